From an optimization exercise on the open Yosys and OpenROAD flow, aimed at small area; shortcuts taken in it are not production practice. The RTL was checked by simulation tests, not by an equivalence proof against the original design. Runs are listed by start time; runs that overlapped did not see each other's results, and the first one shown may already differ from the original design. The series may have gaps, and a smaller design here may also do less where the tests do not look. The clock port is modelled as an ideal driver; clocking choices that lean on that would not hold on a real chip. No activity file was given, so power comes from the tool's default toggle rates.

==> design.v <==
module fifo
  #(
       parameter DEPTH = 32,
       parameter WIDTH = 32
  )
  (
    input clk,
    input rst,
    input push,
    input [WIDTH-1:0] data_in,
    input pop,
    output logic [$clog2(DEPTH)-1:0] pop_pointer,
    output logic mem_full,
    output logic mem_empty,
    output logic [WIDTH-1:0] data_out
  );
  logic [WIDTH-1:0] mem [DEPTH-1:0];
  logic [$clog2(DEPTH)-1:0] push_pointer;
  logic roll_pointer;
  always @ (posedge clk) begin
    if (rst) begin
      for (int i=0; i <= DEPTH-1; i++) begin
        mem[i] <= {WIDTH{1'b0}};
      end
    end
    else if (push & !mem_full) begin
      mem[push_pointer] <= data_in;
    end
  end
  always @ (posedge clk) begin
    if (rst) begin
      push_pointer <= 'b0;
    end
    else if (push) begin
      push_pointer <= (push_pointer + 'b1) % DEPTH;
    end
  end
  always @ (*) begin
    data_out = 'b0;
    if (pop & !mem_empty) begin
      data_out = mem[pop_pointer];
    end
  end
  always @ (posedge clk) begin
    if (rst) begin
      pop_pointer <= 'b0;
    end
    else if (pop) begin
      pop_pointer <= (pop_pointer + 'b1) % DEPTH;
    end
  end
  always @ (posedge clk) begin
    if (rst) begin
      roll_pointer <= 'b0;
    end
    else if ((push & pop) & (push_pointer == (DEPTH-1) & pop_pointer == (DEPTH-1))) begin
      roll_pointer <= roll_pointer;
    end
    else if (push & (push_pointer == (DEPTH-1))) begin
      roll_pointer <= !roll_pointer;
    end
    else if (pop & (pop_pointer == (DEPTH-1))) begin
      roll_pointer <= !roll_pointer;
    end
  end
  assign mem_empty = !roll_pointer & (pop_pointer == push_pointer);
  assign mem_full = roll_pointer & (pop_pointer == push_pointer);
endmodule
==> run.sh <==
#!/bin/bash
# synth_recipe.tcl (not shown) runs the flow's synth.tcl, then flattens the netlist and writes it again
# the make line also repeats each setting of config.mk as NAME=value (left out here)
make -C /OpenROAD-flow-scripts/flow DESIGN_CONFIG=/design/flow/config.mk WORK_HOME=/design/flow/orfs CLKGATE_MAP_FILE= SYNTH_SCRIPT=/design/flow/synth_recipe.tcl finish
==> config.mk <==
export PLATFORM = sky130hd
export DESIGN_NAME = fifo
export DESIGN_NICKNAME = fifo
export VERILOG_FILES = /design/flow/design.v
export SDC_FILE = /design/flow/constraint.sdc
export NUM_CORES = 4
export LEC_CHECK = 0
export CAP_MARGIN = 20
export CORE_MARGIN = 2
export CORE_UTILIZATION = 40
export SLEW_MARGIN = 20
==> constraint.sdc <==
create_clock -name core_clock -period 10.0 [get_ports {clk}]
set_input_delay 2.0000 -clock core_clock [delete_from_list [all_inputs] [get_ports {clk}]]
set_output_delay 2.0000 -clock core_clock [all_outputs]
set_load 0.01 [all_outputs]
==> run_results.csv, run 1 <==
group,metric,value,unit
sta,post-route-period-util,64.8,%
yosys,synth-seq-area-share,66.0,%
grt,grt_pass1_wl,196,mm
power_and_ir_drop,power.static_leakage,18.7,nW
sta,timing.clock.skew,0.0329,ns
critical_path,worstPathRequired,8.00,ns
cells_and_area,finalCoreUtilization,45.7,%
yosys,netlist_instances,2984,
clocking,post_cts_setup_buffer_count,0,
die,die_w,347,um
drt,remaining_drc_errors,0,
die,die_y,347,um
place,io_buffers,74,
drt,drt_wl_total,136,mm
clocking,clock_tree.htree_level_count,3,
grt,grt_start_max_net_pins,132,
grt,grt.overflow.total,0,
clocking,clock-root-buffer,"sky130_fd_sc_hd__clkbuf_16",
grt,initial_antenna_violation_count,7,
die,placement_rows,125,
cells_and_area,final_design_area_no_fill,53200,sq um
clocking,cts_num_sinks,1040,
yosys,syn-mean-instance-area,15.8,sq um
clocking,ctsLongestPathBuffers,3,
critical_path,worst-endpoint-arrival,4.48,ns
die,die_area,120000,sq um
place,detailed_place.area,49600,sq um
sta,setup_total_negative_slack,0,ns
cells_and_area,synthToLayoutAreaGrowth,13.0,%
clocking,post_cts_hold_buffer_count,0,
yosys,synthTopCellsByArea,"sky130_fd_sc_hd__edfxtp_1 65%, sky130_fd_sc_hd__and2_1 14%, sky130_fd_sc_hd__mux4_2 12%",
place,finalWeightedCongestion,0.770,
power_and_ir_drop,power-per-cell-area,186,nW/um^2
critical_path,worst_path_largest_cell_delay,0.70,ns
critical_path,crit_path_frequent_cell,"sky130_fd_sc_hd__clkdlybuf4s50_1",
run_status,status,"no timing/DRC/antenna violations",
yosys,post_synth_instance_area,47100,sq um
critical_path,cpMaxStageDelayCell,"sky130_fd_sc_hd__clkdlybuf4s50_1",
die,top_level_ports,75,
clocking,cts_resized,0,
drt,avgRoutedWirePerCell,29.8,um
yosys,library_cells_used_by_synthesis,34,
place,place.detailed.hpwl,73.4,mm
critical_path,ordered_cell_list_for_the_critical_path,"clkdlybuf4s50_1 > inv_1 > a311oi_4 > buf_4 > a22o_1 > clkdlybuf4s50_1",
critical_path,cp_endpoint_kind,"output pin",
sta,setup_violations,0,
critical_path,worst_setup_path_start_kind,"input port",
die,initial_core_utilization,40.4,%
clocking,clkLatencyLatePin,0.70,ns
critical_path,buffers_plus_inverters_on_the_worst_setup_path,4,
critical_path,crit_path_max_fanout,32,
critical_path,cpLargestDelayFamily,"buffers and inverters",
sta,worst-slew-pin-transition,1.14,ns
clocking,tritoncts,"built",
drt,viasPerCell,5.77,
sta,maximum_clock_rate,154,MHz
hold_path,hold_depth,2,
grt,vias_in_the_first_global_route,27837,
hold_path,hold_path_startpoint,"push_pointer[1]$_SDFFE_PP0P_",
yosys,postSynthRegisterBits,1040,
yosys,netlist.area_leader.share,65.3,%
cells_and_area,layout-drive-gt1-share,19.0,%
clocking,cts.reportedPaths.clkPinSlew,0.06,ns
cells_and_area,nFillCells,9928,
drt,drtPass1Iterations,5,
yosys,netlist.top_cell.by_area,"sky130_fd_sc_hd__edfxtp_1",
critical_path,r2r_start,"push_pointer[3]$_SDFFE_PP0P_",
power_and_ir_drop,fin_total_pwr,9.92,mW
critical_path,crit_cells,6,
job,maxCapViolCount,0,
sta,rsz0062_at_grt,"no",
grt,global_route.usage.total,22.6,%
drt,antenna_violating_nets_post_route,0,
hold_path,worst_hold_path_type,"reg -> reg",
critical_path,setup.worst_path.start,"pop",
yosys,yosysWarnings,1,
cells_and_area,nNetsFinal,2988,
cells_and_area,antennaDiodeCount,0,
die,fp.coreArea,117000,sq um
sta,timing.slew.headroom,24.0,%
sta,period_needed,6.48,ns
clocking,numCtsBuffers,108,
critical_path,crit_type,"in -> out",
critical_path,r2r_cells,7,
drt,detailroute.via_count,26343,
sta,finalHoldViolations,0,
drt,drt_iter0_markers,3098,
yosys,number_of_nets_produced_by_synthesis,3027,
power_and_ir_drop,vdd_ir_drop_max,134,uV
sta,timing.final.max_slew_violations,0,
-- cell type report --
| type | count | area (sq um) | area share (%) |
|---|---|---|---|
| Clock buffer | 132 | 2840 | 5.33 |
| Clock inverter | 71 | 744 | 1.40 |
| Inverter | 4 | 15.0 | 0.0282 |
| Multi-Input combinational cell | 1638 | 15300 | 28.7 |
| Sequential cell | 1040 | 31100 | 58.4 |
| Tap cell | 1524 | 1910 | 3.58 |
| Timing Repair Buffer | 153 | 1360 | 2.55 |
-- cells in the mapped netlist --
| master | instances |
|---|---|
| sky130_fd_sc_hd__buf_1 | 10 |
| sky130_fd_sc_hd__xnor2_1 | 4 |
| sky130_fd_sc_hd__ha_1 | 7 |
| sky130_fd_sc_hd__nor3_2 | 1 |
| sky130_fd_sc_hd__nand4_1 | 2 |
| sky130_fd_sc_hd__buf_2 | 37 |
| sky130_fd_sc_hd__xor2_1 | 9 |
| sky130_fd_sc_hd__or3b_2 | 1 |
| sky130_fd_sc_hd__and2b_2 | 1 |
| sky130_fd_sc_hd__dfxtp_1 | 16 |
| sky130_fd_sc_hd__nor2_1 | 16 |
| sky130_fd_sc_hd__or3_1 | 1 |
| sky130_fd_sc_hd__nand2_1 | 71 |
| sky130_fd_sc_hd__a311oi_1 | 4 |
| sky130_fd_sc_hd__edfxtp_1 | 1024 |
| sky130_fd_sc_hd__nand2_4 | 3 |
| sky130_fd_sc_hd__a311oi_2 | 29 |
| sky130_fd_sc_hd__or2_2 | 32 |
| sky130_fd_sc_hd__a22o_1 | 32 |
| sky130_fd_sc_hd__and3_1 | 2 |
| sky130_fd_sc_hd__clkbuf_1 | 252 |
| sky130_fd_sc_hd__nor2_2 | 1 |
| sky130_fd_sc_hd__and2_1 | 1025 |
| sky130_fd_sc_hd__or3b_1 | 1 |
| sky130_fd_sc_hd__nor2b_1 | 2 |
| sky130_fd_sc_hd__a31oi_1 | 1 |
| sky130_fd_sc_hd__nand2_2 | 1 |
| sky130_fd_sc_hd__a22oi_1 | 128 |
| sky130_fd_sc_hd__mux4_2 | 256 |
| sky130_fd_sc_hd__inv_1 | 4 |
| sky130_fd_sc_hd__nand3_1 | 1 |
| sky130_fd_sc_hd__buf_4 | 3 |
| sky130_fd_sc_hd__nand3b_1 | 3 |
| sky130_fd_sc_hd__mux2i_1 | 4 |
-- report_power, final --
group	internal [mW]	total [mW]	switching, mW
logic	0.319	0.830	0.511
registers	4.93	4.99	0.0579
clock network	2.40	4.10	1.70
-- routing by layer --
layer,vias to the layer above,wire (um),track usage (%)
li1,10985,-,-
met1,13990,52500,29.0
met2,1156,68500,39.0
met3,210,10800,4.12
met4,2,4250,7.20
met5,-,13,0
-- tightest hold or removal path: stages, from the launching register on --
cell	delay [ns]
sky130_fd_sc_hd__dfxtp_1	0.37
sky130_fd_sc_hd__mux2i_1	0.14
sky130_fd_sc_hd__nor2_1	0.05
-- through the flow --
step,instances,hold slack (ns),setup WS (ns)
final,4562,0.600,3.52
after global routing,4562,0.649,3.41
after CTS,4562,0.609,3.47
after detailed placement,4359,0.599,3.48
after global placement,4359,0.588,3.55
after floorplan,2984,0.555,4.76
-- cell usage in the layout (no fill, tap or decap), types with 4 or more instances in the layout --
cell,count
sky130_fd_sc_hd__or2_2,32
sky130_fd_sc_hd__clkdlybuf4s50_1,71
sky130_fd_sc_hd__clkbuf_1,22
sky130_fd_sc_hd__clkbuf_16,110
sky130_fd_sc_hd__edfxtp_1,1024
sky130_fd_sc_hd__mux4_2,256
sky130_fd_sc_hd__a22oi_1,128
sky130_fd_sc_hd__clkinv_1,23
sky130_fd_sc_hd__inv_1,4
sky130_fd_sc_hd__nor2_1,15
sky130_fd_sc_hd__and2_1,1024
sky130_fd_sc_hd__a311oi_4,33
sky130_fd_sc_hd__clkinv_2,23
sky130_fd_sc_hd__mux2i_1,4
sky130_fd_sc_hd__bufinv_16,15
sky130_fd_sc_hd__a22o_1,32
sky130_fd_sc_hd__inv_6,4
sky130_fd_sc_hd__dfxtp_1,13
sky130_fd_sc_hd__ha_1,7
sky130_fd_sc_hd__buf_4,76
sky130_fd_sc_hd__xor2_1,9
sky130_fd_sc_hd__xnor2_1,4
sky130_fd_sc_hd__nand2_1,71
-- worst paths after layout --
check / endpoint / slack [ns]
setup / recovery: data_out[30] / 3.52
hold / removal: push_pointer[1]$_SDFFE_PP0P_ / 0.60
setup reg to reg: mem[29][15]$_SDFFCE_PN0P_ / 6.11
hold reg to reg: push_pointer[1]$_SDFFE_PP0P_ / 0.60
-- cells by family after synthesis --
| group | count (synthesis) | synth area share [%] |
|---|---|---|
| DFF | 1040 | 66.0 |
| muxes | 260 | 12.3 |
| AOI/OAI and AO/OA | 194 | 3.65 |
| buffers and inverters | 306 | 2.56 |
| and+or+nand+nor | 1164 | 15.1 |
| adders and majority gates | 7 | 0.186 |
| xor gates and xnor gates | 13 | 0.242 |
-- flip-flops by register name, summed over array words and instances (netlist names), named ones only --
name	count
mem	1024
push_pointer	5
pop_pointer	5
roll_pointer	1
==> inputs of run 2 (changes only) <==
==> design.v (replaced) <==
module fifo
  #(
       parameter DEPTH = 32,
       parameter WIDTH = 32
  )
  (
    input clk,
    input rst,
    input push,
    input [WIDTH-1:0] data_in,
    input pop,
    output logic [$clog2(DEPTH)-1:0] pop_pointer,
    output logic mem_full,
    output logic mem_empty,
    output logic [WIDTH-1:0] data_out
  );
  localparam AW = $clog2(DEPTH);
  logic [WIDTH-1:0] mem [DEPTH-1:0];
  logic [AW-1:0] push_pointer;
  logic roll_pointer;
  always_ff @(posedge clk) begin
    if (push) mem[push_pointer] <= data_in;
  end
  always_ff @(posedge clk) begin
    if (rst) begin
      push_pointer <= '0;
      pop_pointer  <= '0;
      roll_pointer <= 1'b0;
    end else begin
      if (push) push_pointer <= push_pointer + 1'b1;
      if (pop)  pop_pointer  <= pop_pointer + 1'b1;
      if ((push && push_pointer == AW'(DEPTH-1)) != (pop && pop_pointer == AW'(DEPTH-1)))
        roll_pointer <= ~roll_pointer;
    end
  end
  assign mem_empty = !roll_pointer & (pop_pointer == push_pointer);
  assign mem_full  =  roll_pointer & (pop_pointer == push_pointer);
  always_comb begin
    data_out = '0;
    for (int i = 0; i < DEPTH; i++)
      data_out = data_out | (mem[i] & {WIDTH{pop_pointer == AW'(i)}});
  end
endmodule
==> run_results.csv, run 2 <==
group,metric,value,unit
die,fp.coreArea,96400,sq um
cells_and_area,layout-drive-gt1-share,12.3,%
die,initial_core_utilization,40.2,%
cells_and_area,seqCellArea,31000,sq um
die,top_level_ports,75,
grt,vias_in_the_first_global_route,21507,
sta,post-route-period-util,71.2,%
drt,avgRoutedWirePerCell,29.3,um
grt,initial_antenna_violation_count,5,
place,detailed_place.area,41400,sq um
die,die_area,99500,sq um
sta,finalHoldWorstSlack,0.573,ns
clocking,ctsLongestPathBuffers,3,
sta,finalHoldViolations,0,
drt,drt_wl_total,106,mm
cells_and_area,antennaDiodeCount,0,
power_and_ir_drop,power-per-cell-area,200,nW/um^2
clocking,cts.reportedPaths.clkPinSlew,0.06,ns
clocking,numCtsBuffers,100,
job,maxCapViolCount,0,
place,placed_instances,3445,
grt,global_route.usage.total,21.2,%
critical_path,worst-endpoint-arrival,5.12,ns
drt,drt_iter0_markers,2369,
yosys,synth.top_cells.by_count,"1024 x sky130_fd_sc_hd__edfxtp_1, 157 x sky130_fd_sc_hd__a22oi_1, 156 x sky130_fd_sc_hd__mux2i_1",
critical_path,cp_endpoint_kind,"output pin",
cells_and_area,reg.largest.list,"mem x1024, pop_pointer x5, push_pointer x5",
cells_and_area,nFillCells,8152,
critical_path,crit_type,"reg -> out",
cells_and_area,multi_input_comb_area,7380,sq um
drt,antenna_violating_nets_post_route,0,
drt,viasPerCell,5.97,
place,finalWeightedCongestion,0.797,
sta,maximum_clock_rate,141,MHz
yosys,post_synth_instance_area,38800,sq um
run_status,status,"no timing/DRC/antenna violations",
drt,remaining_drc_errors,0,
critical_path,crit_path_max_fanout,83,
cells_and_area,final_design_area_no_fill,44400,sq um
sta,setup_total_negative_slack,0,ns
yosys,synth-seq-area-share,79.8,%
yosys,library_cells_used_by_synthesis,52,
clocking,post_cts_setup_buffer_count,0,
sta,worst-slew-pin-transition,1.12,ns
yosys,synth_edf_count,1024,
grt,grt_start_max_net_pins,84,
sta,setup_violations,0,
clocking,clock_tree.htree_level_count,3,
critical_path,worstPathRequired,8.00,ns
place,place.detailed.hpwl,58.1,mm
yosys,leading_register_cell_type_out_of_synthesis,"sky130_fd_sc_hd__edfxtp_1",
cells_and_area,finalCoreUtilization,46.1,%
sta,setup_ws,2.88,ns
cells_and_area,post_layout_nonfiller_instances,3627,
clocking,clkLatencyLatePin,0.68,ns
yosys,async_flop_share,0,%
yosys,synthTopCellsByArea,"sky130_fd_sc_hd__edfxtp_1 79%, sky130_fd_sc_hd__mux2i_1 4.0%, sky130_fd_sc_hd__a22oi_1 3.0%",
cells_and_area,final_cell_mix,"1024 x sky130_fd_sc_hd__edfxtp_1, 157 x sky130_fd_sc_hd__a22oi_1, 156 x sky130_fd_sc_hd__mux2i_1",
hold_path,worst_hold_path_type,"reg -> reg",
clocking,post_cts_hold_buffer_count,0,
grt,grt.overflow.total,0,
drt,detailroute.via_count,21644,
yosys,netlist.area_leader.share,79.2,%
grt,grt_pass1_wl,152,mm
sta,rsz0062_at_grt,"no",
yosys,synth.most_common_cell,"sky130_fd_sc_hd__edfxtp_1",
power_and_ir_drop,power.static_leakage,13.6,nW
cells_and_area,nNetsFinal,2318,
clocking,cts_num_sinks,1035,
power_and_ir_drop,vdd_ir_drop_max,141,uV
sta,period_needed,7.12,ns
clocking,cts_resized,0,
yosys,number_of_nets_produced_by_synthesis,2207,
yosys,syn-mean-instance-area,18.0,sq um
sta,timing.slew.headroom,23.7,%
sta,timing.final.max_slew_violations,0,
cells_and_area,largest_register_ffs,1024,
die,placement_rows,114,
yosys,yosysWarnings,1,
critical_path,setup.reg_to_reg.worst_slack,6.94,ns
power_and_ir_drop,fin_total_pwr,8.87,mW
clocking,clock-root-buffer,"sky130_fd_sc_hd__clkbuf_16",
place,pre_cts_slack,3.60,ns
cells_and_area,synthToLayoutAreaGrowth,14.5,%
yosys,netlist_instances,2160,
cells_and_area,regMostFlops,"mem",
die,die_y,315,um
clocking,tritoncts,"built",
sta,timing.clock.skew,0.0214,ns
place,io_buffers,74,
cells_and_area,final_common_cell,"sky130_fd_sc_hd__edfxtp_1",
critical_path,worst_setup_path_start_kind,"register",
yosys,postSynthRegisterBits,1035,
yosys,netlist.top_cell.by_area,"sky130_fd_sc_hd__edfxtp_1",
die,die_w,315,um
drt,drtPass1Iterations,6,
run 2: cell count changes after synthesis, moves of 32 or more:
cell and change:
sky130_fd_sc_hd__mux2i_1 +152, sky130_fd_sc_hd__nor2_1 +48, sky130_fd_sc_hd__a2111oi_0 +32, sky130_fd_sc_hd__clkbuf_1 -173
sky130_fd_sc_hd__o21ai_0 +54, sky130_fd_sc_hd__o22ai_1 +63, sky130_fd_sc_hd__a222oi_1 +33, sky130_fd_sc_hd__nor3_1 +44
sky130_fd_sc_hd__a221oi_1 +32, sky130_fd_sc_hd__and2_1 -1024, sky130_fd_sc_hd__mux4_2 -256, sky130_fd_sc_hd__nand4_1 +32
sky130_fd_sc_hd__or2_2 -32
run 2: layout make-up:
| cell class | count | share of cell area [%] |
|---|---|---|
| clock inverter | 65 | 1.29 |
| inverter | 7 | 0.0592 |
| clock buffer | 117 | 5.78 |
| sequential | 1035 | 69.8 |
| timing repair buffer | 153 | 2.91 |
| tap | 1276 | 3.59 |
| multi-input combinational | 974 | 16.6 |
run 2: logic make-up (layout without fill, tap and decap cells):
kind of cell    after synthesis  in the layout  synth area share (%)
compound gates              518            518                  10.2
flops                      1035           1035                  79.8
mux                         158            158                  4.09
xor+xnor                     13             13                 0.293
fa+ha+maj                    11             11                 0.355
buf+inv                     151            342                  1.84
simple gates                274            274                  3.40
run 2: metal layers:
metal  vias up  share of wire, %  global-route usage, %
li1       9195                 -                      -
met1     11173                40                   28.5
met2      1075                48                   34.8
met3       197               8.3                   3.90
met4         4               3.1                   7.27
met5         -             0.020                      0
run 2: power breakdown:
part | internal (mW) | switching (mW)
logic | 0.144 | 0.292
registers | 4.80 | 0.0136
clock network | 2.02 | 1.61
run 2: worst paths after layout:
check                                   end                   startpoint  cells past startpoint
hold reg to reg   roll_pointer$_SDFFE_PP0P_    roll_pointer$_SDFFE_PP0P_                      3
setup / recovery               data_out[21]  pop_pointer[4]$_SDFFE_PP0P_                      8
setup reg to reg  roll_pointer$_SDFFE_PP0P_  pop_pointer[3]$_SDFFE_PP0P_                      7
hold / removal    roll_pointer$_SDFFE_PP0P_    roll_pointer$_SDFFE_PP0P_                      3
run 2: worst max-delay path: stages (launching register included):
cell,delay [ns]
sky130_fd_sc_hd__dfxtp_4,0.75
sky130_fd_sc_hd__buf_12,0.58
sky130_fd_sc_hd__nor2b_4,0.27
sky130_fd_sc_hd__buf_4,0.49
sky130_fd_sc_hd__and3_1,0.67
sky130_fd_sc_hd__buf_4,0.46
sky130_fd_sc_hd__a2111oi_0,0.18
sky130_fd_sc_hd__nand4_1,0.36
sky130_fd_sc_hd__clkdlybuf4s50_1,0.62
==> inputs of run 3 (changes only) <==
--- a/design.v
+++ b/design.v
@@ -1 +1,29 @@
+module fifo_aoi222 (
+    input  a1, b1, a2, b2, a3, b3,
+    output y
+  );
+  assign y = ~((a1 & b1) | (a2 & b2) | (a3 & b3));
+endmodule
+module fifo_aoi22 (
+    input  a1, b1, a2, b2,
+    output y
+  );
+  assign y = ~((a1 & b1) | (a2 & b2));
+endmodule
+module fifo_rdbit (
+    input  [31:0] sel,
+    input  [31:0] d,
+    output y
+  );
+  logic [10:0] n;
+  genvar g;
+  generate
+    for (g = 0; g < 10; g++) begin : g3
+      fifo_aoi222 u (.a1(sel[3*g]), .b1(d[3*g]), .a2(sel[3*g+1]), .b2(d[3*g+1]),
+                     .a3(sel[3*g+2]), .b3(d[3*g+2]), .y(n[g]));
+    end
+  endgenerate
+  fifo_aoi22 u10 (.a1(sel[30]), .b1(d[30]), .a2(sel[31]), .b2(d[31]), .y(n[10]));
+  assign y = ~&n;
+endmodule
 module fifo
@@ -37,7 +65,15 @@
   assign mem_full  =  roll_pointer & (pop_pointer == push_pointer);
-  always_comb begin
-    data_out = '0;
-    for (int i = 0; i < DEPTH; i++)
-      data_out = data_out | (mem[i] & {WIDTH{pop_pointer == AW'(i)}});
-  end
+  logic [DEPTH-1:0] rsel;
+  always_comb
+    for (int i = 0; i < DEPTH; i++) rsel[i] = (pop_pointer == AW'(i));
+  genvar b, e;
+  generate
+    for (b = 0; b < WIDTH; b++) begin : rd
+      logic [DEPTH-1:0] col;
+      for (e = 0; e < DEPTH; e++) begin : c
+        assign col[e] = mem[e][b];
+      end
+      fifo_rdbit u (.sel(rsel), .d(col), .y(data_out[b]));
+    end
+  endgenerate
 endmodule
--- a/config.mk
+++ b/config.mk
@@ -10,2 +10,5 @@
 export CORE_UTILIZATION = 40
+export CTS_BUF_LIST = sky130_fd_sc_hd__clkbuf_4
 export SLEW_MARGIN = 20
+export SYNTH_HIERARCHICAL = 1
+export SYNTH_MINIMUM_KEEP_SIZE = 0
==> run_results.csv, run 3 <==
group,metric,value,unit
critical_path,crit_type,"reg -> out",
sta,post-route-period-util,66.5,%
place,finalWeightedCongestion,0.764,
critical_path,cpLargestDelayFamily,"simple AND/OR/NAND/NOR gates",
grt,grt.overflow.total,0,
place,placed_instances,2978,
clocking,cts.reportedPaths.clkPinSlew,0.07,ns
clocking,cts_resized,0,
power_and_ir_drop,power.static_leakage,13.1,nW
cells_and_area,final_common_cell,"sky130_fd_sc_hd__edfxtp_1",
power_and_ir_drop,fin_total_pwr,8.36,mW
cells_and_area,synthToLayoutAreaGrowth,16.1,%
drt,wirelength_met1,39.7,mm
power_and_ir_drop,vdd_ir_drop_max,125,uV
critical_path,worst-endpoint-arrival,4.65,ns
drt,remaining_drc_errors,0,
grt,grt_pass1_wl,155,mm
hold_path,hold_depth,2,
drt,antenna_violating_nets_post_route,0,
clocking,clock_tree.htree_level_count,4,
clocking,ctsLongestPathBuffers,3,
drt,avgRoutedWirePerCell,33.0,um
cells_and_area,largest_register_ffs,1024,
power_and_ir_drop,power-per-cell-area,198,nW/um^2
yosys,synthTopCellsByArea,"sky130_fd_sc_hd__edfxtp_1 85%, sky130_fd_sc_hd__a222oi_1 8.8%, sky130_fd_sc_hd__nand4_1 1.1%",
sta,maximum_clock_rate,150,MHz
sta,rsz0062_at_grt,"no",
critical_path,cp_endpoint_kind,"output pin",
critical_path,buffers_plus_inverters_on_the_worst_setup_path,2,
die,die_area,93100,sq um
place,place.detailed.hpwl,57.6,mm
cells_and_area,regMostFlops,"mem",
clocking,numCtsBuffers,234,
critical_path,cpMaxStageDelayCell,"sky130_fd_sc_hd__or2b_1",
cells_and_area,nNetsFinal,2085,
critical_path,r2r_cells,5,
grt,global_route.usage.total,23.7,%
yosys,synth_edf_count,1024,
hold_path,worst_hold_path_type,"reg -> reg",
sta,finalHoldViolations,0,
yosys,synth.top_cells.by_count,"1024 x sky130_fd_sc_hd__edfxtp_1, 320 x sky130_fd_sc_hd__a222oi_1, 66 x sky130_fd_sc_hd__nand4_1",
die,initial_core_utilization,40.3,%
sta,setup_total_negative_slack,0,ns
cells_and_area,finalCoreUtilization,46.9,%
sta,timing.slew.headroom,15.0,%
yosys,netlist.area_leader.share,84.8,%
critical_path,worst_setup_path_start_kind,"register",
hold_path,whs_endpoint,"push_pointer[1]$_SDFFE_PP0P_",
grt,grt_start_max_net_pins,33,
critical_path,crit_path_max_fanout,17,
cells_and_area,post_layout_nonfiller_instances,3376,
die,die_w,305,um
yosys,netlist_instances,1673,
die,die_y,305,um
drt,met3_length,12.4,mm
yosys,syn-mean-instance-area,21.7,sq um
sta,worst-slew-pin-transition,1.28,ns
cells_and_area,layout-drive-gt1-share,24.9,%
critical_path,critical_path.reg2reg.endpoint,"mem[4][7]$_DFFE_PP_",
sta,setup_violations,0,
yosys,synth.most_common_cell,"sky130_fd_sc_hd__edfxtp_1",
clocking,tritoncts,"built",
yosys,post_synth_instance_area,36300,sq um
clocking,post_cts_setup_buffer_count,0,
run_status,status,"no timing/DRC/antenna violations",
drt,viasPerCell,6.31,
drt,drt_iter0_markers,4082,
drt,detailroute.via_count,21316,
drt,drtPass1Iterations,7,
yosys,yosysWarnings,7,
critical_path,ordered_cell_list_for_the_critical_path,"or2b_1 > nor2_4 > buf_4 > a222oi_1 > nand4_1 > or3_1 > clkdlybuf4s50_1",
yosys,number_of_nets_produced_by_synthesis,1720,
die,top_level_ports,75,
hold_path,hold_path_startpoint,"push_pointer[1]$_SDFFE_PP0P_",
cells_and_area,reg.largest.list,"mem x1024, pop_pointer x5, push_pointer x5",
yosys,library_cells_used_by_synthesis,36,
yosys,postSynthRegisterBits,1035,
critical_path,worst_path_largest_cell_delay,0.63,ns
clocking,cts_num_sinks,1035,
drt,met2_wirelength,55.1,mm
clocking,clkLatencyLatePin,1.08,ns
clocking,post_cts_hold_buffer_count,0,
critical_path,worstPathRequired,8.00,ns
place,io_buffers,74,
die,fp.coreArea,89900,sq um
sta,period_needed,6.65,ns
grt,initial_antenna_violation_count,10,
sta,timing.clock.skew,0.0423,ns
yosys,async_flop_share,0,%
drt,top_layer_used,"met5",
die,placement_rows,110,
yosys,synth-seq-area-share,85.4,%
grt,vias_in_the_first_global_route,21343,
cells_and_area,final_cell_mix,"1024 x sky130_fd_sc_hd__edfxtp_1, 347 x sky130_fd_sc_hd__clkbuf_4, 320 x sky130_fd_sc_hd__a222oi_1",
critical_path,setup.reg_to_reg.worst_slack,7.11,ns
critical_path,r2r_start,"push_pointer[0]$_SDFFE_PP0P_",
yosys,leading_register_cell_type_out_of_synthesis,"sky130_fd_sc_hd__edfxtp_1",
job,maxCapViolCount,0,
clocking,clock-root-buffer,"sky130_fd_sc_hd__clkbuf_4",
sta,timing.final.max_slew_violations,0,
yosys,netlist.top_cell.by_area,"sky130_fd_sc_hd__edfxtp_1",
sta,finalHoldWorstSlack,0.593,ns
drt,drt_wl_total,111,mm
-- run 3: how the worst max path moves through the flow --
| stage | startpoint | end | slack (ns) | depth (start not counted) |
|---|---|---|---|---|
| after global placement | push | mem[13][23]$_DFFE_PP_ | 4.47 | 4 |
| after CTS | pop_pointer[3]$_SDFFE_PP0P_ | data_out[2] | 3.34 | 7 |
| final | pop_pointer[3]$_SDFFE_PP0P_ | data_out[2] | 3.35 | 7 |
| after global routing | pop_pointer[2]$_SDFFE_PP0P_ | data_out[11] | 3.31 | 7 |
| after detailed placement | pop_pointer[3]$_SDFFE_PP0P_ | data_out[2] | 4.56 | 7 |
| after floorplan | push | mem[3][0]$_DFFE_PP_ | 4.33 | 2 |
-- run 3: area by class of cell --
cell class,instances,area [sq um]
Timing Repair Buffer,141,1170
Tap cell,1176,1470
Inverter,6,22.5
Antenna cell,7,17.5
Multi-Input combinational cell,620,5590
Sequential cell,1035,31000
Clock buffer,347,2610
Clock inverter,44,262
Fill cell,7497,47800
-- run 3: worst reg2reg max path: cells and delay by family (launching register included) --
kind / cells / cell delay, ns
buffers and inverters: 2 / 0.77
DFF: 1 / 0.40
and+or+nand+nor: 2 / 1.14
adders and majority gates: 1 / 0.16
-- run 3: report_power, final --
| part | switching (mW) | leakage, nW | total, mW | internal (mW) |
|---|---|---|---|---|
| sequential | 0.0106 | 9.31 | 4.81 | 4.79 |
| combinational | 0.232 | 2.11 | 0.348 | 0.117 |
| clock | 1.56 | 1.72 | 3.20 | 1.64 |
-- run 3: kinds of logic after synthesis --
family,share of synthesized area (%)
multiplexers,0.114
AO/OA/AOI/OAI,10.0
AND/OR/NAND/NOR,3.51
adder cells (fa/ha/maj),0.380
buffers and inverters,0.262
flip-flops,85.4
XOR/XNOR,0.283
-- run 3: per-module statistics from Yosys, one instance, submodules excluded --
module,cells,times used,area (sq um)
fifo_aoi22,1,32,12.5
fifo_rdbit,4,32,23.8
fifo_aoi222,1,320,10.0
fifo,1193,1,31900
-- run 3: routing by layer --
| layer | track usage [%] | vias to the layer above |
|---|---|---|
| li1 | - | 8633 |
| met1 | 29.6 | 10915 |
| met2 | 39.5 | 1536 |
| met3 | 5.54 | 230 |
| met4 | 10.3 | 2 |
| met5 | 0 | - |
-- run 3: through the flow --
stage                     cell area [sq um]  setup slack (ns)
after floorplan                       36300              4.33
after global placement                39300              4.47
after detailed placement              39300              4.56
after CTS                             42200              3.34
after global routing                  42100              3.31
final                                 42100              3.35
==> inputs of run 4 (changes only) <==
==> flow/run.sh (new file) <==
#!/bin/bash
set -euo pipefail
export CTS_ARGS="-sink_clustering_enable -repair_clock_nets -dont_use_dummy_load -buf_list sky130_fd_sc_hd__clkbuf_8 -sink_clustering_size 16 -sink_clustering_max_diameter 50"
export BUFFER_PORTS_ARGS="-buffer_cell sky130_fd_sc_hd__buf_1"
bash standard.sh > standard.log 2>&1
==> standard.sh (new file) <==
#!/bin/bash
# synth_recipe.tcl (not shown) runs the flow's synth.tcl, then flattens the netlist and writes it again
# the make line also repeats each setting of config.mk as NAME=value (left out here)
make -C /OpenROAD-flow-scripts/flow DESIGN_CONFIG=/design/flow/config.mk WORK_HOME=/design/flow/orfs CLKGATE_MAP_FILE= SYNTH_SCRIPT=/design/flow/synth_recipe.tcl "${@:-finish}"
--- a/config.mk
+++ b/config.mk
@@ -10,3 +10,2 @@
 export CORE_UTILIZATION = 40
-export CTS_BUF_LIST = sky130_fd_sc_hd__clkbuf_4
 export SLEW_MARGIN = 20
removed: run.sh
==> run_results.csv, run 4 <==
group,metric,value,unit
critical_path,worst-endpoint-arrival,4.09,ns
critical_path,crit_path_max_fanout,18,
yosys,synth.top_cells.by_count,"1024 x sky130_fd_sc_hd__edfxtp_1, 320 x sky130_fd_sc_hd__a222oi_1, 66 x sky130_fd_sc_hd__nand4_1",
power_and_ir_drop,power.combinational.fraction,4.2,%
cells_and_area,reg.largest.list,"mem x1024, pop_pointer x5, push_pointer x5",
yosys,netlist.area_leader.share,84.8,%
yosys,yosysWarnings,7,
drt,drtPass1Iterations,8,
critical_path,worst_setup_path_start_kind,"register",
drt,avgRoutedWirePerCell,34.9,um
die,die_y,305,um
drt,drt_iter0_markers,3649,
yosys,library_cells_used_by_synthesis,36,
grt,grt_pass1_wl,147,mm
yosys,synth.most_common_cell,"sky130_fd_sc_hd__edfxtp_1",
cells_and_area,final_cell_mix,"1024 x sky130_fd_sc_hd__edfxtp_1, 320 x sky130_fd_sc_hd__a222oi_1, 83 x sky130_fd_sc_hd__clkbuf_8",
drt,drt_wl_total,107,mm
yosys,postSynthRegisterBits,1035,
critical_path,worstPathRequired,8.00,ns
cells_and_area,nFillCells,7579,
yosys,leading_register_cell_type_out_of_synthesis,"sky130_fd_sc_hd__edfxtp_1",
cells_and_area,regMostFlops,"mem",
yosys,post_synth_mux_area_share,0.114,%
die,die_w,305,um
grt,vias_in_the_first_global_route,19548,
place,pre_cts_slack,4.68,ns
sta,post-route-period-util,60.9,%
critical_path,r2r_cells,3,
sta,timing.final.max_slew_violations,0,
die,top_level_ports,75,
sta,setup_violations,0,
critical_path,r2r_start,"push_pointer[4]$_SDFFE_PP0P_",
clocking,numCtsBuffers,83,
yosys,async_flop_share,0,%
critical_path,critical_path.reg2reg.endpoint,"mem[30][26]$_DFFE_PP_",
place,placed_instances,2975,
yosys,syn-mean-instance-area,21.7,sq um
cells_and_area,largest_register_ffs,1024,
drt,antenna_violating_nets_post_route,0,
power_and_ir_drop,vdd_ir_drop_max,118,uV
hold_path,worst_hold_path_type,"reg -> reg",
critical_path,crit_type,"reg -> out",
die,die_area,93100,sq um
yosys,number_of_nets_produced_by_synthesis,1720,
yosys,fraction_of_the_mapped_netlist_area_in_simple_logic_gates,3.51,%
sta,timing.clock.skew,0.0876,ns
sta,maximum_clock_rate,164,MHz
power_and_ir_drop,power.static_leakage,11.9,nW
clocking,tritoncts,"built",
drt,remaining_drc_errors,0,
sta,finalHoldViolations,0,
sta,setup_total_negative_slack,0,ns
place,finalWeightedCongestion,0.813,
yosys,post_synth_instance_area,36300,sq um
yosys,synth_top_family_by_area,"compound AO/OA/AOI/OAI gates",
clocking,ctsLongestPathBuffers,3,
clocking,clock_tree.htree_level_count,3,
run_status,status,"no timing/DRC/antenna violations",
clocking,cts.reportedPaths.clkPinSlew,0.07,ns
clocking,clock-root-buffer,"sky130_fd_sc_hd__clkbuf_8",
sta,worst-slew-pin-transition,1.17,ns
die,fp.coreArea,89900,sq um
drt,viasPerCell,6.51,
die,placement_rows,110,
power_and_ir_drop,sw_share,20.9,%
hold_path,hold_depth,2,
hold_path,whs_endpoint,"push_pointer[0]$_SDFFE_PP0P_",
clocking,post_cts_hold_buffer_count,0,
cells_and_area,multi_input_comb_area,5580,sq um
grt,global_route.usage.total,22.5,%
hold_path,hold_path_startpoint,"push_pointer[0]$_SDFFE_PP0P_",
yosys,synth-xor-area-share,0.283,%
power_and_ir_drop,fin_total_pwr,7.09,mW
grt,grt.overflow.total,0,
sta,rsz0062_at_grt,"no",
yosys,synthTopCellsByArea,"sky130_fd_sc_hd__edfxtp_1 85%, sky130_fd_sc_hd__a222oi_1 8.8%, sky130_fd_sc_hd__nand4_1 1.1%",
clocking,clkLatencyLatePin,0.72,ns
place,place.detailed.hpwl,56.1,mm
place,io_buffers,74,
cells_and_area,synthToLayoutAreaGrowth,10.3,%
critical_path,cp_endpoint_kind,"output pin",
clocking,cts_resized,0,
power_and_ir_drop,power-per-cell-area,177,nW/um^2
cells_and_area,layout-drive-gt1-share,14.8,%
cells_and_area,post_layout_nonfiller_instances,3061,
yosys,synth-seq-area-share,85.4,%
sta,setup_ws,3.91,ns
clocking,cts_num_sinks,1035,
power_and_ir_drop,switching_power,1.48,mW
drt,detailroute.via_count,19937,
cells_and_area,final_common_cell,"sky130_fd_sc_hd__edfxtp_1",
sta,period_needed,6.09,ns
clocking,post_cts_setup_buffer_count,0,
yosys,netlist_instances,1673,
die,initial_core_utilization,40.3,%
yosys,synth_edf_count,1024,
power_and_ir_drop,pwr-share-seq,67.7,%
grt,grt_start_max_net_pins,33,
power_and_ir_drop,power.clock.fraction,28.1,%
job,maxCapViolCount,0,
yosys,compound_gate_fraction_of_synth_area,10.0,%
critical_path,setup.reg_to_reg.worst_slack,6.76,ns
grt,initial_antenna_violation_count,11,
sta,timing.slew.headroom,21.8,%
cells_and_area,seqCellArea,31000,sq um
power_and_ir_drop,p_int,5.61,mW
cells_and_area,nNetsFinal,1931,
yosys,netlist.top_cell.by_area,"sky130_fd_sc_hd__edfxtp_1",
yosys,yosys.area_share.adder,0.380,%
[run 4: cell counts after synthesis]
No cell type changed its count.
[run 4: routing by layer]
layer,up-vias,share of wire [%],global-route usage (%)
met2,1284,50,38.8
li1,8053,-,-
met5,-,0.010,0
met1,10402,36,28.1
met4,2,3.0,7.21
met3,196,11,5.31
[run 4: worst max path at each step]
| stage | start | end | slack, ns | cells after the start |
|---|---|---|---|---|
| floorplan | push | mem[3][0]$_DFFE_PP_ | 4.33 | 2 |
| global placement | pop_pointer[3]$_SDFFE_PP0P_ | data_out[30] | 4.75 | 7 |
| detailed placement | pop_pointer[3]$_SDFFE_PP0P_ | data_out[30] | 4.68 | 7 |
| finish | pop_pointer[2]$_SDFFE_PP0P_ | data_out[30] | 3.91 | 7 |
| CTS | pop_pointer[2]$_SDFFE_PP0P_ | data_out[30] | 3.94 | 7 |
| global route | pop_pointer[2]$_SDFFE_PP0P_ | data_out[30] | 3.91 | 7 |
[run 4: worst max-delay path, cell delays in order, from the launching register on]
cell and delay, ns:
sky130_fd_sc_hd__dfxtp_1 0.41, sky130_fd_sc_hd__or2b_1 0.68, sky130_fd_sc_hd__nor2_4 0.29, sky130_fd_sc_hd__buf_4 0.33, sky130_fd_sc_hd__a222oi_1 0.88, sky130_fd_sc_hd__nand4_1 0.24
sky130_fd_sc_hd__or3_1 0.44, sky130_fd_sc_hd__buf_1 0.13
[run 4: layout make-up]
type / count / share of cell area [%]
Multi-Input combinational cell: 620 / 14.0
Inverter: 6 / 0.0563
Clock buffer: 83 / 2.86
Timing Repair Buffer: 138 / 2.01
Tap cell: 1176 / 3.68
Sequential cell: 1035 / 77.4
Antenna cell: 3 / 0.0188
[run 4: kinds of logic (layout without fill, tap and decap cells)]
family          count (synthesis)  in the layout
other cells                     0              3
fa+ha+maj                      11             11
compound gates                356            356
xor+xnor                       10             10
mux                             4              4
flops                        1035           1035
buf+inv                        18            227
simple gates                  239            239
[run 4: power by group through the flow]
stage / logic, mW / registers (mW) / clock network (mW)
after floorplan: 0.120 / 4.90 / 0
after global placement: 0.290 / 4.90 / 0
after detailed placement: 0.299 / 4.90 / 0
after CTS: 0.300 / 4.80 / 2.02
after global routing: 0.319 / 4.80 / 2.17
final: 0.301 / 4.80 / 1.99
[run 4: modules after synthesis (local to each module, per instance)]
module / cells inside / copies in the design / flops+latches / area (sq um)
fifo_rdbit: 4 / 32 / 0 / 23.8
fifo: 1193 / 1 / 1035 / 31900
fifo_aoi222: 1 / 320 / 0 / 10.0
fifo_aoi22: 1 / 32 / 0 / 12.5
[run 4: stage by stage]
step | util [%] | hold WS (ns) | instance area (sq um)
finish | 44.5 | 0.619 | 40000
global route | 44.5 | 0.664 | 40000
CTS | 44.5 | 0.612 | 40000
detailed placement | 43.2 | 0.604 | 38800
global placement | 43.2 | 0.591 | 38800
floorplan | - | 0.554 | 36300
==> inputs of run 5 (changes only) <==
--- a/design.v
+++ b/design.v
@@ -46,24 +46,24 @@
   logic [WIDTH-1:0] mem [DEPTH-1:0];
-  logic [AW-1:0] push_pointer;
-  logic roll_pointer;
   always_ff @(posedge clk) begin
-    if (push) mem[push_pointer] <= data_in;
+    if (push) begin
+      mem[0] <= data_in;
+      for (int i = 1; i < DEPTH; i++) mem[i] <= mem[i-1];
+    end
   end
+  logic [AW:0] last;
   always_ff @(posedge clk) begin
     if (rst) begin
-      push_pointer <= '0;
-      pop_pointer  <= '0;
-      roll_pointer <= 1'b0;
+      last        <= '1;
+      pop_pointer <= '0;
     end else begin
-      if (push) push_pointer <= push_pointer + 1'b1;
-      if (pop)  pop_pointer  <= pop_pointer + 1'b1;
-      if ((push && push_pointer == AW'(DEPTH-1)) != (pop && pop_pointer == AW'(DEPTH-1)))
-        roll_pointer <= ~roll_pointer;
+      if (push && !pop) last <= last + 1'b1;
+      if (pop && !push) last <= last - 1'b1;
+      if (pop) pop_pointer <= pop_pointer + 1'b1;
     end
   end
-  assign mem_empty = !roll_pointer & (pop_pointer == push_pointer);
-  assign mem_full  =  roll_pointer & (pop_pointer == push_pointer);
+  assign mem_empty = last[AW];
+  assign mem_full  = !last[AW] & (&last[AW-1:0]);
   logic [DEPTH-1:0] rsel;
   always_comb
-    for (int i = 0; i < DEPTH; i++) rsel[i] = (pop_pointer == AW'(i));
+    for (int i = 0; i < DEPTH; i++) rsel[i] = (last[AW-1:0] == AW'(i));
   genvar b, e;
==> run_results.csv, run 5 <==
group,metric,value,unit
grt,grt_pass1_wl,129,mm
yosys,syn-mean-instance-area,22.1,sq um
critical_path,cpMaxStageDelayCell,"sky130_fd_sc_hd__nand2b_1",
cells_and_area,synthToLayoutAreaGrowth,9.81,%
critical_path,cpLargestDelayFamily,"simple AND/OR/NAND/NOR gates",
yosys,yosysWarnings,8,
cells_and_area,regMostFlops,"mem",
clocking,post_cts_setup_buffer_count,0,
clocking,clkLatencyLatePin,0.72,ns
critical_path,crit_path_max_fanout,20,
die,top_level_ports,75,
sta,timing.slew.headroom,25.0,%
run_status,status,"no timing/DRC/antenna violations",
yosys,netlist_instances,1633,
power_and_ir_drop,pwr-share-seq,64.5,%
yosys,synth_edf_count,1024,
clocking,clock-root-buffer,"sky130_fd_sc_hd__clkbuf_8",
sta,maximum_clock_rate,171,MHz
sta,period_needed,5.85,ns
critical_path,worst_setup_path_start_kind,"register",
yosys,leading_register_cell_type_out_of_synthesis,"sky130_fd_sc_hd__edfxtp_1",
die,initial_core_utilization,40.2,%
yosys,number_of_nets_produced_by_synthesis,1673,
sta,setup_total_negative_slack,0,ns
cells_and_area,nNetsFinal,1870,
die,placement_rows,110,
place,place.detailed.hpwl,46.0,mm
sta,worst-slew-pin-transition,1.12,ns
cells_and_area,nFillCells,7518,
yosys,synthTopCellsByArea,"sky130_fd_sc_hd__edfxtp_1 85%, sky130_fd_sc_hd__a222oi_1 8.9%, sky130_fd_sc_hd__nand4_1 1.1%",
power_and_ir_drop,vdd_ir_drop_max,111,uV
clocking,cts_resized,0,
sta,timing.final.max_slew_violations,0,
cells_and_area,largest_register_ffs,1024,
power_and_ir_drop,power.clock.fraction,25.9,%
die,fp.coreArea,89600,sq um
cells_and_area,layout-drive-gt1-share,10.9,%
grt,grt.overflow.total,0,
sta,post-route-period-util,58.5,%
grt,initial_antenna_violation_count,2,
clocking,cts_num_sinks,1035,
drt,drt_iter0_markers,4068,
die,die_area,92500,sq um
place,io_buffers,74,
cells_and_area,final_common_cell,"sky130_fd_sc_hd__edfxtp_1",
critical_path,crit_type,"reg -> out",
sta,rsz0062_at_grt,"no",
power_and_ir_drop,p_int,6.10,mW
hold_path,worst_hold_path_type,"reg -> reg",
job,maxCapViolCount,0,
critical_path,worstPathRequired,8.00,ns
clocking,ctsLongestPathBuffers,3,
yosys,synth.most_common_cell,"sky130_fd_sc_hd__edfxtp_1",
clocking,tritoncts,"built",
die,die_w,304,um
sta,timing.clock.skew,0.0675,ns
place,detailed_place.area,38300,sq um
clocking,numCtsBuffers,90,
yosys,async_flop_share,0,%
cells_and_area,final_cell_mix,"1024 x sky130_fd_sc_hd__edfxtp_1, 320 x sky130_fd_sc_hd__a222oi_1, 90 x sky130_fd_sc_hd__clkbuf_8",
clocking,post_cts_hold_buffer_count,0,
power_and_ir_drop,sw_share,24.4,%
critical_path,ordered_cell_list_for_the_critical_path,"nand2b_1 > nor2_4 > buf_4 > a222oi_1 > nand4_1 > or3_1 > buf_1",
sta,setup_violations,0,
yosys,netlist.area_leader.share,85.4,%
power_and_ir_drop,switching_power,1.97,mW
drt,drtPass1Iterations,7,
sta,finalHoldWorstSlack,0.406,ns
grt,vias_in_the_first_global_route,18920,
clocking,cts.reportedPaths.clkPinSlew,0.10,ns
grt,global_route.usage.total,18.9,%
yosys,postSynthRegisterBits,1035,
place,finalWeightedCongestion,0.784,
critical_path,buffers_plus_inverters_on_the_worst_setup_path,2,
critical_path,worst-endpoint-arrival,3.85,ns
yosys,synth.top_cells.by_count,"1024 x sky130_fd_sc_hd__edfxtp_1, 320 x sky130_fd_sc_hd__a222oi_1, 66 x sky130_fd_sc_hd__nand4_1",
yosys,library_cells_used_by_synthesis,37,
drt,detailroute.via_count,19139,
drt,drt_wl_total,90.3,mm
die,die_y,304,um
clocking,clock_tree.htree_level_count,3,
cells_and_area,reg.largest.list,"mem x1024, last x6, pop_pointer x5",
critical_path,cp_endpoint_kind,"output pin",
power_and_ir_drop,power.static_leakage,12.5,nW
power_and_ir_drop,power.combinational.fraction,9.6,%
sta,finalHoldViolations,0,
cells_and_area,final_design_area_no_fill,39600,sq um
grt,grt_start_max_net_pins,209,
critical_path,worst_path_largest_cell_delay,0.71,ns
drt,viasPerCell,6.37,
yosys,synth-seq-area-share,86.0,%
yosys,netlist.top_cell.by_area,"sky130_fd_sc_hd__edfxtp_1",
drt,avgRoutedWirePerCell,30.1,um
yosys,post_synth_instance_area,36000,sq um
drt,antenna_violating_nets_post_route,0,
drt,remaining_drc_errors,0,
power_and_ir_drop,power-per-cell-area,204,nW/um^2
run 5: worst reg2reg max path, stage by stage (launching register included):
cell and delay [ns]:
sky130_fd_sc_hd__dfxtp_1 0.59, sky130_fd_sc_hd__xor2_1 0.20, sky130_fd_sc_hd__ha_1 0.18, sky130_fd_sc_hd__inv_1 0.05
sky130_fd_sc_hd__or3_1 0.34, sky130_fd_sc_hd__a31oi_1 0.22, sky130_fd_sc_hd__mux2i_1 0.20
run 5: worst paths after layout:
path	from	end	slack, ns	depth (start not counted)
worst max-delay path	last[2]$_SDFFE_PP1P_	data_out[25]	4.15	7
worst min-delay path	mem[8][9]$_DFFE_PP_	mem[9][9]$_DFFE_PP_	0.41	0
worst max register to register	last[1]$_SDFFE_PP1P_	last[4]$_SDFFE_PP1P_	8.16	6
worst min register to register	mem[8][9]$_DFFE_PP_	mem[9][9]$_DFFE_PP_	0.41	0
run 5: per-stage QoR:
| step | total power, mW | cells | util [%] | setup slack [ns] |
|---|---|---|---|---|
| final | 8.06 | 3005 | 44.2 | 4.15 |
| after global routing | 8.35 | 3005 | 44.2 | 4.00 |
| after CTS | 8.14 | 3004 | 44.1 | 4.09 |
| after detailed placement | 6.07 | 2914 | 42.8 | 4.39 |
| after global placement | 6.05 | 2914 | 42.8 | 4.57 |
| after floorplan | 5.60 | 1633 | - | 4.90 |
run 5: layout make-up:
cell class,count,area [sq um],share of cell area [%]
Sequential cell,1035,31000,78.3
Antenna cell,1,2.50,0.00633
Timing Repair Buffer,116,629,1.59
Inverter,3,11.3,0.0285
Multi-Input combinational cell,584,5240,13.2
Clock buffer,90,1240,3.13
Tap cell,1176,1470,3.72
run 5: layer usage:
metal | track usage [%] | routed length, um | vias to the layer above
li1 | - | - | 7924
met1 | 24.9 | 34400 | 9876
met2 | 30.5 | 42900 | 1145
met3 | 4.19 | 9540 | 192
met4 | 7.66 | 3430 | 2
met5 | 0 | 13 | -
run 5: kinds of logic after synthesis:
logic type	after synthesis	synth area share, %
compound gates	365	10.3
mux	5	0.139
flops	1035	86.0
buf+inv	14	0.167
fa+ha+maj	4	0.139
xor+xnor	9	0.219
simple gates	201	3.11
run 5: power by group through the flow:
stage / logic, mW / registers [mW] / clock network [mW]
final: 0.774 / 5.20 / 2.09
after global routing: 0.821 / 5.23 / 2.30
after CTS: 0.784 / 5.20 / 2.16
after detailed placement: 0.783 / 5.29 / 0
after global placement: 0.774 / 5.27 / 0
after floorplan: 0.374 / 5.23 / 0
run 5: modules after synthesis (local to each module, per instance):
module	flops+latches	times used	cell area [sq um]
fifo	1035	1	31700
fifo_aoi22	0	32	12.5
fifo_aoi222	0	320	10.0
fifo_rdbit	0	32	23.8
==> inputs of run 6 (changes only) <==
--- a/design.v
+++ b/design.v
@@ -6,7 +6,7 @@
 endmodule
-module fifo_aoi22 (
-    input  a1, b1, a2, b2,
-    output y
+module fifo_ao221 (
+    input  a1, a2, b1, b2, c1,
+    output x
   );
-  assign y = ~((a1 & b1) | (a2 & b2));
+  assign x = (a1 & a2) | (b1 & b2) | c1;
 endmodule
@@ -17,3 +17,3 @@
   );
-  logic [10:0] n;
+  logic [9:0] n;
   genvar g;
@@ -25,4 +25,4 @@
   endgenerate
-  fifo_aoi22 u10 (.a1(sel[30]), .b1(d[30]), .a2(sel[31]), .b2(d[31]), .y(n[10]));
-  assign y = ~&n;
+  fifo_ao221 u10 (.a1(sel[30]), .a2(d[30]), .b1(sel[31]), .b2(d[31]),
+                  .c1((~&n[3:0]) | (~&n[7:4]) | (~&n[9:8])), .x(y));
 endmodule
==> flow/run.sh (replaced) <==
#!/bin/bash
set -euo pipefail
export CTS_ARGS="-sink_clustering_enable -repair_clock_nets -dont_use_dummy_load -buf_list sky130_fd_sc_hd__clkbuf_8 -root_buf sky130_fd_sc_hd__clkbuf_4 -tree_buf sky130_fd_sc_hd__clkbuf_4 -sink_clustering_size 18 -sink_clustering_max_diameter 50"
export BUFFER_PORTS_ARGS="-buffer_cell sky130_fd_sc_hd__buf_1"
bash standard.sh > standard.log 2>&1
==> run_results.csv, run 6 <==
group,metric,value,unit
place,io_buffers,74,
clocking,cts_resized,0,
power_and_ir_drop,power.clock.fraction,26.0,%
yosys,postSynthRegisterBits,1035,
drt,drt_wl_total,87.2,mm
power_and_ir_drop,power-per-cell-area,205,nW/um^2
cells_and_area,seqCellArea,31000,sq um
grt,grt_start_max_net_pins,208,
job,maxCapViolCount,0,
die,initial_core_utilization,40.5,%
clocking,clock-root-buffer,"sky130_fd_sc_hd__clkbuf_4",
yosys,netlist.area_leader.share,85.6,%
yosys,synth-seq-area-share,86.3,%
drt,top_layer_used,"met5",
critical_path,cpLargestDelayFamily,"simple AND/OR/NAND/NOR gates",
place,placed_instances,2899,
yosys,synthTopCellsByArea,"sky130_fd_sc_hd__edfxtp_1 86%, sky130_fd_sc_hd__a222oi_1 8.9%, sky130_fd_sc_hd__nand4_1 1.1%",
grt,grt_pass1_wl,127,mm
grt,grt.overflow.total,0,
critical_path,crit_path_frequent_cell,"sky130_fd_sc_hd__or3_1",
power_and_ir_drop,vdd_ir_drop_max,78.0,uV
sta,worst-slew-pin-transition,1.12,ns
critical_path,crit_path_max_fanout,20,
cells_and_area,final_common_cell,"sky130_fd_sc_hd__edfxtp_1",
place,place.detailed.hpwl,43.7,mm
clocking,cts_num_sinks,1035,
yosys,async_flop_share,0,%
drt,drtPass1Iterations,9,
clocking,post_cts_hold_buffer_count,0,
grt,global_route.usage.total,18.3,%
drt,met2_wirelength,41.4,mm
power_and_ir_drop,power.static_leakage,12.6,nW
sta,period_needed,6.21,ns
grt,vias_in_the_first_global_route,19032,
critical_path,ordered_cell_list_for_the_critical_path,"or3_1 > nor2_4 > buf_4 > a222oi_1 > nand4_1 > or3_1 > a221o_1 > buf_1",
die,die_area,92200,sq um
critical_path,worstPathRequired,8.00,ns
die,die_y,304,um
sta,setup_total_negative_slack,0,ns
die,die_w,304,um
die,placement_rows,109,
critical_path,cp_endpoint_kind,"output pin",
sta,maximum_clock_rate,161,MHz
critical_path,crit_type,"reg -> out",
critical_path,cpMaxStageDelayCell,"sky130_fd_sc_hd__a222oi_1",
critical_path,buffers_plus_inverters_on_the_worst_setup_path,2,
yosys,number_of_nets_produced_by_synthesis,1673,
drt,drt_iter0_markers,3891,
sta,rsz0062_at_grt,"no",
drt,met3_length,9.74,mm
hold_path,worst_hold_path_type,"reg -> reg",
power_and_ir_drop,pwr-share-seq,64.5,%
drt,antenna_violating_nets_post_route,0,
clocking,ctsLongestPathBuffers,3,
critical_path,worst_path_largest_cell_delay,0.70,ns
yosys,leading_register_cell_type_out_of_synthesis,"sky130_fd_sc_hd__edfxtp_1",
cells_and_area,largest_register_ffs,1024,
cells_and_area,regMostFlops,"mem",
critical_path,worst-endpoint-arrival,4.21,ns
critical_path,setup.reg_to_reg.worst_slack,8.10,ns
yosys,synth.top_cells.by_count,"1024 x sky130_fd_sc_hd__edfxtp_1, 320 x sky130_fd_sc_hd__a222oi_1, 66 x sky130_fd_sc_hd__nand4_1",
drt,viasPerCell,6.40,
clocking,cts.reportedPaths.clkPinSlew,0.11,ns
drt,remaining_drc_errors,0,
yosys,netlist_instances,1633,
cells_and_area,multi_input_comb_area,5070,sq um
power_and_ir_drop,p_int,6.11,mW
clocking,clock_tree.htree_level_count,3,
cells_and_area,layout-drive-gt1-share,9.29,%
cells_and_area,synthToLayoutAreaGrowth,9.76,%
clocking,clkLatencyLatePin,0.93,ns
drt,detailroute.via_count,19166,
yosys,yosysWarnings,8,
cells_and_area,nFillCells,7472,
yosys,synth_edf_count,1024,
clocking,tritoncts,"built",
sta,timing.slew.headroom,25.6,%
die,top_level_ports,75,
yosys,post_synth_instance_area,35900,sq um
sta,post-route-period-util,62.1,%
yosys,netlist.top_cell.by_area,"sky130_fd_sc_hd__edfxtp_1",
drt,avgRoutedWirePerCell,29.1,um
cells_and_area,nNetsFinal,1872,
cells_and_area,post_layout_nonfiller_instances,2996,
sta,timing.final.max_slew_violations,0,
clocking,post_cts_setup_buffer_count,0,
sta,finalHoldViolations,0,
grt,initial_antenna_violation_count,2,
sta,timing.clock.skew,0.115,ns
power_and_ir_drop,sw_share,24.2,%
power_and_ir_drop,switching_power,1.95,mW
yosys,synth.most_common_cell,"sky130_fd_sc_hd__edfxtp_1",
cells_and_area,reg.largest.list,"mem x1024, last x6, pop_pointer x5",
die,fp.coreArea,88600,sq um
place,finalWeightedCongestion,0.776,
sta,setup_violations,0,
drt,wirelength_met1,34.0,mm
cells_and_area,final_cell_mix,"1024 x sky130_fd_sc_hd__edfxtp_1, 320 x sky130_fd_sc_hd__a222oi_1, 87 x sky130_fd_sc_hd__clkbuf_8",
power_and_ir_drop,power.combinational.fraction,9.5,%
run_status,status,"no timing/DRC/antenna violations",
clocking,numCtsBuffers,96,
yosys,library_cells_used_by_synthesis,37,
yosys,syn-mean-instance-area,22.0,sq um
critical_path,worst_setup_path_start_kind,"register",
==> run 6: per-layer routing <==
layer	vias to the layer above	GRT usage, %
li1	7917	-
met1	9973	25.2
met2	1153	29.0
met3	121	4.65
met4	2	5.41
met5	-	0.362
==> run 6: area by class of cell <==
class,count,area share (%)
Clock buffer,96,3.21
Inverter,3,0.0286
Sequential cell,1035,78.6
Tap cell,1165,3.70
Antenna cell,1,0.00635
Multi-Input combinational cell,584,12.9
Timing Repair Buffer,112,1.60
==> run 6: cell families (layout without fill, tap and decap cells) <==
logic type	count (synthesis)	count (layout)	share of synthesized area [%]
adders and majority gates	4	4	0.139
AOI/OAI and AO/OA	365	365	10.1
buffers and inverters	14	211	0.167
other	0	1	0
and+or+nand+nor	201	201	3.01
DFF	1035	1035	86.3
xor gates and xnor gates	9	9	0.220
muxes	5	5	0.139
==> run 6: per-stage QoR <==
step	power [mW]	worst slack [ns]	util, %	cell area (sq um)	hold slack (ns)
floorplan	5.60	5.42	-	35900	0.425
global placement	6.04	4.43	43.0	38100	0.430
detailed placement	6.07	4.17	43.0	38100	0.431
CTS	8.15	3.79	44.5	39400	0.357
global route	8.37	3.60	44.5	39400	0.348
finish	8.06	3.79	44.5	39400	0.344
==> run 6: power by group through the flow <==
stage          Sequential [mW]  Clock [mW]  Combinational [mW]
2_1_floorplan             5.22           0               0.375
3_3_place_gp              5.27           0               0.765
3_5_place_dp              5.29           0               0.777
4_1_cts                   5.20        2.18               0.778
5_1_grt                   5.23        2.32               0.819
6_report                  5.20        2.10               0.767
==> run 6: Yosys stat by module, one instance, submodules excluded <==
module	flip-flops and latches	cells inside
fifo_aoi222	0	1
fifo_ao221	0	1
fifo_rdbit	0	4
fifo	1035	1153
==> run 6: final timing paths <==
| kind | to | start | cells after the start |
|---|---|---|---|
| setup reg to reg | last[4]$_SDFFE_PP1P_ | last[1]$_SDFFE_PP1P_ | 6 |
| hold / removal | mem[2][1]$_DFFE_PP_ | mem[1][1]$_DFFE_PP_ | 0 |
| setup / recovery | data_out[16] | last[1]$_SDFFE_PP1P_ | 8 |
| hold reg to reg | mem[2][1]$_DFFE_PP_ | mem[1][1]$_DFFE_PP_ | 0 |
==> run 6: worst register-to-register path: stages (launching register included) <==
cell and delay [ns]:
sky130_fd_sc_hd__dfxtp_1 0.62, sky130_fd_sc_hd__xor2_1 0.21, sky130_fd_sc_hd__ha_1 0.19, sky130_fd_sc_hd__inv_1 0.06, sky130_fd_sc_hd__or3_1 0.33, sky130_fd_sc_hd__a31oi_1 0.21
sky130_fd_sc_hd__mux2i_1 0.19
==> inputs of run 7 (changes only) <==
==> flow/run.sh (replaced) <==
#!/bin/bash
set -euo pipefail
export PRE_CTS_TCL="$PWD/flow/leafclust.tcl"
export CTS_ARGS="-clk_nets clk -sink_clustering_enable -repair_clock_nets -dont_use_dummy_load -buf_list sky130_fd_sc_hd__clkbuf_8"
export BUFFER_PORTS_ARGS="-buffer_cell sky130_fd_sc_hd__buf_1"
bash standard.sh > standard.log 2>&1
==> flow/leafclust.tcl (new file) <==
# Sourced by ORFS cts.tcl (PRE_CTS_TCL) before clock_tree_synthesis.
# Groups the flip-flops into compact clusters by recursive bisection of
# their placed positions and gives each cluster its own clkbuf_16 leaf
# buffer at the cluster's centre. The cluster size is the largest from a
# list whose estimated clock-pin slew stays under a target. TritonCTS then
# builds the tree from the clock port to these leaf buffers only.

proc lc_split {items maxn} {
  if {[llength $items] <= $maxn} { return [list $items] }
  set xs {}; set ys {}
  foreach it $items { lappend xs [lindex $it 1]; lappend ys [lindex $it 2] }
  set xs [lsort -real $xs]; set ys [lsort -real $ys]
  set dx [expr {[lindex $xs end] - [lindex $xs 0]}]
  set dy [expr {[lindex $ys end] - [lindex $ys 0]}]
  set k [expr {$dx >= $dy ? 1 : 2}]
  set s [lsort -real -index $k $items]
  set n [llength $s]
  set nc [expr {($n + $maxn - 1) / $maxn}]
  set left [expr {($nc / 2) * $n / $nc}]
  return [concat [lc_split [lrange $s 0 [expr {$left-1}]] $maxn] \
                 [lc_split [lrange $s $left end] $maxn]]
}

proc lc_sinks {clknet} {
  set items {}
  foreach it [$clknet getITerms] {
    set inst [$it getInst]
    if {![[$inst getMaster] isSequential]} continue
    set bb [$inst getBBox]
    lappend items [list $it [expr {([$bb xMin]+[$bb xMax])/2}] \
                            [expr {([$bb yMin]+[$bb yMax])/2}]]
  }
  return $items
}

proc lc_insert {block clknet items maxn bufcell} {
  set master [[ord::get_db] findMaster $bufcell]
  set made {}
  set i 0
  foreach c [lc_split $items $maxn] {
    set sx 0; set sy 0
    foreach it $c { set sx [expr {$sx + [lindex $it 1]}]; set sy [expr {$sy + [lindex $it 2]}] }
    set cx [expr {int($sx / [llength $c])}]
    set cy [expr {int($sy / [llength $c])}]
    set inst [odb::dbInst_create $block $master "clkleaf_$i"]
    set net [odb::dbNet_create $block "clkleaf_net_$i"]
    $net setSigType CLOCK
    foreach it $c { set t [lindex $it 0]; $t disconnect; $t connect $net }
    [$inst findITerm A] connect $clknet
    [$inst findITerm X] connect $net
    $inst setLocation $cx $cy
    $inst setPlacementStatus PLACED
    lappend made [list $inst $net]
    incr i
  }
  return $made
}

proc lc_undo {clknet made} {
  foreach m $made {
    lassign $m inst net
    foreach t [$net getITerms] {
      if {[$t getInst] == $inst} continue
      $t disconnect; $t connect $clknet
    }
    odb::dbInst_destroy $inst
    odb::dbNet_destroy $net
  }
}

proc lc_max_sink_slew {} {
  set mx 0
  foreach pin [get_pins -hierarchical */CLK] {
    set s [get_property $pin slew_max]
    if {$s > $mx} { set mx $s }
  }
  return $mx
}

proc lc_run {sizes target bufcell} {
  set block [ord::get_db_block]
  set clknet [$block findNet clk]
  set items [lc_sinks $clknet]
  set_propagated_clock [all_clocks]
  foreach n $sizes {
    set made [lc_insert $block $clknet $items $n $bufcell]
    estimate_parasitics -placement
    set s [lc_max_sink_slew]
    puts "leafclust: $n sinks per cluster, [llength $made] clusters, estimated max clock-pin slew $s ns"
    if {$s <= $target || $n == [lindex $sizes end]} break
    lc_undo $clknet $made
  }
  unset_propagated_clock [all_clocks]
}

lc_run {34 32 30 28 26 24 22 20} 0.112 sky130_fd_sc_hd__clkbuf_16
==> run_results.csv, run 7 <==
group,metric,value,unit
run_status,status,"no timing/DRC/antenna violations",
cells_and_area,largest_register_ffs,1024,
clocking,post_cts_hold_buffer_count,0,
critical_path,buffers_plus_inverters_on_the_worst_setup_path,2,
grt,vias_in_the_first_global_route,18269,
sta,timing.slew.headroom,26.1,%
cells_and_area,reg.largest.list,"mem x1024, last x6, pop_pointer x5",
clocking,cts.reportedPaths.clkPinSlew,0.11,ns
drt,drt_wl_total,85.3,mm
cells_and_area,nFillCells,7483,
cells_and_area,finalCoreUtilization,44.1,%
hold_path,worst_hold_path_type,"reg -> reg",
critical_path,worst_setup_path_start_kind,"register",
yosys,async_flop_share,0,%
cells_and_area,antennaDiodeCount,0,
yosys,leading_register_cell_type_out_of_synthesis,"sky130_fd_sc_hd__edfxtp_1",
grt,initial_antenna_violation_count,0,
yosys,post_synth_instance_area,35900,sq um
drt,drt_iter0_markers,3802,
clocking,clkLatencyLatePin,0.72,ns
cells_and_area,final_cell_mix,"1024 x sky130_fd_sc_hd__edfxtp_1, 320 x sky130_fd_sc_hd__a222oi_1, 73 x sky130_fd_sc_hd__buf_1",
place,pre_cts_slack,4.17,ns
yosys,netlist_instances,1633,
die,initial_core_utilization,40.5,%
grt,grt.overflow.total,0,
grt,global_route.usage.total,17.7,%
yosys,netlist.top_cell.by_area,"sky130_fd_sc_hd__edfxtp_1",
cells_and_area,layout-drive-gt1-share,6.53,%
sta,setup_total_negative_slack,0,ns
grt,grt_start_max_net_pins,208,
die,die_w,304,um
yosys,library_cells_used_by_synthesis,37,
critical_path,crit_type,"reg -> out",
place,place.detailed.hpwl,43.7,mm
grt,grt_pass1_wl,123,mm
yosys,synthTopCellsByArea,"sky130_fd_sc_hd__edfxtp_1 86%, sky130_fd_sc_hd__a222oi_1 8.9%, sky130_fd_sc_hd__nand4_1 1.1%",
critical_path,cpLargestDelayFamily,"simple AND/OR/NAND/NOR gates",
cells_and_area,final_common_cell,"sky130_fd_sc_hd__edfxtp_1",
yosys,synth-seq-area-share,86.3,%
cells_and_area,synthToLayoutAreaGrowth,9.00,%
sta,period_needed,5.99,ns
yosys,postSynthRegisterBits,1035,
cells_and_area,multi_input_comb_area,5070,sq um
clocking,tritoncts,"built",
sta,setup_violations,0,
die,placement_rows,109,
critical_path,cp_endpoint_kind,"output pin",
power_and_ir_drop,vdd_ir_drop_max,122,uV
cells_and_area,seqCellArea,31000,sq um
drt,antenna_violating_nets_post_route,0,
critical_path,worst-endpoint-arrival,3.99,ns
clocking,numCtsBuffers,5,
yosys,netlist.area_leader.share,85.6,%
sta,finalHoldViolations,0,
cells_and_area,final_design_area_no_fill,39100,sq um
power_and_ir_drop,fin_total_pwr,7.86,mW
sta,timing.clock.skew,0.0247,ns
drt,detailroute.via_count,18793,
die,top_level_ports,75,
sta,worst-slew-pin-transition,1.11,ns
sta,maximum_clock_rate,167,MHz
critical_path,worst_path_largest_cell_delay,0.69,ns
job,maxCapViolCount,0,
cells_and_area,regMostFlops,"mem",
cells_and_area,nNetsFinal,1818,
place,io_buffers,74,
critical_path,crit_path_frequent_cell,"sky130_fd_sc_hd__or3_1",
critical_path,ordered_cell_list_for_the_critical_path,"or3_1 > nor2_4 > buf_4 > a222oi_1 > nand4_1 > or3_1 > a221o_1 > buf_1",
yosys,synth.top_cells.by_count,"1024 x sky130_fd_sc_hd__edfxtp_1, 320 x sky130_fd_sc_hd__a222oi_1, 66 x sky130_fd_sc_hd__nand4_1",
sta,rsz0062_at_grt,"no",
critical_path,crit_path_max_fanout,20,
drt,viasPerCell,6.39,
drt,avgRoutedWirePerCell,29.0,um
yosys,yosysWarnings,8,
critical_path,cpMaxStageDelayCell,"sky130_fd_sc_hd__a222oi_1",
critical_path,worstPathRequired,8.00,ns
yosys,number_of_nets_produced_by_synthesis,1673,
clocking,cts_resized,0,
die,die_area,92200,sq um
place,finalWeightedCongestion,0.776,
drt,drtPass1Iterations,7,
yosys,syn-mean-instance-area,22.0,sq um
die,die_y,304,um
sta,post-route-period-util,59.9,%
drt,remaining_drc_errors,0,
power_and_ir_drop,power-per-cell-area,201,nW/um^2
die,fp.coreArea,88600,sq um
sta,timing.final.max_slew_violations,0,
clocking,post_cts_setup_buffer_count,0,
place,detailed_place.area,38100,sq um
yosys,synth_edf_count,1024,
yosys,synth.most_common_cell,"sky130_fd_sc_hd__edfxtp_1",
power_and_ir_drop,power.static_leakage,12.4,nW
sta,setup_ws,4.01,ns
-- run 7: power breakdown --
group / leakage (nW) / internal, mW / total (mW) / switching, mW
combinational: 1.83 / 0.248 / 0.763 / 0.515
clock: 0.492 / 0.707 / 1.90 / 1.19
sequential: 10.1 / 5.06 / 5.20 / 0.141
-- run 7: worst paths after layout --
path | startpoint | end | slack (ns) | cells past startpoint
min | mem[20][29]$_DFFE_PP_ | mem[21][29]$_DFFE_PP_ | 0.44 | 0
max reg2reg | last[1]$_SDFFE_PP1P_ | last[4]$_SDFFE_PP1P_ | 8.14 | 6
min reg2reg | mem[20][29]$_DFFE_PP_ | mem[21][29]$_DFFE_PP_ | 0.44 | 0
max | last[1]$_SDFFE_PP1P_ | data_out[16] | 4.01 | 8
-- run 7: final cells by class, clock buffers not listed --
| cell class | count | share of cell area [%] |
|---|---|---|
| repair buffers | 112 | 1.61 |
| flip-flops and latches | 1035 | 79.1 |
| plain buffers | 37 | 2.37 |
| multi-input cells | 584 | 13.0 |
| inverters | 3 | 0.0288 |
| well taps | 1165 | 3.72 |
-- run 7: per-module statistics from Yosys (local to each module, per instance) --
module	cell area, sq um	cells inside
fifo	31700	1153
fifo_rdbit	22.5	4
fifo_ao221	10.0	1
fifo_aoi222	10.0	1
-- run 7: logic make-up after synthesis --
family | share of synthesized area, %
buf+inv | 0.167
compound gates | 10.1
fa+ha+maj | 0.139
flops | 86.3
simple gates | 3.01
mux | 0.139
xor+xnor | 0.220
-- run 7: through the flow --
stage	instances	hold WS [ns]
finish	2941	0.443
global route	2941	0.465
CTS	2941	0.444
detailed placement	2899	0.431
global placement	2899	0.430
floorplan	1633	0.425
-- run 7: routing by layer --
metal | GRT usage (%) | share of wire, % | wire length, um
met5 | 0 | 0 | 0
met4 | 3.53 | 1.9 | 1590
met3 | 3.44 | 10 | 8870
met2 | 28.8 | 48 | 41100
met1 | 25.1 | 40 | 33700
-- run 7: worst register-to-register path: stages (launching register included) --
cell,delay [ns]
sky130_fd_sc_hd__dfxtp_1,0.62
sky130_fd_sc_hd__xor2_1,0.20
sky130_fd_sc_hd__ha_1,0.19
sky130_fd_sc_hd__inv_1,0.06
sky130_fd_sc_hd__or3_1,0.34
sky130_fd_sc_hd__a31oi_1,0.21
sky130_fd_sc_hd__mux2i_1,0.19

[separate check: timing with driven ports]
Ports are ideal in the flow. The routed layouts listed here were re-timed in OpenROAD.
Step 1, drivers: a clkbuf_16 drives clk and a buf_2 each remaining input, both assumed.
Step 2 also shifts input and output timing later by t, the mid clock arrival at the registers, as if the neighbouring blocks saw the same clock.
Three values: no drivers, after step 1, after step 2; two values: the first two.
| run | shift t [ns] | setup WS [ns] | worst data-port slew with drivers (ns) |
|---|---|---|---|
| run 1 | 0.745 | 3.516 / 3.474 / 3.474 | 0.11 |
| run 2 | 0.729 | 2.884 / 2.818 / 3.547 | 0.10 |
| run 3 | 1.127 | 3.354 / 3.299 / 4.426 | 0.18 |
| run 4 | 0.724 | 3.905 / 3.854 / 4.577 | 0.17 |
| run 5 | 0.742 | 4.146 / 4.083 / 4.377 | 0.05 |
| run 6 | 0.940 | 3.792 / 3.733 / 4.058 | 0.04 |
| run 7 | 0.766 | 4.006 / 3.949 / 4.148 | 0.04 |
After both steps setup and hold are still met in every run listed. For run 1, which loses most, drivers alone change the setup slack by -0.042 ns; drivers and shift together by -0.042 ns.
